Background: an optimization exercise with open tools, aiming at a short achievable clock period and few clock cycles. Do not read the settings as production practice.
The RTL was checked by simulation tests, not by an equivalence proof against the original design.
Runs are listed by start time; runs that overlapped did not see each other's results, and the first one shown may already differ from the original design.
The series may have gaps, and a smaller design here may also do less where the tests do not look.
No activity file was given, so power comes from the tool's default toggle rates.

===== flow/design.v =====
module alu (a, b, sel, out, zero, pos);
	input [7:0] a, b;		 
	input [1:0] sel;		 
	output reg [7:0] out;	 
	output reg zero, pos;	 
	always @ (*) begin 
		case(sel)
			2'b00: begin  
				out = a + b;
				if(a == 0) zero = 1;
				else zero = 0;
				if(a > 0) pos = 1;
				else pos = 0;
			end
			2'b01: begin  
				out = a - b;
				if(a == 0) zero = 1;
				else zero = 0;
				if(a > 0) pos = 1;
				else pos = 0;
			end
			2'b10: begin  
				out = a & b;
				if(a == 0) zero = 1;
				else zero = 0;
				if(a > 0) pos = 1;
				else pos = 0;
			end
			default: begin  
				out = a;
				if(a == 0) zero = 1;
				else zero = 0;
				if(a > 0) pos = 1;
				else pos = 0;
			end
		endcase
	end
endmodule
module buff(
	output reg [7:0] result, 	 
	input[7:0] a, 				 
	input buf1					 
);
	always @(*)
		if(buf1 == 1)
			result = a;
		else 
			result = 8'b0000_0000;	 
endmodule
module flopr(
	input clk, clear, load,	 
	input [7:0] d,			 
	output reg [7:0] q		 
);
	always @(posedge clk, posedge clear)
		if(clear) q <= 0;
		else if(load) q <= d;
endmodule
module incrementer (input [4:0] a, output [4:0] y);
	assign y = a + 1;  
endmodule
module mux2w5(
	input [4:0] d0, d1,	 
	input s, 			 
	output [4:0] y		 
);
	assign y = s ? d1 : d0;
endmodule
module mux2w8(
	input [7:0] d0, d1,	 
	input s, 			 
	output [7:0] y		 
);
	assign y = s ? d1 : d0;
endmodule
module programCounter(
	input clk, clear, load,	 
	input [4:0] d,			 
	output reg [4:0] q		 
);
	always @(posedge clk, posedge clear)
		if(clear) q <= 0;
		else if(load) q <= d;
endmodule
module controller(
	input clk, reset, start,		 
	input [7:0] instr,				 
	output PCSrc,
	output reg PCWrite, IorD, MemWrite, 
	output reg IRWrite, OutWrite,
	output reg [1:0] AccSrc, ALUControl,
	output reg AccWrite,
	output reg InAck,				 
	output Halted,					 
	input zero, pos					 
);
	reg branch;
	reg [4:0] state;
	reg [4:0] nextstate;
	parameter S0 = 0;  
	parameter S1 = 1;
	parameter S2 = 2;
	parameter S3 = 3;
	parameter S4 = 4;
	parameter S5 = 5;
	parameter S6 = 6;
	parameter S7 = 7;
	parameter S8 = 8;
	parameter S9 = 9;
	parameter S10 = 10;
	parameter S11 = 11;
	always @(posedge clk, posedge reset)
		if(reset) state <= S0;
		else state <= nextstate;
	always @(*) begin
	PCWrite = 1'b0;
	IorD = 1'b0;
	MemWrite = 1'b0;
	IRWrite = 1'b0;
	OutWrite = 1'b0;
	AccSrc = 2'b00;
	ALUControl = 2'b00;
	AccWrite = 1'b0;
	InAck = 1'b0;
	branch = 1'b0;
	nextstate = S0;
	case(state)
		S0: begin
			if(start) begin
				IRWrite = 1'b1;
				nextstate = S1;
			end
			else nextstate = S0;
		end
		S1: begin
			PCWrite = 1'b1;
			if(instr[7:5] == 3'b000) nextstate = S2;  
			if(instr[7:5] == 3'b001) nextstate = S3;  
			if(instr[7:5] == 3'b010) nextstate = S4;  
			if(instr[7:5] == 3'b011) nextstate = S5;  
			if(instr[7:5] == 3'b100) nextstate = S6;  
			if(instr[7:5] == 3'b101) nextstate = S7;  
			if(instr[7:5] == 3'b110) nextstate = S8;  
			if(instr[7:3] == 5'b11100) nextstate = S9;  
			if(instr[7:3] == 5'b11101) nextstate = S10;  
			if(instr[7:4] == 4'b1111) nextstate = S11;  
		end
		S2: begin  
			IorD = 1'b1;
			AccWrite = 1'b1;
			AccSrc = 2'b01;
			nextstate = S0;
		end
		S3: begin  
			IorD = 1'b1;
			MemWrite = 1'b1;
			nextstate = S0;
		end
		S4: begin  
			IorD = 1'b1;
			ALUControl = 2'b00;
			AccSrc = 2'b00;
			AccWrite = 1'b1;
			nextstate = S0;
		end
		S5: begin  
			IorD = 1'b1;
			ALUControl = 2'b01;
			AccSrc = 2'b00;
			AccWrite = 1'b1;
			nextstate = S0;
		end
		S6: begin  
			IorD = 1'b1;
			ALUControl = 2'b10;
			AccSrc = 2'b00;
			AccWrite = 1'b1;
			nextstate = S0;
		end
		S7: begin  
			PCWrite = zero;
			branch = 1'b1;
			nextstate = S0;
		end
		S8: begin  
			PCWrite = pos;
			branch = 1'b1;
			nextstate = S0;
		end
		S9: begin  
			AccSrc = 2'b10;
			AccWrite = 1'b1;
			InAck = 1'b1;
			nextstate = S0;
		end
		S10: begin  
			OutWrite = 1'b1;
			nextstate = S0;
		end
		S11: begin  
			nextstate = S11;
		end
		default: nextstate = S0;
	endcase
	end
	assign PCSrc = branch;
	assign Halted = (state == S11);
endmodule
module datapath(
	input clk, reset,					 
	input PCWrite, IorD, PCSrc,			 
	input IRWrite, AccWrite, OutWrite,	 
	input [1:0] AccSrc, ALUControl,		 
	output zero, pos,					 
	output [4:0] PC,					 
	input [7:0] memOut, inFromOutside,	 
	output [7:0] IROut,					 
	output [7:0] AccOut, outToOutside	 
);
	wire [4:0] pcRegIn, pcRegOut, PCplus1;
	wire [7:0] accMUX1out, accMUX2out, accIn;
	wire [7:0] ALUOut;
	mux2w5 pcMUX(PCplus1, IROut[4:0], PCSrc, pcRegIn);
	programCounter pcReg(clk, reset, PCWrite, pcRegIn, pcRegOut);
	incrementer PCadd(pcRegOut, PCplus1);
	mux2w5 memAddrIn(pcRegOut, IROut[4:0], IorD, PC);
	flopr instrReg(clk, reset, IRWrite, memOut, IROut);
	mux2w8 accMUX1(ALUOut, memOut, AccSrc[0], accMUX1out);
	mux2w8 accMUX2(inFromOutside, 8'b0, AccSrc[0], accMUX2out);
	mux2w8 accMUX(accMUX1out, accMUX2out, AccSrc[1], accIn);
	flopr accumulator(clk, reset, AccWrite, accIn, AccOut);
	alu ALU(AccOut, memOut, ALUControl, ALUOut, zero, pos);
	buff outBuff(outToOutside, AccOut, OutWrite);
endmodule
module mem(
	input CLK,			 
	input [4:0] addr, 	 
	input [7:0] WD,		 
	input WE,			 
	input LWE,			 
	input [4:0] LA,		 
	input [7:0] LD,		 
	output [7:0] RD		 
);
	reg [7:0] RAM[31:0];  
	assign RD = RAM[addr];
	always @(posedge CLK)
		if(LWE) RAM[LA] <= LD;
		else if(WE) RAM[addr] <= WD;
endmodule
module microProc(
	input clk, reset, start,			 
	output [4:0] PC,					 
	input [7:0] inFromOutside, memOut,	 
	output OutWrite, MemWrite,
	output InAck, Halted,				 
	output [7:0] AccOut, outToOutside
);
	wire PCWrite, IorD, PCSrc, IRWrite, AccWrite;
	wire [1:0] ALUControl, AccSrc;
	wire zero, pos;
	wire [7:0] IROut;
	controller CU(
		clk, reset, start, IROut, PCSrc, PCWrite, 
		IorD, MemWrite, IRWrite, OutWrite, AccSrc, 
		ALUControl, AccWrite, InAck, Halted, zero, pos
	);
	datapath DP(
		clk, reset, PCWrite, IorD, PCSrc, 
		IRWrite, AccWrite, OutWrite,
		AccSrc, ALUControl, zero, pos, PC, 
		memOut, inFromOutside, IROut,
		AccOut, outToOutside
	);
endmodule
module top(
	input clk, reset, start,					 
	input [7:0] inFromOutside,					 
	input load_we,								 
	input [4:0] load_addr,						 
	input [7:0] load_data,						 
	output [7:0] AccOut, outToOutside,			 
	output OutWrite,							 
	output InAck,								 
	output Halted,								 
	output MemWrite,							 
	output [4:0] MemAddr,						 
	output [7:0] MemData						 
);
	wire [7:0] memOut;
	wire [4:0] PC;
	microProc mp(
		clk, reset, start, PC, inFromOutside, memOut, 
		OutWrite, MemWrite, InAck, Halted, AccOut, outToOutside
	);
	mem memory(clk, PC, AccOut, MemWrite, load_we, load_addr, load_data, memOut);
	assign MemAddr = PC;
	assign MemData = AccOut;
endmodule

===== flow/run.sh =====
#!/bin/bash
# synth_recipe.tcl (not shown) runs the flow's synth.tcl, then flattens the netlist and writes it again
# the make line also repeats each setting of config.mk as NAME=value (left out here)
make -C /OpenROAD-flow-scripts/flow DESIGN_CONFIG=/design/flow/config.mk WORK_HOME=/design/flow/orfs CLKGATE_MAP_FILE= SYNTH_SCRIPT=/design/flow/synth_recipe.tcl finish

===== flow/config.mk =====
export PLATFORM = sky130hd
export DESIGN_NAME = top
export DESIGN_NICKNAME = top
export VERILOG_FILES = /design/flow/design.v
export SDC_FILE = /design/flow/constraint.sdc
export NUM_CORES = 4
export LEC_CHECK = 0
export CAP_MARGIN = 20
export CORE_MARGIN = 2
export CORE_UTILIZATION = 40
export SLEW_MARGIN = 20

===== flow/constraint.sdc =====
create_clock -name core_clock -period 8.0 [get_ports {clk}]
set_input_delay 1.6000 -clock core_clock [delete_from_list [all_inputs] [get_ports {clk}]]
set_output_delay 1.6000 -clock core_clock [all_outputs]
set_load 0.01 [all_outputs]

==> results_dict.tcl, run 1 <==
set metrics [dict create \
    routedWlPerCell_um 24.6 \
    coreArea_mm2 0.0316 \
    p_leak_uw 0.00516 \
    dr.pass1.iters 5 \
    grt.overflow.total 0 \
    drc 0 \
    ys_warn_count 6 \
    power_frac_clock 0.210 \
    synth-simple-area-share 0.142 \
    r2r-end "mp.DP.accumulator.q[7]" \
    rsz0062_at_grt "no" \
    synth_edf_count 256 \
    r2r_cells 21 \
    syn_nets 1091 \
    startpoint_type "flip-flop" \
    layout.nets 1129 \
    max-slew-margin-rel 0.258 \
    peakVddDrop_v 0.000261 \
    synth.largest_area_cell "edfxtp_1" \
    setup_viol 0 \
    cts.clk_slew.worst_paths_ps 70 \
    post_cts_resized 0 \
    synth_ff_type "edfxtp_1" \
    drv_cap 0 \
    swShare 0.434 \
    synth.top_cells.by_count "edfxtp_1, nand2_1, nor2_1, nand3_1, a21oi_1" \
    critPathCaptureType "flip-flop" \
    instances_no_fill 1516 \
    wirelength_mm 37.3 \
    hold_violations 0 \
    synthCells 1054 \
    path_cells "nand2_1 > a311oi_1 > nand2_2 > inv_1 > buf_4 > a2111oi_0 > a2111oi_0 > a22oi_1 > o311a_2 > xor2_1 > ha_1 > a21o_1 > a21o_1 > a21oi_1 > o21bai_1 > a21o_1 > a21oi_1 > xnor2_1 > xnor2_1 > xnor2_1 > o311a_1" \
    io_pins 58 \
    grt_max_degree 56 \
    initial_core_util 0.407 \
    cts_hold_buf 0 \
    post-route-min-period_ps 6390 \
    min_to "mp.DP.instrReg.q[0]" \
    cts_setup_buffers 0 \
    synth_xor_area_frac 0.00956 \
    dp_hpwl_mm 23.7 \
    clockRootBuffer "clkbuf_16" \
    slowest_delay_ps 820 \
    hp-class "flip-flop to flip-flop" \
    grt_pass1_wl_mm 55.9 \
    synthMuxAreaShare 0.0269 \
    clock.fmax_mhz 157 \
    reg2reg_from "mp.CU.state[1]" \
    maxSlewViolCount 0 \
    cp_max_fo 44 \
    synth_compound_area_frac 0.126 \
    die_y_um 183 \
    dp_cells 1462 \
    cts_buffer_depth 3 \
    h-tree-depth 1 \
    grt_util_met2 0.340 \
    routed-via-count 9079 \
    p_comb_frac 0.527 \
    power.density_mw_per_mm2 477 \
    drt_iter0_markers 1073 \
    place_area_mm2 0.0137 \
    synth_top_area_share 0.599 \
    numCtsBuffers 30 \
    synth.area.top_cells "edfxtp_1, nand2_1, dfrtp_1" \
    slowest_stage "dfrtp_1" \
    grt_use_total 0.221 \
    synth_area_mm2 0.0128 \
    intPower_uw 3990 \
    synthArstFlopShare 0.0890 \
    design_area_mm2 0.0148 \
    synth_top_family_by_area "simple AND/OR/NAND/NOR gates" \
    use_met3 0.0296 \
    num_antenna_cells 0 \
    routabilityCongestion 0.852 \
    vias_per_cell 5.99 \
    ant_nets 0 \
    cp.arrival_ps 6830 \
    antenna_found_initial 0 \
    synth-adder-area-share 0.0123 \
    tritoncts "done" \
    port_buffers 57 \
    first_global_vias 8670 \
    status "complete, no violations" \
    busiest_layer "met2" \
    fin_setup_tns_ps 0 \
    die-area_mm2 0.0335 \
    finalCritPeriodShare 0.798 \
    hold_depth 2 \
    p_sw_uw 3060 \
    tightest_slew_ps 1110 \
    clock_sinks 281 \
    fp.dieW_um 183 \
    drive_gt1_frac 0.0808 \
    avgSynthCellArea_um2 12.2 \
    clkLatencyLatePin_ps 580 \
    worstHoldStart "mp.DP.instrReg.q[0]" \
    ys_ff_latch 281 \
    fin_skew_ps 26.2 \
    ys_types 78 \
    cp.required_ps 8450 \
    yosysMostFrequentCell "edfxtp_1" \
    path_class "flip-flop to flip-flop" \
    seq_power_share 0.263 \
    ys_seq_area_frac 0.648 \
    num_rows 65 \
    reg2reg_slack_ps 1610 \
    use_met1 0.329 \
    area_delta_synth_final_pct 15.4 \
]
## critical path: cells and delay by family, from the launching register on
family	cells	cell delay [ps]
and+or+nand+nor	2	620
buffers and inverters	2	800
DFF	1	820
AOI/OAI and AO/OA	12	3030
xor gates and xnor gates	4	700
adders and majority gates	1	280
## per-stage QoR
stage                     total power (uW)   util  setup WS, ps  hold slack, ps
after CTS                             7010  0.469          1670             631
after detailed placement              5520  0.436          1690             620
after global routing                  7450  0.469          1140             665
after global placement                5510  0.435          1740             596
after floorplan                       4460      -          3460             541
final                                 7060  0.469          1610             633
## state kept, by name, indices dropped and copies added, names as in the netlist
register	count
memory.RAM	256
mp.CU.state	4
mp.DP.pcReg.q	5
mp.DP.instrReg.q	8
mp.DP.accumulator.q	8
## cells by family after synthesis
family                   after synthesis
multiplexers                          34
buffers and inverters                 92
XOR/XNOR                              14
AND/OR/NAND/NOR                      394
flip-flops                           281
AO/OA/AOI/OAI                        227
adder cells (fa/ha/maj)               12
## final cells by class
cell class              count  area, um^2
repair buffers             80         743
clock buffers              38         801
flip-flops and latches    281        8310
fillers                  2858       16700
clock inverters            16         253
well taps                 402         503
inverters                  18        70.1
multi-input cells         681        4120
## metal layers
layer,share of wire,routed length (um),up-vias
met5,0,0,-
met4,0.028,1030,0
met3,0.082,3070,67
met2,0.45,16800,456
met1,0.44,16400,4484
li1,-,-,4072
## cells in the final DEF, fill, tap and decap left out, types with 10 or more instances in the layout
cell             netlist  routed
ha_1                  11      11
edfxtp_1             256     256
clkdlybuf4s50_1        0      57
a211oi_1              29      29
a31oi_1               16      16
dfrtp_1               25      25
a2111oi_0             14      14
buf_4                 11      23
a21oi_1               47      47
mux2i_1               30      30
a311oi_1              11      10
inv_1                 16      15
and3_1                35      35
clkbuf_16              0      30
and2_1                12      12
nand2_1              183     182
nand3_1               48      48
nor2_1                59      58
nor3_1                11      11
nand4_1               11      11
o21ai_0               28      27
## power by group through the flow
| stage | clock network [uW] | logic (uW) | registers, uW |
|---|---|---|---|
| 2_1_floorplan | 0 | 2640 | 1820 |
| 3_3_place_gp | 0 | 3630 | 1880 |
| 6_report | 1480 | 3720 | 1850 |
| 4_1_cts | 1490 | 3660 | 1850 |
| 5_1_grt | 1560 | 4010 | 1880 |
| 3_5_place_dp | 0 | 3640 | 1880 |
## how the worst max path moves through the flow
stage / startpoint / endpoint / slack [ps] / cells past startpoint
floorplan: mp.CU.state[0] / mp.DP.accumulator.q[7] / 3460 / 23
global placement: mp.CU.state[2] / mp.DP.accumulator.q[7] / 1740 / 21
detailed placement: mp.CU.state[2] / mp.DP.accumulator.q[7] / 1690 / 21
CTS: mp.CU.state[1] / mp.DP.accumulator.q[7] / 1670 / 21
global route: mp.CU.state[2] / mp.DP.accumulator.q[7] / 1140 / 21
finish: mp.CU.state[1] / mp.DP.accumulator.q[7] / 1610 / 21
Testbench counts, summed over its fixed seeds: cycles 31,917.
==> inputs of run 2 (changes only) <==
==> flow/design.v (replaced) <==
module top(
	input clk, reset, start,
	input [7:0] inFromOutside,
	input load_we,
	input [4:0] load_addr,
	input [7:0] load_data,
	output [7:0] AccOut, outToOutside,
	output OutWrite,
	output InAck,
	output Halted,
	output MemWrite,
	output [4:0] MemAddr,
	output [7:0] MemData
);
	reg [7:0] RAM [0:31];
	reg [7:0] IR;		 
	reg [4:0] PC;		 
	reg [7:0] acc;
	reg outw_r, memw_r, inack_r, halt_r;
	reg [7:0] out_r, md_r;
	reg [4:0] ma_r;
	wire [4:0] a = IR[4:0];
	wire [7:0] opnd = RAM[a];
	wire [7:0] imem = RAM[PC];
	wire is_load  = IR[7:5] == 3'b000;
	wire is_store = IR[7:5] == 3'b001;
	wire is_add   = IR[7:5] == 3'b010;
	wire is_sub   = IR[7:5] == 3'b011;
	wire is_and   = IR[7:5] == 3'b100;
	wire is_jz    = IR[7:5] == 3'b101;
	wire is_jpos  = IR[7:5] == 3'b110;
	wire is_in    = IR[7:3] == 5'b11100;
	wire is_out   = IR[7:3] == 5'b11101;
	wire is_halt  = IR[7:4] == 4'b1111;
	wire accz = (acc == 8'd0);
	wire taken = (is_jz & accz) | (is_jpos & ~accz);
	wire exec = start & ~is_halt & ~(is_in & inack_r);
	wire fwd = is_store & (a == PC);
	wire [7:0] ir_next = taken ? opnd : (fwd ? acc : imem);
	wire [4:0] pc_next = (taken ? a : PC) + 5'd1;
	wire next_halt = ir_next[7:4] == 4'b1111;
	reg [7:0] acc_next;
	always @(*) begin
		case (1'b1)
			is_load: acc_next = opnd;
			is_add:  acc_next = acc + opnd;
			is_sub:  acc_next = acc - opnd;
			is_and:  acc_next = acc & opnd;
			is_in:   acc_next = inFromOutside;
			default: acc_next = acc;
		endcase
	end
	always @(posedge clk)
		if (load_we) RAM[load_addr] <= load_data;
		else if (!reset && is_store) RAM[a] <= acc;
	always @(posedge clk)
		if (reset) IR <= (load_we && load_addr == 5'd0) ? load_data : RAM[0];
		else if (exec) IR <= ir_next;
	always @(posedge clk, posedge reset)
		if (reset) begin
			PC <= 5'd1;
			acc <= 8'd0;
			outw_r <= 1'b0; memw_r <= 1'b0; inack_r <= 1'b0; halt_r <= 1'b0;
			out_r <= 8'd0; md_r <= 8'd0; ma_r <= 5'd0;
		end else begin
			outw_r <= exec & is_out;
			out_r <= (exec & is_out) ? acc : 8'd0;
			memw_r <= exec & is_store;
			if (exec & is_store) begin
				ma_r <= a;
				md_r <= acc;
			end
			inack_r <= exec & is_in;
			if (exec) begin
				acc <= acc_next;
				PC <= pc_next;
			end
			halt_r <= halt_r | (start & is_halt) | (exec & next_halt);
		end
	assign AccOut = acc;
	assign outToOutside = out_r;
	assign OutWrite = outw_r;
	assign MemWrite = memw_r;
	assign MemAddr = ma_r;
	assign MemData = md_r;
	assign InAck = inack_r;
	assign Halted = halt_r;
endmodule
==> run 2 against run 1 <==
  * Cell area up 21%
  * Largest cell class unchanged
  * Sequential power up 24%
  * Worst hold slack worse by 130 ps
  * Critical path type unchanged
  * Setup slack better by 1500 ps
  * Routed wire length up 20%
  * Largest power group unchanged
  * Highest routed layer is now met5
==> results_dict.tcl, run 2 <==
set metrics [dict create \
    r2r_cells 13 \
    setup_viol 0 \
    synthCells 971 \
    dpl_worst_slack_ps 2790 \
    final_common_cell "edfxtp_1" \
    reg2reg_slack_ps 3140 \
    p_comb_frac 0.430 \
    fin_ws_ps 3140 \
    die-area_mm2 0.0406 \
    maxSlewViolCount 0 \
    ys_ff_latch 307 \
    h-tree-depth 2 \
    drive_gt1_frac 0.257 \
    num_antenna_cells 0 \
    numCtsBuffers 34 \
    drt_iter0_markers 1147 \
    cp.required_ps 8400 \
    largest_reg_flops 256 \
    ys_seq_area_frac 0.575 \
    routed-via-count 9614 \
    status "complete, no violations" \
    area_delta_synth_final_pct 14.3 \
    initial_core_util 0.405 \
    power_frac_clock 0.233 \
    critPathCaptureType "flip-flop" \
    tightest_slew_ps 1090 \
    path_class "flip-flop to flip-flop" \
    clkLatencyLatePin_ps 530 \
    ant_nets 0 \
    avgSynthCellArea_um2 16.1 \
    fin_skew_ps 21.4 \
    seq_power_share 0.337 \
    cp.arrival_ps 5260 \
    ys_warn_count 1 \
    synth_ff_type "edfxtp_1" \
    synth.top_cells.by_count "edfxtp_1, mux4_2, nor2_1, nand2_1, a21oi_1" \
    hold_depth 2 \
    syn_nets 1017 \
    top_register "RAM" \
    hp-class "flip-flop to flip-flop" \
    clockRootBuffer "clkbuf_16" \
    layout.nets 1066 \
    yosysMostFrequentCell "edfxtp_1" \
    post-route-min-period_ps 4860 \
    routabilityCongestion 0.881 \
    coreArea_mm2 0.0386 \
    grt_use_total 0.223 \
    vias_per_cell 6.15 \
    fin_setup_tns_ps 0 \
    intPower_uw 4270 \
    power.density_mw_per_mm2 382 \
    hold_violations 0 \
    drc 0 \
    p_sw_uw 2550 \
    clock.fmax_mhz 206 \
    routedWlPerCell_um 28.6 \
    p_leak_uw 0.00597 \
    cp_max_fo 31 \
    grt_pass1_wl_mm 65.7 \
    grt.overflow.total 0 \
    io_pins 58 \
    min_to "halt_r" \
    r2r-end "acc[7]" \
    startpoint_type "flip-flop" \
    post-route-util 0.463 \
    antenna_found_initial 1 \
    synth.largest_area_cell "edfxtp_1" \
    drv_cap 0 \
    cts_buffer_depth 3 \
    synth_area_mm2 0.0156 \
    max-slew-margin-rel 0.270 \
    ys_types 66 \
    finalCritPeriodShare 0.607 \
    peakVddDrop_v 0.000198 \
    post_cts_resized 0 \
    wirelength_mm 44.7 \
    synth_top_area_share 0.508 \
    swShare 0.375 \
    grt_max_degree 61 \
    synthArstFlopShare 0.124 \
    cts.clk_slew.worst_paths_ps 60 \
    num_rows 72 \
    clock_sinks 307 \
    die_y_um 202 \
    design_area_mm2 0.0178 \
    dr.pass1.iters 6 \
    cts_hold_buf 0 \
    fp.dieW_um 202 \
    finalPower_uw 6820 \
    rsz0062_at_grt "no" \
    synth.area.top_cells "edfxtp_1, mux4_2, dfrtp_1" \
    first_global_vias 9453 \
    layout_common_cells "edfxtp_1, mux4_2, nor2_1" \
    worstHoldStart "halt_r" \
    synth_edf_count 264 \
    dp_hpwl_mm 31.1 \
    place_area_mm2 0.0167 \
    tritoncts "done" \
    port_buffers 57 \
    cts_setup_buffers 0 \
]
## run 2: cell count changes in the layout (fill, tap and decap cells not counted), sizes merged, moves of 10 or more
cell	before	now
dfrtp	25	37
a31oi	17	7
mux2	4	18
mux4	0	153
nand3	48	3
a2111oi	15	1
and3	35	3
a311oi	11	1
nand2	183	55
a211oi	31	5
## run 2: worst max-delay path: stages, from the launching register on
cell and delay (ps):
dfxtp_4 770, buf_4 430, mux4_2 590, mux4_2 600
mux2i_4 270, ha_1 300, nor2b_1 130, o21ai_0 180
a21boi_0 160, o41ai_1 540, mux2i_1 150, a21oi_1 150
o21ai_0 100, a221o_1 320
## run 2: cells by family (layout without fill, tap and decap cells)
| kind of cell | Yosys count | count (layout) | share of synthesized area |
|---|---|---|---|
| buffers and inverters | 89 | 163 | 0.0274 |
| AO/OA/AOI/OAI | 157 | 157 | 0.0638 |
| adder cells (fa/ha/maj) | 21 | 21 | 0.0178 |
| AND/OR/NAND/NOR | 184 | 184 | 0.0548 |
| XOR/XNOR | 13 | 13 | 0.00730 |
| multiplexers | 200 | 200 | 0.253 |
| flip-flops | 307 | 307 | 0.575 |
## run 2: area by class of cell
cell class / instances / area (um^2)
fill: 3343 / 20700
sequential: 307 / 8990
multi-input combinational: 575 / 6230
clock buffer: 44 / 970
timing repair buffer: 78 / 748
tap: 518 / 648
clock inverter: 17 / 164
inverter: 24 / 90.1
## run 2: through the flow
stage	cells	hold WS, ps
6_report	1563	504
5_1_grt	1563	528
4_1_cts	1562	501
3_5_place_dp	1501	486
3_3_place_gp	1501	490
2_1_floorplan	971	515
## run 2: power groups by stage
stage / sequential (uW) / clock [uW] / combinational, uW
after floorplan: 2040 / 0 / 2240
after global placement: 2340 / 0 / 2880
after detailed placement: 2340 / 0 / 2880
after CTS: 2300 / 1610 / 2900
after global routing: 2340 / 1680 / 3130
final: 2300 / 1590 / 2930
## run 2: worst max path at each step
stage / end
after floorplan: RAM[0][0]
after global placement: RAM[16][2]
after detailed placement: RAM[2][2]
after CTS: acc[7]
after global routing: acc[7]
final: acc[7]
## run 2: per-layer routing
metal | track usage | up-vias | wire length (um) | share of wire
met1 | 0.317 | 4989 | 18700 | 0.42
met5 | 0 | - | 30 | 0.00067
met3 | 0.0526 | 82 | 4160 | 0.093
met4 | 0.0733 | 4 | 1360 | 0.031
li1 | - | 4041 | - | -
met2 | 0.340 | 498 | 20400 | 0.46
Testbench counts for the RTL of run 2, summed over its fixed seeds: cycles 10,676.
==> inputs of run 3 (changes only) <==
--- a/flow/config.mk
+++ b/flow/config.mk
@@ -8,4 +8,5 @@
 export CAP_MARGIN = 20
 export CORE_MARGIN = 2
 export CORE_UTILIZATION = 40
+export SETUP_SLACK_MARGIN = 5
 export SLEW_MARGIN = 20
==> run 3 against run 2 <==
  * Global-route usage is 0.91 points higher
  * Area after synthesis unchanged
  * Sequential power fell by 9.6%
  * Largest cell class unchanged
==> results_dict.tcl, run 3 <==
set metrics [dict create \
    top_register "RAM" \
    first_global_vias 9952 \
    die-area_mm2 0.0406 \
    synthMuxAreaShare 0.253 \
    grt_max_degree 49 \
    io_pins 58 \
    dr.pass1.iters 6 \
    fp.dieW_um 202 \
    worstHoldStart "ma_r[0]" \
    setup_viol 0 \
    drive_gt1_frac 0.426 \
    hold_violations 0 \
    peakVddDrop_v 0.000221 \
    synth_xor_area_frac 0.00730 \
    syn_nets 1017 \
    layout_common_cells "edfxtp_1, mux4_2, buf_4" \
    ant_nets 0 \
    vias_per_cell 6.06 \
    antenna_found_initial 0 \
    clock_sinks 307 \
    port_buffers 57 \
    ys_types 66 \
    drv_cap 0 \
    path_class "flip-flop to flip-flop" \
    wirelength_mm 47.1 \
    fin_setup_tns_ps 0 \
    cp_max_fo 6 \
    clock.fmax_mhz 266 \
    tritoncts "done" \
    max-slew-margin-rel 0.358 \
    synth_area_mm2 0.0156 \
    grt_pass1_wl_mm 68.3 \
    numCtsBuffers 36 \
    avgSynthCellArea_um2 16.1 \
    tightest_slew_ps 960 \
    drc 0 \
    routedWlPerCell_um 28.2 \
    post-route-min-period_ps 3750 \
    hp-class "flip-flop to flip-flop" \
    critical_path_buf_inv_count 4 \
    h-tree-depth 2 \
    drt_iter0_markers 902 \
    fin_skew_ps 14.4 \
    clockRootBuffer "clkbuf_16" \
    initial_core_util 0.405 \
    synth_top_family_by_area "multiplexers" \
    slowest_stage "mux4_2" \
    startpoint_type "flip-flop" \
    grt_use_total 0.232 \
    crit_family "multiplexers" \
    cpMostUsedCell "buf_6" \
    grt.overflow.total 0 \
    ys_seq_area_frac 0.575 \
    synth.largest_area_cell "edfxtp_1" \
    coreArea_mm2 0.0386 \
    routabilityCongestion 0.898 \
    synthCells 971 \
    synth.top_cells.by_count "edfxtp_1, mux4_2, nor2_1, nand2_1, a21oi_1" \
    synthArstFlopShare 0.124 \
    path_cells "buf_12 > buf_6 > mux4_2 > mux4_2 > mux2_4 > buf_6 > buf_6 > ha_4 > nor2b_4 > o21ai_2 > a21oi_2 > o21ai_2 > and4_1 > nor3_2 > a311oi_2 > o31ai_1" \
    power.density_mw_per_mm2 398 \
    finalCritPeriodShare 0.469 \
    ys_warn_count 1 \
    slowest_delay_ps 540 \
    largest_reg_flops 256 \
    rsz0062_at_grt "yes" \
    area_delta_synth_final_pct 27.4 \
    layout.nets 1174 \
    cp.required_ps 8420 \
    num_antenna_cells 0 \
    num_rows 72 \
    cts.clk_slew.worst_paths_ps 60 \
    cts_buffer_depth 3 \
    synth_edf_count 264 \
    synth_compound_area_frac 0.0638 \
    dp_hpwl_mm 29.2 \
    final_common_cell "edfxtp_1" \
    die_y_um 202 \
    synth-adder-area-share 0.0178 \
    p_leak_uw 0.00698 \
    synth_top_area_share 0.508 \
    routed-via-count 10100 \
    critPathCaptureType "flip-flop" \
    synth.area.top_cells "edfxtp_1, mux4_2, dfrtp_1" \
    maxSlewViolCount 0 \
    cp.arrival_ps 4170 \
    design_area_mm2 0.0199 \
    ys_ff_latch 307 \
    place_area_mm2 0.0171 \
    yosysMostFrequentCell "edfxtp_1" \
    clkLatencyLatePin_ps 540 \
    synth_ff_type "edfxtp_1" \
    status "complete, no violations" \
    synth-simple-area-share 0.0548 \
]
-- run 3: cell count changes in the layout (fill, tap and decap cells not counted), sizes merged --
| cell | before | now |
|---|---|---|
| clkinvlp | 0 | 2 |
| buf | 21 | 128 |
| dlymetal6s2s | 0 | 11 |
| dlygate4sd2 | 0 | 24 |
| bufinv | 3 | 2 |
| clkdlybuf4s50 | 57 | 19 |
| clkbuf | 44 | 46 |
-- run 3: what timing repair did --
item,4_1_cts,5_1_grt
setup endpoints to repair,559,351
pin swaps,36,40
buffers inserted,74,32
hold buffers,0,0
gates resized for setup,143,59
gates cloned,4,1
-- run 3: cell type report --
cell class | instances | area, um^2
multi-input cells | 575 | 7040
clock inverters | 18 | 174
fillers | 3206 | 18700
inverters | 24 | 90.1
flip-flops and latches | 307 | 9000
repair buffers | 184 | 1960
clock buffers | 44 | 962
well taps | 518 | 648
-- run 3: metrics by stage --
step | util | hold slack, ps | total power, uW | setup slack [ps] | cells
final | 0.516 | 498 | 7910 | 4250 | 1670
after detailed placement | 0.443 | 496 | 5270 | 3310 | 1497
after global routing | 0.516 | 516 | 8240 | 4160 | 1670
after CTS | 0.503 | 505 | 7570 | 4370 | 1637
after floorplan | - | 515 | 4380 | 4560 | 971
after global placement | 0.443 | 492 | 5250 | 3350 | 1497
-- run 3: worst paths after layout --
path | end | slack (ps) | cells past startpoint
min in group asynchronous | PC[3] | 1280 | 3
worst max register to register | acc[5] | 4250 | 16
worst min register to register | ma_r[0] | 500 | 1
worst min-delay path | ma_r[0] | 500 | 1
max in group asynchronous | PC[1] | 6250 | 3
worst max-delay path | acc[5] | 4250 | 16
-- run 3: kinds of logic after synthesis --
logic type	Yosys count
DFF	307
muxes	200
xor gates and xnor gates	13
and+or+nand+nor	184
AOI/OAI and AO/OA	157
buffers and inverters	89
adders and majority gates	21
-- run 3: metal layers --
metal / part of all wire / wire [um] / vias up / track usage
li1: - / - / 4298 / -
met1: 0.41 / 19200 / 5309 / 0.314
met2: 0.48 / 22400 / 411 / 0.366
met3: 0.077 / 3630 / 104 / 0.0552
met4: 0.039 / 1860 / 0 / 0.0872
met5: 0 / 0 / - / 0
-- run 3: report_power, final --
| group | leakage (uW) | switching (uW) | total [uW] | internal [uW] |
|---|---|---|---|---|
| registers | 0.00290 | 162 | 2080 | 1920 |
| clock network | 0.000549 | 666 | 1590 | 928 |
| logic | 0.00354 | 2160 | 4230 | 2070 |
==> inputs of run 4 (changes only) <==
--- a/flow/config.mk
+++ b/flow/config.mk
@@ -5,8 +5,10 @@
 export SDC_FILE = /design/flow/constraint.sdc
 export NUM_CORES = 4
 export LEC_CHECK = 0
+export ABC_CLOCK_PERIOD_IN_PS = 2000
 export CAP_MARGIN = 20
 export CORE_MARGIN = 2
 export CORE_UTILIZATION = 40
 export SETUP_SLACK_MARGIN = 5
 export SLEW_MARGIN = 20
+export TNS_END_PERCENT = 100
==> run 4 against run 3 <==
  * Still clean on timing, DRC and antenna
  * Core utilization is the same
  * Clock skew is the same
  * Synthesized cell count is the same
  * Flip-flop and latch count is the same
  * Worst hold slack is the same
  * Total power is the same
  * Sequential power is essentially flat
  * Via count is the same
  * Clock power is essentially flat
  * Global-route usage is the same
  * Sequential share of layout area is the same
  * Setup slack is the same
  * Critical endpoint unchanged
  * Largest cell class unchanged
  * Largest power group unchanged
==> results_dict.tcl, run 4 <==
set metrics [dict create \
    status "complete, no violations" \
    synth.area.top_cells "edfxtp_1, mux4_2, dfrtp_1" \
    use_met3 0.0552 \
    ant_nets 0 \
    synth_edf_count 264 \
    post-route-util 0.516 \
    p_leak_uw 0.00698 \
    first_global_vias 9952 \
    cp.depth 16 \
    path_class "flip-flop to flip-flop" \
    h-tree-depth 2 \
    drive_gt1_frac 0.426 \
    clock.fmax_mhz 266 \
    path_cells "buf_12 > buf_6 > mux4_2 > mux4_2 > mux2_4 > buf_6 > buf_6 > ha_4 > nor2b_4 > o21ai_2 > a21oi_2 > o21ai_2 > and4_1 > nor3_2 > a311oi_2 > o31ai_1" \
    post-route-min-period_ps 3750 \
    rsz0062_at_grt "yes" \
    grt.overflow.total 0 \
    layout.nets 1174 \
    use_met1 0.314 \
    coreArea_mm2 0.0386 \
    synth_top_area_share 0.508 \
    crit_family "multiplexers" \
    largest_reg_flops 256 \
    r2r_cells 16 \
    numCtsBuffers 36 \
    cts.clk_slew.worst_paths_ps 60 \
    setup_viol 0 \
    grt_use_total 0.232 \
    dpl_worst_slack_ps 3310 \
    die_y_um 202 \
    hold_violations 0 \
    fin_skew_ps 14.4 \
    num_antenna_cells 0 \
    cp.arrival_ps 4170 \
    routedWlPerCell_um 28.2 \
    fp.dieW_um 202 \
    hold_depth 1 \
    grt_pass1_wl_mm 68.3 \
    port_buffers 57 \
    synth.largest_area_cell "edfxtp_1" \
    die-area_mm2 0.0406 \
    maxSlewViolCount 0 \
    dp_hpwl_mm 29.2 \
    avgSynthCellArea_um2 16.1 \
    ys_types 66 \
    synth.top_cells.by_count "edfxtp_1, mux4_2, nor2_1, nand2_1, a21oi_1" \
    synth_ff_type "edfxtp_1" \
    critPathCaptureType "flip-flop" \
    cpMostUsedCell "buf_6" \
    ys_seq_area_frac 0.575 \
    routed-via-count 10100 \
    peakVddDrop_v 0.000221 \
    slowest_stage "mux4_2" \
    wirelength_mm 47.1 \
    finalCritPeriodShare 0.469 \
    fin_setup_tns_ps 0 \
    hp-class "flip-flop to flip-flop" \
    syn_nets 1017 \
    grt_util_met2 0.366 \
    grt_max_degree 49 \
    clkLatencyLatePin_ps 540 \
    cp_max_fo 6 \
    ys_warn_count 1 \
    startpoint_type "flip-flop" \
    area_delta_synth_final_pct 27.4 \
    critical_path_buf_inv_count 4 \
    initial_core_util 0.405 \
    num_rows 72 \
    synthCells 971 \
    ys_ff_latch 307 \
    layout_common_cells "edfxtp_1, mux4_2, buf_4" \
    cts_buffer_depth 3 \
    drc 0 \
    power.density_mw_per_mm2 398 \
    io_pins 58 \
    clockRootBuffer "clkbuf_16" \
    drv_cap 0 \
    vias_per_cell 6.06 \
    tightest_slew_ps 960 \
    synth_area_mm2 0.0156 \
    max-slew-margin-rel 0.358 \
    synthArstFlopShare 0.124 \
    slowest_delay_ps 540 \
    tritoncts "done" \
    dr.pass1.iters 6 \
    busiest_layer "met2" \
    routabilityCongestion 0.898 \
    cp.required_ps 8420 \
    fin_ws_ps 4250 \
    antenna_found_initial 0 \
    clock_sinks 307 \
    drt_iter0_markers 902 \
    yosysMostFrequentCell "edfxtp_1" \
    final_common_cell "edfxtp_1" \
    top_register "RAM" \
]
-- run 4: metrics by stage --
step / total power [uW] / std cells / instance area (um^2) / hold WS, ps
finish: 7910 / 1670 / 19900 / 498
global route: 8240 / 1670 / 19900 / 516
CTS: 7570 / 1637 / 19400 / 505
detailed placement: 5270 / 1497 / 17100 / 496
global placement: 5250 / 1497 / 17100 / 492
floorplan: 4380 / 971 / 16200 / 515
-- run 4: kinds of logic after synthesis --
kind of cell,synth area share
xor+xnor,0.00730
flops,0.575
simple gates,0.0548
compound gates,0.0638
mux,0.253
fa+ha+maj,0.0178
buf+inv,0.0274
-- run 4: timing repair --
action | 4_1_cts | 5_1_grt
gates resized for setup | 143 | 59
setup endpoints to repair | 559 | 351
cloned | 4 | 1
setup buffers | 74 | 32
pin swaps | 36 | 40
hold buffers | 0 | 0
-- run 4: metal layers --
layer / share of wire / routed length (um) / up-vias
met3: 0.077 / 3630 / 104
met5: 0 / 0 / -
li1: - / - / 4298
met1: 0.41 / 19200 / 5309
met4: 0.039 / 1860 / 0
met2: 0.48 / 22400 / 411
-- run 4: worst register-to-register path: cells and delay by family (launching register included) --
kind | cells | cell delay [ps]
compound gates | 5 | 800
fa+ha+maj | 1 | 160
buf+inv | 4 | 530
flops | 1 | 360
mux | 3 | 1380
simple gates | 3 | 420
-- run 4: area by class of cell --
| class | instances | area, um^2 |
|---|---|---|
| fillers | 3206 | 18700 |
| flip-flops and latches | 307 | 9000 |
| multi-input cells | 575 | 7040 |
| repair buffers | 184 | 1960 |
| clock buffers | 44 | 962 |
| well taps | 518 | 648 |
| clock inverters | 18 | 174 |
| inverters | 24 | 90.1 |
-- run 4: path summary, 6_finish.rpt --
check                               start       to  slack (ps)
worst min-delay path              ma_r[0]  ma_r[0]         500
worst max-delay path            flip-flop   acc[5]        4250
worst max register to register  flip-flop   acc[5]        4250
worst min register to register    ma_r[0]  ma_r[0]         500
min in group asynchronous           reset    PC[3]        1280
max in group asynchronous           reset    PC[1]        6250
-- run 4: where the power goes --
part           switching (uW)  total, uW  internal [uW]
Sequential                162       2080           1920
Combinational            2160       4230           2070
Clock                     666       1590            928
==> inputs of run 5 (changes only) <==
==> flow/design.v (replaced) <==
module top(
	input clk, reset, start,
	input [7:0] inFromOutside,
	input load_we,
	input [4:0] load_addr,
	input [7:0] load_data,
	output [7:0] AccOut, outToOutside,
	output OutWrite,
	output InAck,
	output Halted,
	output MemWrite,
	output [4:0] MemAddr,
	output [7:0] MemData
);
	reg [7:0] RAM [0:31];
	reg [7:0] IR0, IR1;	 
	reg [31:0] A0, A1;	 
	reg [31:0] P1;		 
	reg [7:0] acc;
	reg outw_r, memw_r, inack_r, halt_r;
	reg [7:0] out_r, md_r;
	reg [4:0] ma_r;
	function [31:0] onehot(input [4:0] x);
		onehot = 32'd1 << x;
	endfunction
	function [31:0] rot(input [31:0] x);
		rot = {x[30:0], x[31]};
	endfunction
	wire [31:0] P2 = rot(P1);
	wire [31:0] P3 = rot(P2);
	wire [31:0] A0n = rot(A0);
	wire [31:0] A1n = rot(A1);
	reg [7:0] op0, op1, mP2, mP3, mA0n, mA1n;
	integer i;
	always @(*) begin
		op0 = 8'd0; op1 = 8'd0; mP2 = 8'd0; mP3 = 8'd0; mA0n = 8'd0; mA1n = 8'd0;
		for (i = 0; i < 32; i = i + 1) begin
			op0  = op0  | (RAM[i] & {8{A0[i]}});
			op1  = op1  | (RAM[i] & {8{A1[i]}});
			mP2  = mP2  | (RAM[i] & {8{P2[i]}});
			mP3  = mP3  | (RAM[i] & {8{P3[i]}});
			mA0n = mA0n | (RAM[i] & {8{A0n[i]}});
			mA1n = mA1n | (RAM[i] & {8{A1n[i]}});
		end
	end
	wire ld0 = IR0[7:5] == 3'b000, ld1 = IR1[7:5] == 3'b000;
	wire st0 = IR0[7:5] == 3'b001, st1 = IR1[7:5] == 3'b001;
	wire ad0 = IR0[7:5] == 3'b010, ad1 = IR1[7:5] == 3'b010;
	wire sb0 = IR0[7:5] == 3'b011, sb1 = IR1[7:5] == 3'b011;
	wire an0 = IR0[7:5] == 3'b100, an1 = IR1[7:5] == 3'b100;
	wire jz0 = IR0[7:5] == 3'b101, jz1 = IR1[7:5] == 3'b101;
	wire jp0 = IR0[7:5] == 3'b110, jp1 = IR1[7:5] == 3'b110;
	wire in0 = IR0[7:3] == 5'b11100, in1 = IR1[7:3] == 5'b11100;
	wire ou0 = IR0[7:3] == 5'b11101, ou1 = IR1[7:3] == 5'b11101;
	wire ht0 = IR0[7:4] == 4'b1111, ht1 = IR1[7:4] == 4'b1111;
	wire accz = (acc == 8'd0);
	wire taken0 = (jz0 & accz) | (jp0 & ~accz);
	wire haz01 = st0 & |(A0 & P1);		 
	wire haz1 = st1 & |(A1 & (P2 | P3));	 
	wire pair = ~taken0 & ~ht0 & ~ht1 & ~in0 & ~(in1 & inack_r) &
	            ~(st0 & st1) & ~(ou0 & ou1) & ~haz01 & ~haz1;
	wire exec = start & ~ht0 & ~(in0 & inack_r);
	wire [7:0] acc1 =
		ld0 ? op0 :
		ad0 ? acc + op0 :
		sb0 ? acc - op0 :
		an0 ? (acc & op0) :
		in0 ? inFromOutside : acc;
	wire [7:0] sx = acc ^ op0;
	wire [7:0] so = acc | op0;
	wire addz = (sx ^ {so[6:0], 1'b0}) == 8'd0;
	wire z1 =
		ld0 ? (op0 == 8'd0) :
		ad0 ? addz :
		sb0 ? (acc == op0) :
		an0 ? ((acc & op0) == 8'd0) : accz;
	wire taken1 = (jz1 & z1) | (jp1 & ~z1);
	wire [7:0] op1f = (st0 & |(A0 & A1)) ? acc : op1;
	wire as0 = ad0 | sb0, as1 = ad1 | sb1;
	wire [7:0] x0 = sb0 ? ~op0 : op0;
	wire [7:0] x1 = sb1 ? ~op1f : op1f;
	wire [7:0] css = acc ^ x0 ^ x1;
	wire [7:0] csc = (acc & x0) | (acc & x1) | (x0 & x1);
	wire [7:0] add3 = css + {csc[6:0], sb0} + {7'd0, sb1};
	wire [7:0] acc2 =
		ld1 ? op1f :
		(as0 & as1) ? add3 :
		ad1 ? acc1 + op1f :
		sb1 ? acc1 - op1f :
		an1 ? (acc1 & op1f) :
		in1 ? inFromOutside : acc1;
	wire s1 = pair & st1;
	wire sany = st0 | s1;
	wire [31:0] waddr = s1 ? A1 : A0;
	wire [7:0] wdata = s1 ? acc1 : acc;
	wire [31:0] wmask = st0 ? A0 : 32'd0;
	wire t1 = pair & taken1;
	wire [31:0] accoh = onehot(acc[4:0]);
	wire hP1 = |(wmask & P1), hP2 = |(wmask & P2), hP3 = |(wmask & P3);
	wire hA1 = |(wmask & A1), hA1n = |(wmask & A1n);
	reg [7:0] n0, n1;
	reg [31:0] nP1, nA0, nA1;
	always @(*) begin
		if (taken0) begin
			n0 = op0; nA0 = onehot(op0[4:0]);
			n1 = mA0n; nA1 = onehot(mA0n[4:0]);
			nP1 = A0n;
		end else if (!pair) begin
			n0 = hP1 ? acc : IR1; nA0 = hP1 ? accoh : A1;
			n1 = hP2 ? acc : mP2; nA1 = hP2 ? accoh : onehot(mP2[4:0]);
			nP1 = P2;
		end else if (taken1) begin
			n0 = hA1 ? acc : op1; nA0 = hA1 ? accoh : onehot(op1[4:0]);
			n1 = hA1n ? acc : mA1n; nA1 = hA1n ? accoh : onehot(mA1n[4:0]);
			nP1 = A1n;
		end else begin
			n0 = hP2 ? acc : mP2; nA0 = hP2 ? accoh : onehot(mP2[4:0]);
			n1 = hP3 ? acc : mP3; nA1 = hP3 ? accoh : onehot(mP3[4:0]);
			nP1 = P3;
		end
	end
	wire wen = ~reset & (st0 | (exec & s1));
	integer j;
	always @(posedge clk)
		for (j = 0; j < 32; j = j + 1)
			if (load_we && load_addr == j) RAM[j] <= load_data;
			else if (wen && waddr[j]) RAM[j] <= wdata;
	wire [7:0] r0 = (load_we && load_addr == 5'd0) ? load_data : RAM[0];
	wire [7:0] r1 = (load_we && load_addr == 5'd1) ? load_data : RAM[1];
	always @(posedge clk)
		if (reset) begin
			IR0 <= r0; A0 <= onehot(r0[4:0]);
			IR1 <= r1; A1 <= onehot(r1[4:0]);
		end else if (exec) begin
			IR0 <= n0; A0 <= nA0;
			IR1 <= n1; A1 <= nA1;
		end
	always @(posedge clk, posedge reset)
		if (reset) begin
			P1 <= 32'd2;
			acc <= 8'd0;
			outw_r <= 1'b0; memw_r <= 1'b0; inack_r <= 1'b0; halt_r <= 1'b0;
			out_r <= 8'd0; md_r <= 8'd0; ma_r <= 5'd0;
		end else begin
			outw_r <= exec & (ou0 | (pair & ou1));
			out_r <= exec ? (ou0 ? acc : (pair & ou1) ? acc1 : 8'd0) : 8'd0;
			memw_r <= exec & sany;
			if (exec & sany) begin
				ma_r <= s1 ? IR1[4:0] : IR0[4:0];
				md_r <= wdata;
			end
			inack_r <= exec & (in0 | (pair & in1));
			if (exec) begin
				acc <= pair ? acc2 : acc1;
				P1 <= nP1;
			end
			halt_r <= halt_r | (start & ht0) | (exec & (n0[7:4] == 4'b1111));
		end
	assign AccOut = acc;
	assign outToOutside = out_r;
	assign OutWrite = outw_r;
	assign MemWrite = memw_r;
	assign MemAddr = ma_r;
	assign MemData = md_r;
	assign InAck = inack_r;
	assign Halted = halt_r;
endmodule
==> flow/config.mk (replaced) <==
export PLATFORM = sky130hd
export DESIGN_NAME = top
export DESIGN_NICKNAME = top
export VERILOG_FILES = /design/flow/design.v
export SDC_FILE = /design/flow/constraint.sdc
export NUM_CORES = 4
export LEC_CHECK = 0
export CAP_MARGIN = 20
export CORE_MARGIN = 2
export CORE_UTILIZATION = 20
export PLACE_DENSITY = 0.35
export SETUP_SLACK_MARGIN = 5
export SLEW_MARGIN = 20
==> run 5 against run 4 <==
  * First-iteration DRC count rose to 9.9 times the previous value
  * Routed wire length grew to 6.8 times the previous value
  * Area after synthesis is 120% higher
  * Clock power grew 64%
  * Die area rose to 4.4 times the previous value
  * Combinational power rose to 3.3 times the previous value
  * Total power grew to 2.5 times the previous value
  * Core utilization shrank 22 points
  * Via count increased to 4.6 times the previous value
  * Global-route usage increased by 12 points
  * Highest routed layer is now met5
  * Worst hold slack got worse by 12 ps
  * Cell area increased to 2.6 times the previous value
==> results_dict.tcl, run 5 <==
set metrics [dict create \
    n_fill_cell 18000 \
    grt.overflow.total 0 \
    drive_gt1_frac 0.327 \
    tritoncts "done" \
    maxSlewViolCount 0 \
    cts_buffer_depth 3 \
    final-seq-area_mm2 0.0117 \
    first_global_vias 43300 \
    max-slew-margin-rel 0.133 \
    synth.top_cells.by_count "a22oi_1, nor2_1, a21oi_1, clkbuf_1, edfxtp_1" \
    avgSynthCellArea_um2 8.28 \
    synthArstFlopShare 0.162 \
    ys_ff_latch 401 \
    syn_nets 4281 \
    hold_violations 0 \
    setup_viol 0 \
    drv_cap 0 \
    clock.fmax_mhz 195 \
    wirelength_mm 321 \
    cts.clk_slew.worst_paths_ps 60 \
    routedWlPerCell_um 46.5 \
    reg2reg_from "A1[30]" \
    layout.nets 4618 \
    clockRootBuffer "clkbuf_16" \
    synth_ff_type "edfxtp_1" \
    grt_pass1_wl_mm 417 \
    cp.depth 19 \
    yosysMostFrequentCell "a22oi_1" \
    fin_skew_ps 68.6 \
    h-tree-depth 2 \
    synth_area_mm2 0.0347 \
    numCtsBuffers 56 \
    whs_ps 486 \
    cp.arrival_ps 5740 \
    die-area_mm2 0.177 \
    synth.largest_area_cell "edfxtp_1" \
    peakVddDrop_v 0.000208 \
    routed-via-count 46400 \
    worstSetupEndpoint "acc[7]" \
    dr.pass1.iters 10 \
    critPathCaptureType "flip-flop" \
    r2r-end "acc[7]" \
    top_register "RAM" \
    synth_top_area_share 0.290 \
    dp_cells 6343 \
    die_y_um 421 \
    ys_types 81 \
    rsz0062_at_grt "yes" \
    dpl_worst_slack_ps 1700 \
    p_leak_uw 0.0174 \
    r2r_cells 19 \
    drc 0 \
    largest_reg_flops 256 \
    io_pins 58 \
    finalCritPeriodShare 0.642 \
    synth.area.top_cells "edfxtp_1, a22oi_1, a21oi_1" \
    synthCells 4197 \
    routabilityCongestion 1.01 \
    slowest_stage "edfxtp_1" \
    final_common_cell "a22oi_1" \
    fin_ws_ps 2870 \
    cts_hold_buf 0 \
    power.density_mw_per_mm2 392 \
    drt_iter0_markers 8918 \
    grt_use_total 0.348 \
    vias_per_cell 6.72 \
    multi_input_comb_area_mm2 0.0255 \
    critPathLaunch "A1[30]" \
    path_cells "buf_4 > a22oi_1 > nand4_1 > nor4_4 > buf_4 > nand2_1 > o21ai_1 > buf_4 > xnor2_1 > fa_1 > ha_1 > a21o_1 > a21oi_2 > o21bai_1 > a21oi_2 > o21ai_0 > xnor2_1 > a211o_1 > o31a_1" \
    grt_max_degree 84 \
    hp-class "flip-flop to flip-flop" \
    antenna_found_initial 20 \
    clkLatencyLatePin_ps 730 \
    clock_sinks 401 \
    num_rows 152 \
    ant_nets 0 \
    fp.dieW_um 421 \
    status "complete, no violations" \
    critical_path_buf_inv_count 3 \
    path_class "flip-flop to flip-flop" \
    dp_hpwl_mm 202 \
    layout_common_cells "a22oi_1, nor2_1, edfxtp_1" \
    port_buffers 57 \
    crit_family "compound AO/OA/AOI/OAI gates" \
    instances_no_fill 6902 \
    coreArea_mm2 0.172 \
    slowest_delay_ps 570 \
    post-route-min-period_ps 5130 \
    cpMostUsedCell "buf_4" \
    reg2reg_slack_ps 2870 \
    ys_seq_area_frac 0.337 \
    fin_setup_tns_ps 0 \
    ys_warn_count 2 \
    synth_edf_count 336 \
    cp_max_fo 22 \
    initial_core_util 0.202 \
    startpoint_type "flip-flop" \
    cp.required_ps 8610 \
    area_delta_synth_final_pct 47.3 \
    tightest_slew_ps 1300 \
]
run 5: final cells by class:
cell class	instances	share of cell area
Multi-Input combinational cell	3300	0.499
Sequential cell	401	0.229
Timing Repair Buffer	715	0.174
Tap cell	2310	0.0565
Clock buffer	74	0.0291
Clock inverter	29	0.00606
Inverter	60	0.00511
Antenna cell	13	0.000636
run 5: worst min path at each step:
stage               startpoint      end  depth (start not counted)
global placement       ma_r[1]  ma_r[1]                          2
CTS                    ma_r[0]  ma_r[0]                          2
floorplan               IR0[0]  ma_r[0]                          2
detailed placement     ma_r[0]  ma_r[0]                          2
global route           ma_r[2]  ma_r[2]                          2
finish                 ma_r[0]  ma_r[0]                          2
run 5: per-stage QoR:
step                       util  area (um^2)  power [uW]
after floorplan               -        36400        8610
after global routing      0.297        51100       20200
after CTS                 0.285        49100       18300
final                     0.297        51200       20100
after global placement    0.229        39400       12600
after detailed placement  0.229        39500       12500
run 5: where the power goes:
group          internal, uW  leakage, uW  switching (uW)
logic                  5300       0.0126            8690
clock network          1470     0.000870            1130
registers              2830      0.00398             646
run 5: cells by family (layout without fill, tap and decap cells):
group / after synthesis / count (layout) / synth area share
simple gates: 1149 / 1151 / 0.156
other cells: 0 / 13 / 0
buf+inv: 503 / 878 / 0.0566
compound gates: 1903 / 1908 / 0.375
mux: 132 / 132 / 0.0393
fa+ha+maj: 59 / 59 / 0.0241
flops: 401 / 401 / 0.337
xor+xnor: 50 / 50 / 0.0126
run 5: what timing repair did:
action | in CTS | in global routing
cloned | 57 | 6
pin swaps | 213 | 168
buffers inserted | 306 | 73
endpoints found under the setup margin | 770 | 735
resized for setup | 813 | 293
run 5: layer usage:
layer  track usage  wire length (um)
met1         0.426            121000
met2         0.491            127000
met3         0.150             43800
met4         0.230             29200
met5             0               232
run 5: worst reg2reg max path, stage by stage (launching register included):
cell      delay, ps
edfxtp_1        570
buf_4           430
a22oi_1         340
nand4_1         190
nor4_4          470
buf_4           240
nand2_1          60
o21ai_1          70
buf_4           180
xnor2_1         150
fa_1            490
ha_1            310
a21o_1          170
a21oi_2         210
o21bai_1        140
a21oi_2         190
o21ai_0         140
xnor2_1         150
a211o_1         310
o31a_1          280
Testbench counts for the RTL of run 5, summed over its fixed seeds: cycles 6,183.
==> inputs of run 6 (changes only) <==
==> flow/design.v (replaced) <==
module top(
	input clk, reset, start,
	input [7:0] inFromOutside,
	input load_we,
	input [4:0] load_addr,
	input [7:0] load_data,
	output [7:0] AccOut, outToOutside,
	output OutWrite,
	output InAck,
	output Halted,
	output MemWrite,
	output [4:0] MemAddr,
	output [7:0] MemData
);
	reg [7:0] RAM [0:31];
	reg [7:0] IR;		 
	reg [31:0] aoh;		 
	reg [31:0] poh;		 
	reg [7:0] acc;
	reg outw_r, memw_r, inack_r, halt_r;
	reg [7:0] out_r, md_r;
	reg [4:0] ma_r;
	function [31:0] onehot(input [4:0] x);
		onehot = 32'd1 << x;
	endfunction
	wire [4:0] a = IR[4:0];
	reg [7:0] opnd, imem;
	integer i;
	always @(*) begin
		opnd = 8'd0;
		imem = 8'd0;
		for (i = 0; i < 32; i = i + 1) begin
			opnd = opnd | (RAM[i] & {8{aoh[i]}});
			imem = imem | (RAM[i] & {8{poh[i]}});
		end
	end
	wire is_load  = IR[7:5] == 3'b000;
	wire is_store = IR[7:5] == 3'b001;
	wire is_add   = IR[7:5] == 3'b010;
	wire is_sub   = IR[7:5] == 3'b011;
	wire is_and   = IR[7:5] == 3'b100;
	wire is_jz    = IR[7:5] == 3'b101;
	wire is_jpos  = IR[7:5] == 3'b110;
	wire is_in    = IR[7:3] == 5'b11100;
	wire is_out   = IR[7:3] == 5'b11101;
	wire is_halt  = IR[7:4] == 4'b1111;
	wire accz = (acc == 8'd0);
	wire taken = (is_jz & accz) | (is_jpos & ~accz);
	wire exec = start & ~is_halt & ~(is_in & inack_r);
	wire fwd = is_store & |(aoh & poh);
	wire [7:0] ir_next = taken ? opnd : (fwd ? acc : imem);
	wire [31:0] fa = taken ? aoh : poh;
	wire [31:0] poh_next = {fa[30:0], fa[31]};
	wire next_halt = ir_next[7:4] == 4'b1111;
	wire [7:0] sum = acc + opnd;
	wire [7:0] dif = acc - opnd;
	wire [7:0] acc_next =
		({8{is_load}} & opnd) |
		({8{is_add}} & sum) |
		({8{is_sub}} & dif) |
		({8{is_and}} & (acc & opnd)) |
		({8{is_in}} & inFromOutside) |
		({8{~(is_load | is_add | is_sub | is_and | is_in)}} & acc);
	integer j;
	always @(posedge clk)
		for (j = 0; j < 32; j = j + 1)
			if (load_we && load_addr == j) RAM[j] <= load_data;
			else if (!reset && is_store && aoh[j]) RAM[j] <= acc;
	wire [7:0] ir0 = (load_we && load_addr == 5'd0) ? load_data : RAM[0];
	always @(posedge clk)
		if (reset) begin
			IR <= ir0;
			aoh <= onehot(ir0[4:0]);
		end else if (exec) begin
			IR <= ir_next;
			aoh <= onehot(ir_next[4:0]);
		end
	always @(posedge clk, posedge reset)
		if (reset) begin
			poh <= 32'd2;
			acc <= 8'd0;
			outw_r <= 1'b0; memw_r <= 1'b0; inack_r <= 1'b0; halt_r <= 1'b0;
			out_r <= 8'd0; md_r <= 8'd0; ma_r <= 5'd0;
		end else begin
			outw_r <= exec & is_out;
			out_r <= (exec & is_out) ? acc : 8'd0;
			memw_r <= exec & is_store;
			if (exec & is_store) begin
				ma_r <= a;
				md_r <= acc;
			end
			inack_r <= exec & is_in;
			if (exec) begin
				acc <= acc_next;
				poh <= poh_next;
			end
			halt_r <= halt_r | (start & is_halt) | (exec & next_halt);
		end
	assign AccOut = acc;
	assign outToOutside = out_r;
	assign OutWrite = outw_r;
	assign MemWrite = memw_r;
	assign MemAddr = ma_r;
	assign MemData = md_r;
	assign InAck = inack_r;
	assign Halted = halt_r;
endmodule
--- a/flow/config.mk
+++ b/flow/config.mk
@@ -7,7 +7,6 @@
 export LEC_CHECK = 0
 export CAP_MARGIN = 20
 export CORE_MARGIN = 2
-export CORE_UTILIZATION = 20
-export PLACE_DENSITY = 0.35
+export CORE_UTILIZATION = 40
 export SETUP_SLACK_MARGIN = 5
 export SLEW_MARGIN = 20
==> run 6 against run 5 <==
  * Clock power decreased by 27%
  * Core utilization increased by 22 points
  * Global-route usage increased by 8.0 points
  * Area after synthesis decreased by 44%
  * Total power decreased by 56%
  * Register-to-register slack improved by 1600 ps
  * Critical path depth decreased by 4
  * Setup slack improved by 1600 ps
  * Combinational power decreased by 72%
  * First-iteration DRC count decreased by 63%
  * Sequential share of layout area increased by 20 points
  * Critical path type unchanged
  * Critical endpoint is now acc[4]
  * Largest power group unchanged
==> results_dict.tcl, run 6 <==
set metrics [dict create \
    tightest_slew_ps 1020 \
    routedWlPerCell_um 44.3 \
    hold_violations 0 \
    tritoncts "done" \
    critPathCaptureType "flip-flop" \
    dp_hpwl_mm 70.1 \
    ys_warn_count 2 \
    clkLatencyLatePin_ps 590 \
    grt_use_total 0.428 \
    synthArstFlopShare 0.180 \
    whs_ps 498 \
    hp-class "flip-flop to flip-flop" \
    first_global_vias 16500 \
    grt_max_degree 70 \
    synth.largest_area_cell "edfxtp_1" \
    num_rows 80 \
    setup_viol 0 \
    cp.arrival_ps 3960 \
    area_delta_synth_final_pct 26.5 \
    max-slew-margin-rel 0.321 \
    wirelength_mm 109 \
    yosysMostFrequentCell "edfxtp_1" \
    p_leak_uw 0.00908 \
    synth_edf_count 296 \
    clockRootBuffer "clkbuf_16" \
    synth_top_area_share 0.456 \
    fin_ws_ps 4500 \
    cpMostUsedCell "inv_2" \
    drc 0 \
    finalCritPeriodShare 0.437 \
    ys_seq_area_frac 0.540 \
    syn_nets 1748 \
    synth_ff_type "edfxtp_1" \
    top_register "RAM" \
    vias_per_cell 7.25 \
    peakVddDrop_v 0.000192 \
    antenna_found_initial 5 \
    largest_reg_flops 256 \
    port_buffers 57 \
    cp.required_ps 8460 \
    status "complete, no violations" \
    synth.area.top_cells "edfxtp_1, mux2_2, a22oi_1" \
    routabilityCongestion 1.07 \
    layout_common_cells "edfxtp_1, a22oi_1, mux2_2" \
    rsz0062_at_grt "yes" \
    power.density_mw_per_mm2 358 \
    ys_types 61 \
    synth.top_cells.by_count "edfxtp_1, a22oi_1, mux2_2, nand2_1, clkbuf_1" \
    post-route-util 0.514 \
    fp.dieW_um 225 \
    cts_buffer_depth 3 \
    path_cells "buf_4 > a22oi_2 > nand4_1 > nor4_4 > inv_2 > ha_4 > inv_2 > fa_2 > nor2b_1 > o21ai_1 > nor3b_2 > nor2_1 > a222oi_1 > o221ai_1 > a22o_1" \
    dr.pass1.iters 7 \
    crit_family "compound AO/OA/AOI/OAI gates" \
    drive_gt1_frac 0.339 \
    intPower_uw 5100 \
    critical_path_buf_inv_count 3 \
    final_common_cell "edfxtp_1" \
    path_class "flip-flop to flip-flop" \
    maxSlewViolCount 0 \
    coreArea_mm2 0.0479 \
    synth_area_mm2 0.0195 \
    seq_power_share 0.331 \
    layout.nets 1863 \
    cts.clk_slew.worst_paths_ps 70 \
    numCtsBuffers 41 \
    avgSynthCellArea_um2 11.4 \
    routed-via-count 17900 \
    p_comb_frac 0.452 \
    fin_skew_ps 33.9 \
    dp_cells 2271 \
    clock.fmax_mhz 286 \
    drt_iter0_markers 3300 \
    instances_no_fill 2469 \
    post-route-min-period_ps 3500 \
    top_regs "RAM (256), aoh (32), poh (32)" \
    initial_core_util 0.406 \
    drv_cap 0 \
    synthCells 1704 \
    cp_max_fo 11 \
    dpl_worst_slack_ps 3080 \
    h-tree-depth 2 \
    slowest_delay_ps 400 \
    grt.overflow.total 0 \
    p_sw_uw 3720 \
    die_y_um 225 \
    power_frac_clock 0.217 \
    io_pins 58 \
    ant_nets 0 \
    swShare 0.422 \
    clock_sinks 361 \
    fin_setup_tns_ps 0 \
    ys_ff_latch 361 \
    grt_pass1_wl_mm 145 \
    die-area_mm2 0.0505 \
    slowest_stage "nor4_4" \
    startpoint_type "flip-flop" \
]
run 6: power by group through the flow:
stage / Combinational (uW) / Clock [uW] / Sequential [uW]
after floorplan: 1860 / 0 / 2590
after global placement: 2940 / 0 / 2930
after detailed placement: 2970 / 0 / 2930
after CTS: 3620 / 1910 / 2860
after global routing: 4060 / 1970 / 2890
final: 3990 / 1910 / 2920
run 6: per-layer routing:
layer,up-vias,wire [um],global-route usage
li1,6845,-,-
met5,-,23,0
met3,456,15100,0.154
met2,1582,45000,0.615
met1,9017,40200,0.549
met4,4,9210,0.267
run 6: cell type report:
type                       count  area (um^2)
clock buffer                  53         1110
fill                        4199        23300
antenna                        3         7.51
sequential                   361        10500
timing repair buffer         242         2750
tap                          615          769
multi-input combinational   1145         9140
clock inverter                22          195
timing repair inverter         1         8.76
inverter                      27          128
run 6: timing repair:
action,CTS,global route
pin swaps,37,48
hold buffers,0,0
cloned,14,2
endpoints found under the setup margin,628,211
resized for setup,260,93
setup buffers,79,24
run 6: cells by family after synthesis:
| kind of cell | share of synthesized area |
|---|---|
| AOI/OAI and AO/OA | 0.180 |
| xor gates and xnor gates | 0.00405 |
| adders and majority gates | 0.0130 |
| buffers and inverters | 0.0397 |
| DFF | 0.540 |
| muxes | 0.120 |
| and+or+nand+nor | 0.104 |
run 6: per-stage QoR:
| stage | cell area [um^2] | total power [uW] |
|---|---|---|
| floorplan | 19700 | 4450 |
| global placement | 20800 | 5880 |
| detailed placement | 20800 | 5900 |
| CTS | 24000 | 8380 |
| global route | 24600 | 8920 |
| finish | 24600 | 8820 |
run 6: worst paths after layout:
| check | slack (ps) | cells past startpoint | from | endpoint |
|---|---|---|---|---|
| max | 4500 | 15 | aoh[29] | acc[4] |
| min | 500 | 1 | md_r[0] | md_r[0] |
| max reg2reg | 4500 | 15 | aoh[29] | acc[4] |
| min reg2reg | 500 | 1 | md_r[0] | md_r[0] |
| max in group asynchronous | 6520 | 2 | reset | poh[10] |
| min in group asynchronous | 1090 | 2 | reset | poh[19] |
Testbench counts for the RTL of run 6, summed over its fixed seeds: cycles 10,676.
==> inputs of run 7 (changes only) <==
==> flow/design.v (replaced) <==
module top(
	input clk, reset, start,
	input [7:0] inFromOutside,
	input load_we,
	input [4:0] load_addr,
	input [7:0] load_data,
	output [7:0] AccOut, outToOutside,
	output OutWrite,
	output InAck,
	output Halted,
	output MemWrite,
	output [4:0] MemAddr,
	output [7:0] MemData
);
	reg [7:0] RAM [0:31];
	reg [7:0] IR0, IR1;	 
	reg [31:0] A0, A1;	 
	reg [31:0] P1;		 
	reg [7:0] acc;
	reg outw_r, memw_r, inack_r, halt_r;
	reg [7:0] out_r, md_r;
	reg [4:0] ma_r;
	function [31:0] onehot(input [4:0] x);
		onehot = 32'd1 << x;
	endfunction
	function [31:0] rot(input [31:0] x);
		rot = {x[30:0], x[31]};
	endfunction
	wire [31:0] P2 = rot(P1);
	wire [31:0] P3 = rot(P2);
	wire [31:0] A0n = rot(A0);
	wire [31:0] A1n = rot(A1);
	wire accz_e = (acc == 8'd0);
	wire tk0 = (IR0[7:5] == 3'b101 & accz_e) | (IR0[7:5] == 3'b110 & ~accz_e);
	wire [31:0] Jn = tk0 ? A0n : A1n;
	reg [7:0] op0, op1, mP2, mP3, mJn;
	integer i;
	always @(*) begin
		op0 = 8'd0; op1 = 8'd0; mP2 = 8'd0; mP3 = 8'd0; mJn = 8'd0;
		for (i = 0; i < 32; i = i + 1) begin
			op0  = op0  | (RAM[i] & {8{A0[i]}});
			op1  = op1  | (RAM[i] & {8{A1[i]}});
			mP2  = mP2  | (RAM[i] & {8{P2[i]}});
			mP3  = mP3  | (RAM[i] & {8{P3[i]}});
			mJn  = mJn  | (RAM[i] & {8{Jn[i]}});
		end
	end
	wire ld0 = IR0[7:5] == 3'b000, ld1 = IR1[7:5] == 3'b000;
	wire st0 = IR0[7:5] == 3'b001, st1 = IR1[7:5] == 3'b001;
	wire ad0 = IR0[7:5] == 3'b010, ad1 = IR1[7:5] == 3'b010;
	wire sb0 = IR0[7:5] == 3'b011, sb1 = IR1[7:5] == 3'b011;
	wire an0 = IR0[7:5] == 3'b100, an1 = IR1[7:5] == 3'b100;
	wire jz0 = IR0[7:5] == 3'b101, jz1 = IR1[7:5] == 3'b101;
	wire jp0 = IR0[7:5] == 3'b110, jp1 = IR1[7:5] == 3'b110;
	wire in0 = IR0[7:3] == 5'b11100, in1 = IR1[7:3] == 5'b11100;
	wire ou0 = IR0[7:3] == 5'b11101, ou1 = IR1[7:3] == 5'b11101;
	wire ht0 = IR0[7:4] == 4'b1111, ht1 = IR1[7:4] == 4'b1111;
	wire accz = (acc == 8'd0);
	wire taken0 = (jz0 & accz) | (jp0 & ~accz);
	wire haz01 = st0 & |(A0 & P1);		 
	wire haz1 = st1 & |(A1 & (P2 | P3));	 
	wire pair = ~taken0 & ~ht0 & ~ht1 & ~in0 & ~(in1 & inack_r) &
	            ~(st0 & st1) & ~(ou0 & ou1) & ~haz01 & ~haz1;
	wire exec = start & ~ht0 & ~(in0 & inack_r);
	wire [7:0] acc1 =
		ld0 ? op0 :
		ad0 ? acc + op0 :
		sb0 ? acc - op0 :
		an0 ? (acc & op0) :
		in0 ? inFromOutside : acc;
	wire [7:0] sx = acc ^ op0;
	wire [7:0] so = acc | op0;
	wire addz = (sx ^ {so[6:0], 1'b0}) == 8'd0;
	wire z1 =
		ld0 ? (op0 == 8'd0) :
		ad0 ? addz :
		sb0 ? (acc == op0) :
		an0 ? ((acc & op0) == 8'd0) : accz;
	wire taken1 = (jz1 & z1) | (jp1 & ~z1);
	wire [7:0] op1f = (st0 & |(A0 & A1)) ? acc : op1;
	wire as0 = ad0 | sb0, as1 = ad1 | sb1;
	wire [7:0] x0 = sb0 ? ~op0 : op0;
	wire [7:0] x1 = sb1 ? ~op1f : op1f;
	wire [7:0] css = acc ^ x0 ^ x1;
	wire [7:0] csc = (acc & x0) | (acc & x1) | (x0 & x1);
	wire [7:0] add3 = css + {csc[6:0], sb0} + {7'd0, sb1};
	wire [7:0] acc1s = ld0 ? op0 : an0 ? (acc & op0) : acc;
	wire [7:0] sum1 = acc1s + op1f;
	wire [7:0] dif1 = acc1s - op1f;
	wire [7:0] acc2 =
		ld1 ? op1f :
		as1 ? (as0 ? add3 : ad1 ? sum1 : dif1) :
		an1 ? (acc1 & op1f) :
		in1 ? inFromOutside : acc1;
	wire s1 = pair & st1;
	wire sany = st0 | s1;
	wire [31:0] waddr = s1 ? A1 : A0;
	wire [7:0] wdata = s1 ? acc1 : acc;
	wire [31:0] wmask = st0 ? A0 : 32'd0;
	wire t1 = pair & taken1;
	wire [31:0] accoh = onehot(acc[4:0]);
	wire hP1 = |(wmask & P1), hP2 = |(wmask & P2), hP3 = |(wmask & P3);
	wire hA1 = |(wmask & A1), hA1n = |(wmask & A1n);
	reg [7:0] n0, n1;
	reg [31:0] nP1, nA0, nA1;
	always @(*) begin
		if (taken0) begin
			n0 = op0; nA0 = onehot(op0[4:0]);
			n1 = mJn; nA1 = onehot(mJn[4:0]);
			nP1 = A0n;
		end else if (!pair) begin
			n0 = hP1 ? acc : IR1; nA0 = hP1 ? accoh : A1;
			n1 = hP2 ? acc : mP2; nA1 = hP2 ? accoh : onehot(mP2[4:0]);
			nP1 = P2;
		end else if (taken1) begin
			n0 = hA1 ? acc : op1; nA0 = hA1 ? accoh : onehot(op1[4:0]);
			n1 = hA1n ? acc : mJn; nA1 = hA1n ? accoh : onehot(mJn[4:0]);
			nP1 = A1n;
		end else begin
			n0 = hP2 ? acc : mP2; nA0 = hP2 ? accoh : onehot(mP2[4:0]);
			n1 = hP3 ? acc : mP3; nA1 = hP3 ? accoh : onehot(mP3[4:0]);
			nP1 = P3;
		end
	end
	wire wen = ~reset & (st0 | (exec & s1));
	integer j;
	always @(posedge clk)
		for (j = 0; j < 32; j = j + 1)
			if (load_we && load_addr == j) RAM[j] <= load_data;
			else if (wen && waddr[j]) RAM[j] <= wdata;
	wire [7:0] r0 = (load_we && load_addr == 5'd0) ? load_data : RAM[0];
	wire [7:0] r1 = (load_we && load_addr == 5'd1) ? load_data : RAM[1];
	always @(posedge clk)
		if (reset) begin
			IR0 <= r0; A0 <= onehot(r0[4:0]);
			IR1 <= r1; A1 <= onehot(r1[4:0]);
		end else if (exec) begin
			IR0 <= n0; A0 <= nA0;
			IR1 <= n1; A1 <= nA1;
		end
	always @(posedge clk, posedge reset)
		if (reset) begin
			P1 <= 32'd2;
			acc <= 8'd0;
			outw_r <= 1'b0; memw_r <= 1'b0; inack_r <= 1'b0; halt_r <= 1'b0;
			out_r <= 8'd0; md_r <= 8'd0; ma_r <= 5'd0;
		end else begin
			outw_r <= exec & (ou0 | (pair & ou1));
			out_r <= exec ? (ou0 ? acc : (pair & ou1) ? acc1 : 8'd0) : 8'd0;
			memw_r <= exec & sany;
			if (exec & sany) begin
				ma_r <= s1 ? IR1[4:0] : IR0[4:0];
				md_r <= wdata;
			end
			inack_r <= exec & (in0 | (pair & in1));
			if (exec) begin
				acc <= pair ? acc2 : acc1;
				P1 <= nP1;
			end
			halt_r <= halt_r | (start & ht0) | (exec & (n0[7:4] == 4'b1111));
		end
	assign AccOut = acc;
	assign outToOutside = out_r;
	assign OutWrite = outw_r;
	assign MemWrite = memw_r;
	assign MemAddr = ma_r;
	assign MemData = md_r;
	assign InAck = inack_r;
	assign Halted = halt_r;
endmodule
--- a/flow/config.mk
+++ b/flow/config.mk
@@ -7,6 +7,7 @@
 export LEC_CHECK = 0
 export CAP_MARGIN = 20
 export CORE_MARGIN = 2
-export CORE_UTILIZATION = 40
+export CORE_UTILIZATION = 20
+export PLACE_DENSITY = 0.35
 export SETUP_SLACK_MARGIN = 5
 export SLEW_MARGIN = 20
==> run 7 against run 6 <==
  * Cell count increased to 3.0 times the previous value
  * Flip-flop and latch count increased by 40
  * Sequential power increased by 32%
  * Register-to-register slack got worse by 1800 ps
  * Non-clock buffer count increased by 642
  * Area after synthesis increased by 87%
  * Fmax decreased by 34%
  * Sequential share of layout area decreased by 21 points
  * Worst hold slack got worse by 12 ps
  * Cell area increased by 120%
  * Die area increased to 3.7 times the previous value
  * Combinational power increased to 5.6 times the previous value
  * Largest power group unchanged
==> results_dict.tcl, run 7 <==
set metrics [dict create \
    path_class "flip-flop to flip-flop" \
    design_area_mm2 0.0543 \
    status "complete, no violations" \
    h-tree-depth 2 \
    first_global_vias 47000 \
    place_area_mm2 0.0419 \
    grt_max_degree 63 \
    clock.fmax_mhz 187 \
    top_register "RAM" \
    coreArea_mm2 0.181 \
    dpl_worst_slack_ps 1550 \
    cp_max_fo 6 \
    maxSlewViolCount 0 \
    vias_per_cell 7.01 \
    synthArstFlopShare 0.162 \
    drv_cap 0 \
    crit_family "simple AND/OR/NAND/NOR gates" \
    layout.nets 5021 \
    syn_nets 4561 \
    yosysMostFrequentCell "a22oi_1" \
    synth_area_mm2 0.0365 \
    critical_path_buf_inv_count 9 \
    fp.dieW_um 431 \
    routed-via-count 51800 \
    max-slew-margin-rel 0.111 \
    drc 0 \
    ys_seq_area_frac 0.321 \
    largest_reg_flops 256 \
    synth_ff_type "edfxtp_1" \
    ys_types 97 \
    hold_violations 0 \
    io_pins 58 \
    critPathCaptureType "flip-flop" \
    ys_ff_latch 401 \
    post-route-util 0.300 \
    routedWlPerCell_um 51.3 \
    wirelength_mm 379 \
    area_delta_synth_final_pct 48.9 \
    die-area_mm2 0.186 \
    grt_use_total 0.388 \
    synth_edf_count 336 \
    fin_skew_ps 105 \
    hp-class "flip-flop to flip-flop" \
    p_leak_uw 0.0193 \
    ant_nets 0 \
    cts_buffer_depth 3 \
    tightest_slew_ps 1320 \
    clkLatencyLatePin_ps 790 \
    grt.overflow.total 0 \
    die_y_um 431 \
    routabilityCongestion 1.05 \
    slowest_delay_ps 550 \
    path_cells "buf_8 > a22oi_2 > nand4_1 > nor4_2 > buf_4 > ha_4 > or4_1 > or4_4 > a32oi_2 > o21ai_2 > and3_4 > buf_6 > nor4_4 > buf_6 > buf_8 > buf_12 > buf_16 > buf_12 > buf_4 > o221ai_4 > a21oi_2 > o221ai_2" \
    numCtsBuffers 54 \
    grt_pass1_wl_mm 482 \
    final_common_cell "a22oi_1" \
    cp.arrival_ps 5770 \
    peakVddDrop_v 0.000344 \
    cts.clk_slew.worst_paths_ps 60 \
    avgSynthCellArea_um2 8.13 \
    synth.largest_area_cell "edfxtp_1" \
    power.density_mw_per_mm2 533 \
    dp_hpwl_mm 235 \
    synth_top_area_share 0.277 \
    startpoint_type "flip-flop" \
    tritoncts "done" \
    synth.top_cells.by_count "a22oi_1, nor2_1, a21oi_1, nand2_1, clkbuf_1" \
    synthCells 4487 \
    rsz0062_at_grt "yes" \
    cp.required_ps 8430 \
    slowest_stage "edfxtp_1" \
    setup_viol 0 \
    drt_iter0_markers 9690 \
    ys_warn_count 2 \
    initial_core_util 0.202 \
    dr.pass1.iters 10 \
    antenna_found_initial 37 \
    whs_ps 487 \
    drive_gt1_frac 0.345 \
    layout_common_cells "a22oi_1, buf_4, nor2_1" \
    post-route-min-period_ps 5340 \
    fin_ws_ps 2660 \
    finalCritPeriodShare 0.668 \
    synth.area.top_cells "edfxtp_1, a22oi_1, a21oi_1" \
    clock_sinks 401 \
    port_buffers 57 \
    fin_setup_tns_ps 0 \
    clockRootBuffer "clkbuf_16" \
    num_rows 156 \
]
[run 7: changes by cell type after synthesis, sizes merged, moves of 84 or more]
| cell | delta |
|---|---|
| a21oi | +424 |
| nor2 | +390 |
| a22oi | +375 |
| clkbuf | +233 |
| nand2 | +229 |
| nand3 | +117 |
| nand4 | +91 |
| a221oi | +85 |
| buf | +85 |
| o21ai | +84 |
[run 7: cells by family (layout without fill, tap and decap cells)]
| logic type | after synthesis | in the layout | synth area share |
|---|---|---|---|
| flip-flops | 401 | 401 | 0.321 |
| adder cells (fa/ha/maj) | 49 | 49 | 0.0193 |
| buffers and inverters | 550 | 1044 | 0.0593 |
| XOR/XNOR | 49 | 49 | 0.0118 |
| other | 0 | 24 | 0 |
| AO/OA/AOI/OAI | 1877 | 1879 | 0.355 |
| multiplexers | 199 | 199 | 0.0583 |
| AND/OR/NAND/NOR | 1362 | 1369 | 0.175 |
[run 7: worst reg2reg max path, cell delays in order, from the launching register on]
cell and delay [ps]:
edfxtp_1 550, buf_8 210, a22oi_2 310, nand4_1 240
nor4_2 300, buf_4 260, ha_4 220, or4_1 460
or4_4 420, a32oi_2 170, o21ai_2 110, and3_4 180
buf_6 110, nor4_4 240, buf_6 210, buf_8 150
buf_12 110, buf_16 100, buf_12 100, buf_4 120
o221ai_4 90, a21oi_2 240, o221ai_2 120
[run 7: path summary, 6_finish.rpt]
check                         from       to  slack [ps]  cells past startpoint
setup / recovery            A0[12]   A1[21]        2660                     22
hold / removal             md_r[1]  md_r[1]         490                      2
hold reg to reg            md_r[1]  md_r[1]         490                      2
min in group asynchronous    reset   acc[3]         900                      2
setup reg to reg            A0[12]   A1[21]        2660                     22
max in group asynchronous    reset   halt_r        6160                      3
[run 7: what timing repair did]
action | CTS | global route
endpoints found under the setup margin | 770 | 716
hold endpoints to repair | 0 | 0
hold buffers | 0 | 0
pin swaps | 184 | 159
resized for setup | 705 | 357
gates cloned | 61 | 9
setup buffers | 344 | 133
[run 7: metal layers]
| layer | vias to the layer above | track usage | wire length, um |
|---|---|---|---|
| met5 | - | 0.0167 | 199 |
| met4 | 16 | 0.316 | 42600 |
| met3 | 2072 | 0.201 | 55400 |
| met2 | 5320 | 0.526 | 143000 |
| met1 | 25700 | 0.448 | 137000 |
| li1 | 18700 | - | - |
[run 7: area by class of cell]
cell class | count | area (um^2)
clock buffer | 74 | 1470
sequential | 401 | 11700
inverter | 61 | 249
clock inverter | 25 | 231
fill | 18900 | 127000
tap | 2370 | 2970
multi-input combinational | 3545 | 27100
antenna | 24 | 60.1
timing repair buffer | 884 | 10500
[run 7: per-stage QoR]
step | cells | total power (uW)
after CTS | 7216 | 25600
final | 7384 | 28900
after floorplan | 4487 | 11800
after detailed placement | 6712 | 18200
after global placement | 6711 | 18400
after global routing | 7366 | 28700
[run 7: power breakdown]
part | switching (uW) | internal [uW]
combinational | 14300 | 8200
clock | 1170 | 1350
sequential | 792 | 3070
Testbench counts for the RTL of run 7, summed over its fixed seeds: cycles 6,183.

-- re-timing with driven ports --
In the flow no input, the clock included, has a driving cell. The finished layouts below were timed again as built, in two steps.
Step 1 assumes that a clkbuf_16 drives the clock port and a buf_2 every other input.
Step 2 moves the port delays by t, midway between the first and last clock arrival at a register: inputs arrive t later, outputs are due t later. That takes back most of the time a late clock gives input paths.
Slacks: ideal ports / drivers / drivers and shift; pairs: ideal ports / drivers.
| run | shift t [ns] | setup WS [ns] | worst setup path at the end | slew at the worst register clock pin (ns) |
|---|---|---|---|---|
| run 1 | 0.614 | 1.612 / 1.612 / 1.612 | register to register | 0.07 / 0.07 |
| run 2 | 0.575 | 3.142 / 3.142 / 2.885 | input to register | 0.07 / 0.07 |
| run 3 | 0.591 | 4.246 / 4.246 / 4.246 | register to register | 0.07 / 0.07 |
| run 4 | 0.591 | 4.246 / 4.246 / 4.246 | register to register | 0.07 / 0.07 |
| run 5 | 0.787 | 2.867 / 2.867 / 2.723 | input to register | 0.08 / 0.08 |
| run 6 | 0.639 | 4.501 / 4.501 / 4.296 | input to register | 0.07 / 0.07 |
| run 7 | 0.840 | 2.659 / 2.659 / 2.190 | input to register | 0.08 / 0.08 |
After both steps every run listed still meets setup and hold. The setup slack of run 7, which loses most, moves by 0.000 ns with the drivers and by -0.469 ns with both steps.
